Background: an optimization exercise with open tools, aiming at small area. Do not read the settings as production practice. The RTL was checked by simulation tests, not by an equivalence proof against the original design. Order is by start time. A run may have started before the one above it ended, and the first run may already hold edits. The series may have gaps, and a smaller design here may also do less where the tests do not look. No activity file was given, so power comes from the tool's default toggle rates. The flow treats the clock pin as an ideal source, which a real chip does not have.

==> design/flow/config.mk <==
export PLATFORM = sky130hd
export DESIGN_NAME = viterbi_top
export DESIGN_NICKNAME = viterbi_top
export VERILOG_FILES = /design/flow/design.v
export SDC_FILE = /design/flow/constraint.sdc
export NUM_CORES = 4
export LEC_CHECK = 0
export CAP_MARGIN = 20
export CORE_MARGIN = 2
export CORE_UTILIZATION = 40
export SLEW_MARGIN = 20
==> design/flow/run.sh <==
#!/bin/bash
# synth_recipe.tcl (not shown) runs the flow's synth.tcl, then flattens the netlist and writes it again
# the make line also repeats each setting of config.mk as NAME=value (left out here)
make -C /OpenROAD-flow-scripts/flow DESIGN_CONFIG=/design/flow/config.mk WORK_HOME=/design/flow/orfs CLKGATE_MAP_FILE= SYNTH_SCRIPT=/design/flow/synth_recipe.tcl finish
==> design/flow/constraint.sdc <==
create_clock -name core_clock -period 5.0 [get_ports {clk}]
set_input_delay 1.0000 -clock core_clock [delete_from_list [all_inputs] [get_ports {clk}]]
set_output_delay 1.0000 -clock core_clock [all_outputs]
set_load 0.01 [all_outputs]
==> design/flow/design.v <==
module viterbi_top(input clk, input reset, input clk_enable, input [31:0] encoded, output [15:0] Out);
  Viterbi_Decoder1 u_bit15 (.clk(clk),
                                       .reset(reset),
                                       .enb(clk_enable),
                                       .Viterbi_Decoder1_in_0(encoded[31]),   
                                       .Viterbi_Decoder1_in_1(encoded[30]),   
                                       .decoded(Out[15])
                                       );
  Viterbi_Decoder1 u_bit14 (.clk(clk),
                                       .reset(reset),
                                       .enb(clk_enable),
                                       .Viterbi_Decoder1_in_0(encoded[29]),   
                                       .Viterbi_Decoder1_in_1(encoded[28]),   
                                       .decoded(Out[14])
                                       );
  Viterbi_Decoder1 u_bit13 (.clk(clk),
                                       .reset(reset),
                                       .enb(clk_enable),
                                       .Viterbi_Decoder1_in_0(encoded[27]),   
                                       .Viterbi_Decoder1_in_1(encoded[26]),   
                                       .decoded(Out[13])
                                       );
  Viterbi_Decoder1 u_bit12 (.clk(clk),
                                       .reset(reset),
                                       .enb(clk_enable),
                                       .Viterbi_Decoder1_in_0(encoded[25]),   
                                       .Viterbi_Decoder1_in_1(encoded[24]),   
                                       .decoded(Out[12])
                                       );
  Viterbi_Decoder1 u_bit11 (.clk(clk),
                                       .reset(reset),
                                       .enb(clk_enable),
                                       .Viterbi_Decoder1_in_0(encoded[23]),   
                                       .Viterbi_Decoder1_in_1(encoded[22]),   
                                       .decoded(Out[11])
                                       );
  Viterbi_Decoder1 u_bit10 (.clk(clk),
                                       .reset(reset),
                                       .enb(clk_enable),
                                       .Viterbi_Decoder1_in_0(encoded[21]),   
                                       .Viterbi_Decoder1_in_1(encoded[20]),   
                                       .decoded(Out[10])
                                       );
  Viterbi_Decoder1 u_bit9 (.clk(clk),
                                       .reset(reset),
                                       .enb(clk_enable),
                                       .Viterbi_Decoder1_in_0(encoded[19]),   
                                       .Viterbi_Decoder1_in_1(encoded[18]),   
                                       .decoded(Out[9])
                                       );
  Viterbi_Decoder1 u_bit8 (.clk(clk),
                                       .reset(reset),
                                       .enb(clk_enable),
                                       .Viterbi_Decoder1_in_0(encoded[17]),   
                                       .Viterbi_Decoder1_in_1(encoded[16]),   
                                       .decoded(Out[8])
                                       );
  Viterbi_Decoder1 u_bit7 (.clk(clk),
                                       .reset(reset),
                                       .enb(clk_enable),
                                       .Viterbi_Decoder1_in_0(encoded[15]),   
                                       .Viterbi_Decoder1_in_1(encoded[14]),   
                                       .decoded(Out[7])
                                       );
  Viterbi_Decoder1 u_bit6 (.clk(clk),
                                       .reset(reset),
                                       .enb(clk_enable),
                                       .Viterbi_Decoder1_in_0(encoded[13]),   
                                       .Viterbi_Decoder1_in_1(encoded[12]),   
                                       .decoded(Out[6])
                                       );
  Viterbi_Decoder1 u_bit5 (.clk(clk),
                                       .reset(reset),
                                       .enb(clk_enable),
                                       .Viterbi_Decoder1_in_0(encoded[11]),   
                                       .Viterbi_Decoder1_in_1(encoded[10]),   
                                       .decoded(Out[5])
                                       );
  Viterbi_Decoder1 u_bit4 (.clk(clk),
                                       .reset(reset),
                                       .enb(clk_enable),
                                       .Viterbi_Decoder1_in_0(encoded[9]),   
                                       .Viterbi_Decoder1_in_1(encoded[8]),   
                                       .decoded(Out[4])
                                       );
  Viterbi_Decoder1 u_bit3 (.clk(clk),
                                       .reset(reset),
                                       .enb(clk_enable),
                                       .Viterbi_Decoder1_in_0(encoded[7]),   
                                       .Viterbi_Decoder1_in_1(encoded[6]),   
                                       .decoded(Out[3])
                                       );
  Viterbi_Decoder1 u_bit2 (.clk(clk),
                                       .reset(reset),
                                       .enb(clk_enable),
                                       .Viterbi_Decoder1_in_0(encoded[5]),   
                                       .Viterbi_Decoder1_in_1(encoded[4]),   
                                       .decoded(Out[2])
                                       );
  Viterbi_Decoder1 u_bit1 (.clk(clk),
                                       .reset(reset),
                                       .enb(clk_enable),
                                       .Viterbi_Decoder1_in_0(encoded[3]),   
                                       .Viterbi_Decoder1_in_1(encoded[2]),   
                                       .decoded(Out[1])
                                       );
  Viterbi_Decoder1 u_bit0 (.clk(clk),
                                       .reset(reset),
                                       .enb(clk_enable),
                                       .Viterbi_Decoder1_in_0(encoded[1]),   
                                       .Viterbi_Decoder1_in_1(encoded[0]),   
                                       .decoded(Out[0])
                                       );
endmodule
`timescale 1 ns / 1 ns
module Viterbi_Decoder1
          (clk,
           reset,
           enb,
           Viterbi_Decoder1_in_0,
           Viterbi_Decoder1_in_1,
           decoded);
  input   clk;
  input   reset;
  input   enb;
  input   Viterbi_Decoder1_in_0;   
  input   Viterbi_Decoder1_in_1;   
  output  decoded;
  wire [1:0] Viterbi_Decoder1_in;   
  reg  [1:0] regin;   
  wire [1:0] bMet_0;   
  wire [1:0] bMet_1;   
  wire [1:0] bMet_2;   
  wire [1:0] bMet_3;   
  wire [1:0] bMet [0:3];   
  reg [1:0] regBMet [0:3];   
  wire dec_0;   
  wire dec_1;   
  wire dec_2;   
  wire dec_3;   
  wire [1:0] idx;   
  wire [3:0] dec;   
  reg  [3:0] regdec;   
  reg [1:0] regidx;   
  wire decoded_1;   
  reg  outreg;   
  reg signed [31:0] BMetRegister_t_0_0;   
  reg signed [31:0] BMetRegister_t_1;   
  assign Viterbi_Decoder1_in[0] = Viterbi_Decoder1_in_0;
  assign Viterbi_Decoder1_in[1] = Viterbi_Decoder1_in_1;
  always @(posedge clk or posedge reset)
    begin : InputRegister_process
      if (reset == 1'b1) begin
        regin <= {2{1'b0}};
      end
      else begin
        if (enb) begin
          regin <= Viterbi_Decoder1_in;
        end
      end
    end
  BranchMetric u_BMet_inst (.din_0(regin[0]),   
                            .din_1(regin[1]),   
                            .bMet_0(bMet_0),   
                            .bMet_1(bMet_1),   
                            .bMet_2(bMet_2),   
                            .bMet_3(bMet_3)   
                            );
  assign bMet[0] = bMet_0;
  assign bMet[1] = bMet_1;
  assign bMet[2] = bMet_2;
  assign bMet[3] = bMet_3;
  always @(posedge clk or posedge reset)
    begin : BMetRegister_process
      if (reset == 1'b1) begin
        for(BMetRegister_t_1 = 32'sd0; BMetRegister_t_1 <= 32'sd3; BMetRegister_t_1 = BMetRegister_t_1 + 32'sd1) begin
          regBMet[BMetRegister_t_1] <= 2'b00;
        end
      end
      else begin
        if (enb) begin
          for(BMetRegister_t_0_0 = 32'sd0; BMetRegister_t_0_0 <= 32'sd3; BMetRegister_t_0_0 = BMetRegister_t_0_0 + 32'sd1) begin
            regBMet[BMetRegister_t_0_0] <= bMet[BMetRegister_t_0_0];
          end
        end
      end
    end
  ACS u_ACS_inst (.clk(clk),
                  .reset(reset),
                  .enb(enb),
                  .acs_in_0(regBMet[0]),   
                  .acs_in_1(regBMet[1]),   
                  .acs_in_2(regBMet[2]),   
                  .acs_in_3(regBMet[3]),   
                  .dec_0(dec_0),   
                  .dec_1(dec_1),   
                  .dec_2(dec_2),   
                  .dec_3(dec_3),   
                  .idx(idx)   
                  );
  assign dec[0] = dec_0;
  assign dec[1] = dec_1;
  assign dec[2] = dec_2;
  assign dec[3] = dec_3;
  always @(posedge clk or posedge reset)
    begin : decRegister_process
      if (reset == 1'b1) begin
        regdec <= {4{1'b0}};
      end
      else begin
        if (enb) begin
          regdec <= dec;
        end
      end
    end
  always @(posedge clk or posedge reset)
    begin : idxRegister_process
      if (reset == 1'b1) begin
        regidx <= 2'b00;
      end
      else begin
        if (enb) begin
          regidx <= idx;
        end
      end
    end
  Traceback u_Traceback_inst (.clk(clk),
                              .reset(reset),
                              .enb(enb),
                              .dec_0(regdec[0]),   
                              .dec_1(regdec[1]),   
                              .dec_2(regdec[2]),   
                              .dec_3(regdec[3]),   
                              .idx(regidx),   
                              .decoded(decoded_1)   
                              );
  always @(posedge clk or posedge reset)
    begin : DecoderoutputRegister_process
      if (reset == 1'b1) begin
        outreg <= 1'b0;
      end
      else begin
        if (enb) begin
          outreg <= decoded_1;
        end
      end
    end
  assign decoded = outreg;
endmodule   
`timescale 1 ns / 1 ns
module BranchMetric
          (din_0,
           din_1,
           bMet_0,
           bMet_1,
           bMet_2,
           bMet_3);
  input   din_0;   
  input   din_1;   
  output  [1:0] bMet_0;   
  output  [1:0] bMet_1;   
  output  [1:0] bMet_2;   
  output  [1:0] bMet_3;   
  wire [1:0] BMet_adders_1;   
  wire [1:0] BMet_adders_2;   
  wire [1:0] bMet_entry1;   
  wire nsDecmax;
  wire maxsubin2;
  wire [1:0] BMet_adders_4;   
  wire [1:0] BMet_adders_5;   
  wire [1:0] bMet_entry2;   
  wire maxsubin1;
  wire [1:0] BMet_adders_7;   
  wire [1:0] BMet_adders_8;   
  wire [1:0] bMet_entry3;   
  wire [1:0] BMet_adders_10;   
  wire [1:0] BMet_adders_11;   
  wire [1:0] bMet_entry4;   
  assign BMet_adders_1 = {1'b0, din_1};
  assign BMet_adders_2 = {1'b0, din_0};
  assign bMet_entry1 = BMet_adders_1 + BMet_adders_2;
  assign bMet_0 = bMet_entry1;
  assign nsDecmax = 1'b1;
  assign maxsubin2 = nsDecmax ^ din_1;
  assign BMet_adders_4 = {1'b0, maxsubin2};
  assign BMet_adders_5 = {1'b0, din_0};
  assign bMet_entry2 = BMet_adders_4 + BMet_adders_5;
  assign bMet_1 = bMet_entry2;
  assign maxsubin1 = nsDecmax ^ din_0;
  assign BMet_adders_7 = {1'b0, din_1};
  assign BMet_adders_8 = {1'b0, maxsubin1};
  assign bMet_entry3 = BMet_adders_7 + BMet_adders_8;
  assign bMet_2 = bMet_entry3;
  assign BMet_adders_10 = {1'b0, maxsubin2};
  assign BMet_adders_11 = {1'b0, maxsubin1};
  assign bMet_entry4 = BMet_adders_10 + BMet_adders_11;
  assign bMet_3 = bMet_entry4;
endmodule   
`timescale 1 ns / 1 ns
module ACS
          (clk,
           reset,
           enb,
           acs_in_0,
           acs_in_1,
           acs_in_2,
           acs_in_3,
           dec_0,
           dec_1,
           dec_2,
           dec_3,
           idx);
  input   clk;
  input   reset;
  input   enb;
  input   [1:0] acs_in_0;   
  input   [1:0] acs_in_1;   
  input   [1:0] acs_in_2;   
  input   [1:0] acs_in_3;   
  output  dec_0;   
  output  dec_1;   
  output  dec_2;   
  output  dec_3;   
  output  [1:0] idx;   
  wire [1:0] acs_in [0:3];   
  reg [1:0] syncnt;   
  wire isCntLimit;   
  wire synaccu;   
  reg  dsyncaccu;   
  wire stMetregEnb;
  reg [3:0] stMet [0:3];   
  wire [3:0] nstMet_0;   
  wire [3:0] nstMet_1;   
  wire [3:0] nstMet_2;   
  wire [3:0] nstMet_3;   
  wire [3:0] nstMet [0:3];   
  reg [3:0] stMetRegister_1 [0:3];   
  wire [3:0] bMet_normed [0:3];   
  wire [3:0] normval;   
  reg [3:0] dnormval;   
  wire [3:0] BMet_adjustment_adders_1 [0:3];   
  wire acsdec_0;   
  wire acsdec_1;   
  wire acsdec_2;   
  wire acsdec_3;   
  wire intdelay_out_1;   
  reg  [3:0] intdelay_1_reg;   
  wire intdelay_out_2;   
  wire intdelay_out_3;   
  wire intdelay_out_4;   
  reg  [3:0] intdelay_1_reg_1;   
  reg  [3:0] intdelay_1_reg_2;   
  reg  [3:0] intdelay_1_reg_3;   
  reg signed [31:0] stMetRegister_t_0_0;   
  reg signed [31:0] stMetRegister_t_1;   
  assign acs_in[0] = acs_in_0;
  assign acs_in[1] = acs_in_1;
  assign acs_in[2] = acs_in_2;
  assign acs_in[3] = acs_in_3;
  always @(posedge clk or posedge reset)
    begin : counter_process
      if (reset == 1'b1) begin
        syncnt <= 2'b00;
      end
      else begin
        if (enb) begin
          if (syncnt >= 2'b10) begin
            syncnt <= 2'b00;
          end
          else begin
            syncnt <= syncnt + 2'b01;
          end
        end
      end
    end
  assign isCntLimit = syncnt >= 2'b10;
  always @(posedge clk or posedge reset)
    begin : synaccuRegister_process
      if (reset == 1'b1) begin
        dsyncaccu <= 1'b0;
      end
      else begin
        if (enb) begin
          dsyncaccu <= synaccu;
        end
      end
    end
  assign synaccu = isCntLimit | dsyncaccu;
  assign stMetregEnb = synaccu > 1'b0;
  assign nstMet[0] = nstMet_0;
  assign nstMet[1] = nstMet_1;
  assign nstMet[2] = nstMet_2;
  assign nstMet[3] = nstMet_3;
  always @(posedge clk or posedge reset)
    begin : stMetRegister_process
      if (reset == 1'b1) begin
        stMet[0] <= 4'b0000;
        stMet[1] <= 4'b0111;
        stMet[2] <= 4'b0111;
        stMet[3] <= 4'b0111;
      end
      else begin
        if (enb && stMetregEnb) begin
          for(stMetRegister_t_0_0 = 32'sd0; stMetRegister_t_0_0 <= 32'sd3; stMetRegister_t_0_0 = stMetRegister_t_0_0 + 32'sd1) begin
            stMet[stMetRegister_t_0_0] <= nstMet[stMetRegister_t_0_0];
          end
        end
      end
    end
  ACSRenorm u_ACSrenorm_inst (.clk(clk),
                              .reset(reset),
                              .enb(enb),
                              .stMet_0(nstMet_0),   
                              .stMet_1(nstMet_1),   
                              .stMet_2(nstMet_2),   
                              .stMet_3(nstMet_3),   
                              .normval(normval),   
                              .idx(idx)   
                              );
  always @(posedge clk or posedge reset)
    begin : NormvalRegister_process
      if (reset == 1'b1) begin
        dnormval <= 4'b0000;
      end
      else begin
        if (enb) begin
          dnormval <= normval;
        end
      end
    end
  genvar t_0_01;
  generate
    for(t_0_01 = 32'sd0; t_0_01 <= 32'sd3; t_0_01 = t_0_01 + 32'sd1) begin:bMet_normed_gen
      assign BMet_adjustment_adders_1[t_0_01] = {2'b0, acs_in[t_0_01]};
      assign bMet_normed[t_0_01] = BMet_adjustment_adders_1[t_0_01] + dnormval;
    end
  endgenerate
  ACSEngine u_ACSEngine (.branchMetric_0(bMet_normed[0]),   
                         .branchMetric_1(bMet_normed[1]),   
                         .branchMetric_2(bMet_normed[2]),   
                         .branchMetric_3(bMet_normed[3]),   
                         .stateMetric_0(stMet[0]),   
                         .stateMetric_1(stMet[1]),   
                         .stateMetric_2(stMet[2]),   
                         .stateMetric_3(stMet[3]),   
                         .acsDecision_0(acsdec_0),   
                         .acsDecision_1(acsdec_1),   
                         .acsDecision_2(acsdec_2),   
                         .acsDecision_3(acsdec_3),   
                         .nextStateMetric_0(nstMet_0),   
                         .nextStateMetric_1(nstMet_1),   
                         .nextStateMetric_2(nstMet_2),   
                         .nextStateMetric_3(nstMet_3)   
                         );
  always @(posedge clk or posedge reset)
    begin : intdelay_1_process
      if (reset == 1'b1) begin
        intdelay_1_reg <= {4{1'b0}};
        intdelay_1_reg_1 <= {4{1'b0}};
        intdelay_1_reg_2 <= {4{1'b0}};
        intdelay_1_reg_3 <= {4{1'b0}};
      end
      else begin
        if (enb) begin
          intdelay_1_reg[0] <= acsdec_0;
          intdelay_1_reg[32'sd3:32'sd1] <= intdelay_1_reg[32'sd2:32'sd0];
          intdelay_1_reg_1[0] <= acsdec_1;
          intdelay_1_reg_1[32'sd3:32'sd1] <= intdelay_1_reg_1[32'sd2:32'sd0];
          intdelay_1_reg_2[0] <= acsdec_2;
          intdelay_1_reg_2[32'sd3:32'sd1] <= intdelay_1_reg_2[32'sd2:32'sd0];
          intdelay_1_reg_3[0] <= acsdec_3;
          intdelay_1_reg_3[32'sd3:32'sd1] <= intdelay_1_reg_3[32'sd2:32'sd0];
        end
      end
    end
  assign intdelay_out_1 = intdelay_1_reg[3];
  assign intdelay_out_2 = intdelay_1_reg_1[3];
  assign intdelay_out_3 = intdelay_1_reg_2[3];
  assign intdelay_out_4 = intdelay_1_reg_3[3];
  assign dec_0 = intdelay_out_1;
  assign dec_1 = intdelay_out_2;
  assign dec_2 = intdelay_out_3;
  assign dec_3 = intdelay_out_4;
endmodule   
`timescale 1 ns / 1 ns
module ACSEngine
          (branchMetric_0,
           branchMetric_1,
           branchMetric_2,
           branchMetric_3,
           stateMetric_0,
           stateMetric_1,
           stateMetric_2,
           stateMetric_3,
           acsDecision_0,
           acsDecision_1,
           acsDecision_2,
           acsDecision_3,
           nextStateMetric_0,
           nextStateMetric_1,
           nextStateMetric_2,
           nextStateMetric_3);
  input   [3:0] branchMetric_0;   
  input   [3:0] branchMetric_1;   
  input   [3:0] branchMetric_2;   
  input   [3:0] branchMetric_3;   
  input   [3:0] stateMetric_0;   
  input   [3:0] stateMetric_1;   
  input   [3:0] stateMetric_2;   
  input   [3:0] stateMetric_3;   
  output  acsDecision_0;   
  output  acsDecision_1;   
  output  acsDecision_2;   
  output  acsDecision_3;   
  output  [3:0] nextStateMetric_0;   
  output  [3:0] nextStateMetric_1;   
  output  [3:0] nextStateMetric_2;   
  output  [3:0] nextStateMetric_3;   
  wire acsdec_entry0;   
  wire [3:0] nstMet_entry0;   
  wire acsdec_entry1;   
  wire [3:0] nstMet_entry1;   
  wire acsdec_entry2;   
  wire [3:0] nstMet_entry2;   
  wire acsdec_entry3;   
  wire [3:0] nstMet_entry3;   
  ACSUnit u_ACSUnit1 (.bmet0(branchMetric_0),   
                      .bmet1(branchMetric_1),   
                      .smet0(stateMetric_0),   
                      .smet1(stateMetric_1),   
                      .branchdec(acsdec_entry0),   
                      .nextsmet(nstMet_entry0)   
                      );
  assign acsDecision_0 = acsdec_entry0;
  ACSUnit u_ACSUnit2 (.bmet0(branchMetric_3),   
                      .bmet1(branchMetric_2),   
                      .smet0(stateMetric_2),   
                      .smet1(stateMetric_3),   
                      .branchdec(acsdec_entry1),   
                      .nextsmet(nstMet_entry1)   
                      );
  assign acsDecision_1 = acsdec_entry1;
  ACSUnit u_ACSUnit3 (.bmet0(branchMetric_3),   
                      .bmet1(branchMetric_2),   
                      .smet0(stateMetric_0),   
                      .smet1(stateMetric_1),   
                      .branchdec(acsdec_entry2),   
                      .nextsmet(nstMet_entry2)   
                      );
  assign acsDecision_2 = acsdec_entry2;
  ACSUnit u_ACSUnit4 (.bmet0(branchMetric_0),   
                      .bmet1(branchMetric_1),   
                      .smet0(stateMetric_2),   
                      .smet1(stateMetric_3),   
                      .branchdec(acsdec_entry3),   
                      .nextsmet(nstMet_entry3)   
                      );
  assign acsDecision_3 = acsdec_entry3;
  assign nextStateMetric_0 = nstMet_entry0;
  assign nextStateMetric_1 = nstMet_entry1;
  assign nextStateMetric_2 = nstMet_entry2;
  assign nextStateMetric_3 = nstMet_entry3;
endmodule   
`timescale 1 ns / 1 ns
module ACSUnit
          (bmet0,
           bmet1,
           smet0,
           smet1,
           branchdec,
           nextsmet);
  input   [3:0] bmet0;   
  input   [3:0] bmet1;   
  input   [3:0] smet0;   
  input   [3:0] smet1;   
  output  branchdec;   
  output  [3:0] nextsmet;   
  wire [3:0] sum0;   
  wire [3:0] sum1;   
  wire relop_relop1;
  assign sum0 = bmet0 + smet0;
  assign sum1 = bmet1 + smet1;
  assign relop_relop1 = sum0 > sum1;
  assign branchdec = relop_relop1;
  assign nextsmet = (relop_relop1 == 1'b0 ? sum0 :
              sum1);
endmodule   
`timescale 1 ns / 1 ns
module ACSRenorm
          (clk,
           reset,
           enb,
           stMet_0,
           stMet_1,
           stMet_2,
           stMet_3,
           normval,
           idx);
  input   clk;
  input   reset;
  input   enb;
  input   [3:0] stMet_0;   
  input   [3:0] stMet_1;   
  input   [3:0] stMet_2;   
  input   [3:0] stMet_3;   
  output  [3:0] normval;   
  output  [1:0] idx;   
  wire [3:0] stMet [0:3];   
  reg [3:0] stMetRegister_1 [0:3];   
  reg [3:0] dstMet [0:3];   
  wire [3:0] stMet_reorder [0:3];   
  reg [3:0] MininputRegister_1 [0:3];   
  reg [3:0] dstMet_reorder [0:3];   
  wire [1:0] const_idx [0:3];   
  wire [1:0] MinimumTree_treestage1_isless;   
  wire [3:0] MinimumTree_stage1_val [0:1];   
  wire [1:0] MinimumTree_stage1_idx [0:1];   
  reg [3:0] MinimumTree_stage1_val_reg [0:1];   
  reg [1:0] MinimumTree_stage1_idx_reg [0:1];   
  wire MinimumTree_treestage2_isless;
  wire [3:0] MinimumTree_stage2_val;   
  wire [1:0] MinimumTree_stage2_idx;   
  reg [3:0] MinimumTree_stage2_val_reg;   
  wire sel;   
  wire switch_compare_1;
  wire [3:0] conststep;   
  wire [3:0] constzero;   
  wire [1:0] idxmax;   
  reg [1:0] MinimumTree_stage2_idx_reg;   
  reg signed [31:0] stMetRegister_t_0_0;   
  reg signed [31:0] stMetRegister_t_1;   
  reg signed [31:0] MininputRegister_t_0_0;   
  reg signed [31:0] MininputRegister_t_1;   
  reg signed [31:0] MinimumTree_stage1_val_t_0_0;   
  reg signed [31:0] MinimumTree_stage1_val_t_1;   
  reg signed [31:0] MinimumTree_stage1_idx_t_0_0;   
  reg signed [31:0] MinimumTree_stage1_idx_t_1;   
  assign stMet[0] = stMet_0;
  assign stMet[1] = stMet_1;
  assign stMet[2] = stMet_2;
  assign stMet[3] = stMet_3;
  always @(posedge clk or posedge reset)
    begin : stMetRegister_process
      if (reset == 1'b1) begin
        dstMet[0] <= 4'b0111;
        dstMet[1] <= 4'b0111;
        dstMet[2] <= 4'b0111;
        dstMet[3] <= 4'b0000;
      end
      else begin
        if (enb) begin
          for(stMetRegister_t_0_0 = 32'sd0; stMetRegister_t_0_0 <= 32'sd3; stMetRegister_t_0_0 = stMetRegister_t_0_0 + 32'sd1) begin
            dstMet[stMetRegister_t_0_0] <= stMet[stMetRegister_t_0_0];
          end
        end
      end
    end
  assign stMet_reorder[0] = dstMet[3];
  assign stMet_reorder[1] = dstMet[2];
  assign stMet_reorder[2] = dstMet[1];
  assign stMet_reorder[3] = dstMet[0];
  always @(posedge clk or posedge reset)
    begin : MininputRegister_process
      if (reset == 1'b1) begin
        dstMet_reorder[0] <= 4'b0111;
        dstMet_reorder[1] <= 4'b0111;
        dstMet_reorder[2] <= 4'b0111;
        dstMet_reorder[3] <= 4'b0000;
      end
      else begin
        if (enb) begin
          for(MininputRegister_t_0_0 = 32'sd0; MininputRegister_t_0_0 <= 32'sd3; MininputRegister_t_0_0 = MininputRegister_t_0_0 + 32'sd1) begin
            dstMet_reorder[MininputRegister_t_0_0] <= stMet_reorder[MininputRegister_t_0_0];
          end
        end
      end
    end
  assign const_idx[0] = 2'b00;
  assign const_idx[1] = 2'b01;
  assign const_idx[2] = 2'b10;
  assign const_idx[3] = 2'b11;
  assign MinimumTree_treestage1_isless[0] = (dstMet_reorder[0] <= dstMet_reorder[1] ? 1'b1 :
              1'b0);
  assign MinimumTree_stage1_val[0] = (MinimumTree_treestage1_isless[0] ? dstMet_reorder[0] :
              dstMet_reorder[1]);
  assign MinimumTree_stage1_idx[0] = (MinimumTree_treestage1_isless[0] ? const_idx[0] :
              const_idx[1]);
  assign MinimumTree_treestage1_isless[1] = (dstMet_reorder[2] <= dstMet_reorder[3] ? 1'b1 :
              1'b0);
  assign MinimumTree_stage1_val[1] = (MinimumTree_treestage1_isless[1] ? dstMet_reorder[2] :
              dstMet_reorder[3]);
  assign MinimumTree_stage1_idx[1] = (MinimumTree_treestage1_isless[1] ? const_idx[2] :
              const_idx[3]);
  always @(posedge clk or posedge reset)
    begin : MinimumTree_stage1_val_1_process
      if (reset == 1'b1) begin
        for(MinimumTree_stage1_val_t_1 = 32'sd0; MinimumTree_stage1_val_t_1 <= 32'sd1; MinimumTree_stage1_val_t_1 = MinimumTree_stage1_val_t_1 + 32'sd1) begin
          MinimumTree_stage1_val_reg[MinimumTree_stage1_val_t_1] <= 4'b0000;
        end
      end
      else begin
        if (enb) begin
          for(MinimumTree_stage1_val_t_0_0 = 32'sd0; MinimumTree_stage1_val_t_0_0 <= 32'sd1; MinimumTree_stage1_val_t_0_0 = MinimumTree_stage1_val_t_0_0 + 32'sd1) begin
            MinimumTree_stage1_val_reg[MinimumTree_stage1_val_t_0_0] <= MinimumTree_stage1_val[MinimumTree_stage1_val_t_0_0];
          end
        end
      end
    end
  always @(posedge clk or posedge reset)
    begin : MinimumTree_stage1_idx_1_process
      if (reset == 1'b1) begin
        for(MinimumTree_stage1_idx_t_1 = 32'sd0; MinimumTree_stage1_idx_t_1 <= 32'sd1; MinimumTree_stage1_idx_t_1 = MinimumTree_stage1_idx_t_1 + 32'sd1) begin
          MinimumTree_stage1_idx_reg[MinimumTree_stage1_idx_t_1] <= 2'b00;
        end
      end
      else begin
        if (enb) begin
          for(MinimumTree_stage1_idx_t_0_0 = 32'sd0; MinimumTree_stage1_idx_t_0_0 <= 32'sd1; MinimumTree_stage1_idx_t_0_0 = MinimumTree_stage1_idx_t_0_0 + 32'sd1) begin
            MinimumTree_stage1_idx_reg[MinimumTree_stage1_idx_t_0_0] <= MinimumTree_stage1_idx[MinimumTree_stage1_idx_t_0_0];
          end
        end
      end
    end
  assign MinimumTree_treestage2_isless = MinimumTree_stage1_val_reg[0] <= MinimumTree_stage1_val_reg[1];
  assign MinimumTree_stage2_val = (MinimumTree_treestage2_isless ? MinimumTree_stage1_val_reg[0] :
              MinimumTree_stage1_val_reg[1]);
  assign MinimumTree_stage2_idx = (MinimumTree_treestage2_isless ? MinimumTree_stage1_idx_reg[0] :
              MinimumTree_stage1_idx_reg[1]);
  always @(posedge clk or posedge reset)
    begin : MinimumTree_stage2_val_1_process
      if (reset == 1'b1) begin
        MinimumTree_stage2_val_reg <= 4'b0000;
      end
      else begin
        if (enb) begin
          MinimumTree_stage2_val_reg <= MinimumTree_stage2_val;
        end
      end
    end
  assign sel = MinimumTree_stage2_val_reg < 4'b0101;
  assign switch_compare_1 = sel > 1'b0;
  assign conststep = 4'b1111;
  assign constzero = 4'b0000;
  assign normval = (switch_compare_1 == 1'b0 ? conststep :
              constzero);
  assign idxmax = 2'b11;
  always @(posedge clk or posedge reset)
    begin : MinimumTree_stage2_idx_1_process
      if (reset == 1'b1) begin
        MinimumTree_stage2_idx_reg <= 2'b00;
      end
      else begin
        if (enb) begin
          MinimumTree_stage2_idx_reg <= MinimumTree_stage2_idx;
        end
      end
    end
  assign idx = idxmax - MinimumTree_stage2_idx_reg;
endmodule   
`timescale 1 ns / 1 ns
module Traceback
          (clk,
           reset,
           enb,
           dec_0,
           dec_1,
           dec_2,
           dec_3,
           idx,
           decoded);
  input   clk;
  input   reset;
  input   enb;
  input   dec_0;   
  input   dec_1;   
  input   dec_2;   
  input   dec_3;   
  input   [1:0] idx;   
  output  decoded;   
  wire dec1_0;   
  wire dec1_1;   
  wire dec1_2;   
  wire dec1_3;   
  wire [1:0] idx1;   
  wire dec2_0;   
  wire dec2_1;   
  wire dec2_2;   
  wire dec2_3;   
  wire [1:0] idx2;   
  wire dec3_0;   
  wire dec3_1;   
  wire dec3_2;   
  wire dec3_3;   
  wire [1:0] idx3;   
  wire dec4_0;   
  wire dec4_1;   
  wire dec4_2;   
  wire dec4_3;   
  wire [1:0] idx4;   
  wire [3:0] dec4;   
  reg  [3:0] decpipereg1;   
  reg [1:0] idxpipereg1;   
  wire dec5_0;   
  wire dec5_1;   
  wire dec5_2;   
  wire dec5_3;   
  wire [1:0] idx5;   
  wire dec6_0;   
  wire dec6_1;   
  wire dec6_2;   
  wire dec6_3;   
  wire [1:0] idx6;   
  wire dec7_0;   
  wire dec7_1;   
  wire dec7_2;   
  wire dec7_3;   
  wire [1:0] idx7;   
  wire dec8_0;   
  wire dec8_1;   
  wire dec8_2;   
  wire dec8_3;   
  wire [1:0] idx8;   
  wire [3:0] dec8;   
  reg  [3:0] decpipereg2;   
  reg [1:0] idxpipereg2;   
  wire dec9_0;   
  wire dec9_1;   
  wire dec9_2;   
  wire dec9_3;   
  wire [1:0] idx9;   
  wire dec10_0;   
  wire dec10_1;   
  wire dec10_2;   
  wire dec10_3;   
  wire [1:0] idx10;   
  wire dec11_0;   
  wire dec11_1;   
  wire dec11_2;   
  wire dec11_3;   
  wire [1:0] idx11;   
  wire dec12_0;   
  wire dec12_1;   
  wire dec12_2;   
  wire dec12_3;   
  wire [1:0] idx12;   
  wire [3:0] dec12;   
  reg  [3:0] decpipereg3;   
  reg [1:0] idxpipereg3;   
  wire dec13_0;   
  wire dec13_1;   
  wire dec13_2;   
  wire dec13_3;   
  wire [1:0] idx13;   
  wire dec14_0;   
  wire dec14_1;   
  wire dec14_2;   
  wire dec14_3;   
  wire [1:0] idx14;   
  wire dec15_0;   
  wire dec15_1;   
  wire dec15_2;   
  wire dec15_3;   
  wire [1:0] idx15;   
  wire dec16_0;   
  wire dec16_1;   
  wire dec16_2;   
  wire dec16_3;   
  wire [1:0] idx16;   
  wire [3:0] dec16;   
  reg  [3:0] decpipereg4;   
  reg [1:0] idxpipereg4;   
  wire dec17_0;   
  wire dec17_1;   
  wire dec17_2;   
  wire dec17_3;   
  wire [1:0] idx17;   
  wire dec18_0;   
  wire dec18_1;   
  wire dec18_2;   
  wire dec18_3;   
  wire [1:0] idx18;   
  wire dec19_0;   
  wire dec19_1;   
  wire dec19_2;   
  wire dec19_3;   
  wire [1:0] idx19;   
  wire dec20_0;   
  wire dec20_1;   
  wire dec20_2;   
  wire dec20_3;   
  wire [1:0] idx20;   
  wire [3:0] dec20;   
  reg  [3:0] decpipereg5;   
  reg [1:0] idxpipereg5;   
  wire dec21_0;   
  wire dec21_1;   
  wire dec21_2;   
  wire dec21_3;   
  wire [1:0] idx21;   
  wire dec22_0;   
  wire dec22_1;   
  wire dec22_2;   
  wire dec22_3;   
  wire [1:0] idx22;   
  wire dec23_0;   
  wire dec23_1;   
  wire dec23_2;   
  wire dec23_3;   
  wire [1:0] idx23;   
  wire dec24_0;   
  wire dec24_1;   
  wire dec24_2;   
  wire dec24_3;   
  wire [1:0] idx24;   
  wire [3:0] dec24;   
  reg  [3:0] decpipereg6;   
  reg [1:0] idxpipereg6;   
  wire dec25_0;   
  wire dec25_1;   
  wire dec25_2;   
  wire dec25_3;   
  wire [1:0] idx25;   
  wire dec26_0;   
  wire dec26_1;   
  wire dec26_2;   
  wire dec26_3;   
  wire [1:0] idx26;   
  wire dec27_0;   
  wire dec27_1;   
  wire dec27_2;   
  wire dec27_3;   
  wire [1:0] idx27;   
  wire dec28_0;   
  wire dec28_1;   
  wire dec28_2;   
  wire dec28_3;   
  wire [1:0] idx28;   
  wire [3:0] dec28;   
  reg  [3:0] decpipereg7;   
  reg [1:0] idxpipereg7;   
  wire dec29_0;   
  wire dec29_1;   
  wire dec29_2;   
  wire dec29_3;   
  wire [1:0] idx29;   
  wire dec30_0;   
  wire dec30_1;   
  wire dec30_2;   
  wire dec30_3;   
  wire [1:0] idx30;   
  wire dec31_0;   
  wire dec31_1;   
  wire dec31_2;   
  wire dec31_3;   
  wire [1:0] idx31;   
  wire dec32deadOut_0;   
  wire dec32deadOut_1;   
  wire dec32deadOut_2;   
  wire dec32deadOut_3;   
  wire [1:0] idx32;   
  reg [1:0] idxpipereg8;   
  TracebackUnit u_TracebackComp_inst1 (.clk(clk),
                                       .reset(reset),
                                       .enb(enb),
                                       .dec_in_0(dec_0),   
                                       .dec_in_1(dec_1),   
                                       .dec_in_2(dec_2),   
                                       .dec_in_3(dec_3),   
                                       .idx_in(idx),   
                                       .dec_out_0(dec1_0),   
                                       .dec_out_1(dec1_1),   
                                       .dec_out_2(dec1_2),   
                                       .dec_out_3(dec1_3),   
                                       .idx_out(idx1)   
                                       );
  TracebackUnit u_TracebackComp_inst2 (.clk(clk),
                                       .reset(reset),
                                       .enb(enb),
                                       .dec_in_0(dec1_0),   
                                       .dec_in_1(dec1_1),   
                                       .dec_in_2(dec1_2),   
                                       .dec_in_3(dec1_3),   
                                       .idx_in(idx1),   
                                       .dec_out_0(dec2_0),   
                                       .dec_out_1(dec2_1),   
                                       .dec_out_2(dec2_2),   
                                       .dec_out_3(dec2_3),   
                                       .idx_out(idx2)   
                                       );
  TracebackUnit u_TracebackComp_inst3 (.clk(clk),
                                       .reset(reset),
                                       .enb(enb),
                                       .dec_in_0(dec2_0),   
                                       .dec_in_1(dec2_1),   
                                       .dec_in_2(dec2_2),   
                                       .dec_in_3(dec2_3),   
                                       .idx_in(idx2),   
                                       .dec_out_0(dec3_0),   
                                       .dec_out_1(dec3_1),   
                                       .dec_out_2(dec3_2),   
                                       .dec_out_3(dec3_3),   
                                       .idx_out(idx3)   
                                       );
  TracebackUnit u_TracebackComp_inst4 (.clk(clk),
                                       .reset(reset),
                                       .enb(enb),
                                       .dec_in_0(dec3_0),   
                                       .dec_in_1(dec3_1),   
                                       .dec_in_2(dec3_2),   
                                       .dec_in_3(dec3_3),   
                                       .idx_in(idx3),   
                                       .dec_out_0(dec4_0),   
                                       .dec_out_1(dec4_1),   
                                       .dec_out_2(dec4_2),   
                                       .dec_out_3(dec4_3),   
                                       .idx_out(idx4)   
                                       );
  assign dec4[0] = dec4_0;
  assign dec4[1] = dec4_1;
  assign dec4[2] = dec4_2;
  assign dec4[3] = dec4_3;
  always @(posedge clk or posedge reset)
    begin : decpipelineregister_process
      if (reset == 1'b1) begin
        decpipereg1 <= {4{1'b0}};
      end
      else begin
        if (enb) begin
          decpipereg1 <= dec4;
        end
      end
    end
  always @(posedge clk or posedge reset)
    begin : idxpipelineregister_process
      if (reset == 1'b1) begin
        idxpipereg1 <= 2'b00;
      end
      else begin
        if (enb) begin
          idxpipereg1 <= idx4;
        end
      end
    end
  TracebackUnit u_TracebackComp_inst5 (.clk(clk),
                                       .reset(reset),
                                       .enb(enb),
                                       .dec_in_0(decpipereg1[0]),   
                                       .dec_in_1(decpipereg1[1]),   
                                       .dec_in_2(decpipereg1[2]),   
                                       .dec_in_3(decpipereg1[3]),   
                                       .idx_in(idxpipereg1),   
                                       .dec_out_0(dec5_0),   
                                       .dec_out_1(dec5_1),   
                                       .dec_out_2(dec5_2),   
                                       .dec_out_3(dec5_3),   
                                       .idx_out(idx5)   
                                       );
  TracebackUnit u_TracebackComp_inst6 (.clk(clk),
                                       .reset(reset),
                                       .enb(enb),
                                       .dec_in_0(dec5_0),   
                                       .dec_in_1(dec5_1),   
                                       .dec_in_2(dec5_2),   
                                       .dec_in_3(dec5_3),   
                                       .idx_in(idx5),   
                                       .dec_out_0(dec6_0),   
                                       .dec_out_1(dec6_1),   
                                       .dec_out_2(dec6_2),   
                                       .dec_out_3(dec6_3),   
                                       .idx_out(idx6)   
                                       );
  TracebackUnit u_TracebackComp_inst7 (.clk(clk),
                                       .reset(reset),
                                       .enb(enb),
                                       .dec_in_0(dec6_0),   
                                       .dec_in_1(dec6_1),   
                                       .dec_in_2(dec6_2),   
                                       .dec_in_3(dec6_3),   
                                       .idx_in(idx6),   
                                       .dec_out_0(dec7_0),   
                                       .dec_out_1(dec7_1),   
                                       .dec_out_2(dec7_2),   
                                       .dec_out_3(dec7_3),   
                                       .idx_out(idx7)   
                                       );
  TracebackUnit u_TracebackComp_inst8 (.clk(clk),
                                       .reset(reset),
                                       .enb(enb),
                                       .dec_in_0(dec7_0),   
                                       .dec_in_1(dec7_1),   
                                       .dec_in_2(dec7_2),   
                                       .dec_in_3(dec7_3),   
                                       .idx_in(idx7),   
                                       .dec_out_0(dec8_0),   
                                       .dec_out_1(dec8_1),   
                                       .dec_out_2(dec8_2),   
                                       .dec_out_3(dec8_3),   
                                       .idx_out(idx8)   
                                       );
  assign dec8[0] = dec8_0;
  assign dec8[1] = dec8_1;
  assign dec8[2] = dec8_2;
  assign dec8[3] = dec8_3;
  always @(posedge clk or posedge reset)
    begin : decpipelineregister_1_process
      if (reset == 1'b1) begin
        decpipereg2 <= {4{1'b0}};
      end
      else begin
        if (enb) begin
          decpipereg2 <= dec8;
        end
      end
    end
  always @(posedge clk or posedge reset)
    begin : idxpipelineregister_1_process
      if (reset == 1'b1) begin
        idxpipereg2 <= 2'b00;
      end
      else begin
        if (enb) begin
          idxpipereg2 <= idx8;
        end
      end
    end
  TracebackUnit u_TracebackComp_inst9 (.clk(clk),
                                       .reset(reset),
                                       .enb(enb),
                                       .dec_in_0(decpipereg2[0]),   
                                       .dec_in_1(decpipereg2[1]),   
                                       .dec_in_2(decpipereg2[2]),   
                                       .dec_in_3(decpipereg2[3]),   
                                       .idx_in(idxpipereg2),   
                                       .dec_out_0(dec9_0),   
                                       .dec_out_1(dec9_1),   
                                       .dec_out_2(dec9_2),   
                                       .dec_out_3(dec9_3),   
                                       .idx_out(idx9)   
                                       );
  TracebackUnit u_TracebackComp_inst10 (.clk(clk),
                                        .reset(reset),
                                        .enb(enb),
                                        .dec_in_0(dec9_0),   
                                        .dec_in_1(dec9_1),   
                                        .dec_in_2(dec9_2),   
                                        .dec_in_3(dec9_3),   
                                        .idx_in(idx9),   
                                        .dec_out_0(dec10_0),   
                                        .dec_out_1(dec10_1),   
                                        .dec_out_2(dec10_2),   
                                        .dec_out_3(dec10_3),   
                                        .idx_out(idx10)   
                                        );
  TracebackUnit u_TracebackComp_inst11 (.clk(clk),
                                        .reset(reset),
                                        .enb(enb),
                                        .dec_in_0(dec10_0),   
                                        .dec_in_1(dec10_1),   
                                        .dec_in_2(dec10_2),   
                                        .dec_in_3(dec10_3),   
                                        .idx_in(idx10),   
                                        .dec_out_0(dec11_0),   
                                        .dec_out_1(dec11_1),   
                                        .dec_out_2(dec11_2),   
                                        .dec_out_3(dec11_3),   
                                        .idx_out(idx11)   
                                        );
  TracebackUnit u_TracebackComp_inst12 (.clk(clk),
                                        .reset(reset),
                                        .enb(enb),
                                        .dec_in_0(dec11_0),   
                                        .dec_in_1(dec11_1),   
                                        .dec_in_2(dec11_2),   
                                        .dec_in_3(dec11_3),   
                                        .idx_in(idx11),   
                                        .dec_out_0(dec12_0),   
                                        .dec_out_1(dec12_1),   
                                        .dec_out_2(dec12_2),   
                                        .dec_out_3(dec12_3),   
                                        .idx_out(idx12)   
                                        );
  assign dec12[0] = dec12_0;
  assign dec12[1] = dec12_1;
  assign dec12[2] = dec12_2;
  assign dec12[3] = dec12_3;
  always @(posedge clk or posedge reset)
    begin : decpipelineregister_2_process
      if (reset == 1'b1) begin
        decpipereg3 <= {4{1'b0}};
      end
      else begin
        if (enb) begin
          decpipereg3 <= dec12;
        end
      end
    end
  always @(posedge clk or posedge reset)
    begin : idxpipelineregister_2_process
      if (reset == 1'b1) begin
        idxpipereg3 <= 2'b00;
      end
      else begin
        if (enb) begin
          idxpipereg3 <= idx12;
        end
      end
    end
  TracebackUnit u_TracebackComp_inst13 (.clk(clk),
                                        .reset(reset),
                                        .enb(enb),
                                        .dec_in_0(decpipereg3[0]),   
                                        .dec_in_1(decpipereg3[1]),   
                                        .dec_in_2(decpipereg3[2]),   
                                        .dec_in_3(decpipereg3[3]),   
                                        .idx_in(idxpipereg3),   
                                        .dec_out_0(dec13_0),   
                                        .dec_out_1(dec13_1),   
                                        .dec_out_2(dec13_2),   
                                        .dec_out_3(dec13_3),   
                                        .idx_out(idx13)   
                                        );
  TracebackUnit u_TracebackComp_inst14 (.clk(clk),
                                        .reset(reset),
                                        .enb(enb),
                                        .dec_in_0(dec13_0),   
                                        .dec_in_1(dec13_1),   
                                        .dec_in_2(dec13_2),   
                                        .dec_in_3(dec13_3),   
                                        .idx_in(idx13),   
                                        .dec_out_0(dec14_0),   
                                        .dec_out_1(dec14_1),   
                                        .dec_out_2(dec14_2),   
                                        .dec_out_3(dec14_3),   
                                        .idx_out(idx14)   
                                        );
  TracebackUnit u_TracebackComp_inst15 (.clk(clk),
                                        .reset(reset),
                                        .enb(enb),
                                        .dec_in_0(dec14_0),   
                                        .dec_in_1(dec14_1),   
                                        .dec_in_2(dec14_2),   
                                        .dec_in_3(dec14_3),   
                                        .idx_in(idx14),   
                                        .dec_out_0(dec15_0),   
                                        .dec_out_1(dec15_1),   
                                        .dec_out_2(dec15_2),   
                                        .dec_out_3(dec15_3),   
                                        .idx_out(idx15)   
                                        );
  TracebackUnit u_TracebackComp_inst16 (.clk(clk),
                                        .reset(reset),
                                        .enb(enb),
                                        .dec_in_0(dec15_0),   
                                        .dec_in_1(dec15_1),   
                                        .dec_in_2(dec15_2),   
                                        .dec_in_3(dec15_3),   
                                        .idx_in(idx15),   
                                        .dec_out_0(dec16_0),   
                                        .dec_out_1(dec16_1),   
                                        .dec_out_2(dec16_2),   
                                        .dec_out_3(dec16_3),   
                                        .idx_out(idx16)   
                                        );
  assign dec16[0] = dec16_0;
  assign dec16[1] = dec16_1;
  assign dec16[2] = dec16_2;
  assign dec16[3] = dec16_3;
  always @(posedge clk or posedge reset)
    begin : decpipelineregister_3_process
      if (reset == 1'b1) begin
        decpipereg4 <= {4{1'b0}};
      end
      else begin
        if (enb) begin
          decpipereg4 <= dec16;
        end
      end
    end
  always @(posedge clk or posedge reset)
    begin : idxpipelineregister_3_process
      if (reset == 1'b1) begin
        idxpipereg4 <= 2'b00;
      end
      else begin
        if (enb) begin
          idxpipereg4 <= idx16;
        end
      end
    end
  TracebackUnit u_TracebackComp_inst17 (.clk(clk),
                                        .reset(reset),
                                        .enb(enb),
                                        .dec_in_0(decpipereg4[0]),   
                                        .dec_in_1(decpipereg4[1]),   
                                        .dec_in_2(decpipereg4[2]),   
                                        .dec_in_3(decpipereg4[3]),   
                                        .idx_in(idxpipereg4),   
                                        .dec_out_0(dec17_0),   
                                        .dec_out_1(dec17_1),   
                                        .dec_out_2(dec17_2),   
                                        .dec_out_3(dec17_3),   
                                        .idx_out(idx17)   
                                        );
  TracebackUnit u_TracebackComp_inst18 (.clk(clk),
                                        .reset(reset),
                                        .enb(enb),
                                        .dec_in_0(dec17_0),   
                                        .dec_in_1(dec17_1),   
                                        .dec_in_2(dec17_2),   
                                        .dec_in_3(dec17_3),   
                                        .idx_in(idx17),   
                                        .dec_out_0(dec18_0),   
                                        .dec_out_1(dec18_1),   
                                        .dec_out_2(dec18_2),   
                                        .dec_out_3(dec18_3),   
                                        .idx_out(idx18)   
                                        );
  TracebackUnit u_TracebackComp_inst19 (.clk(clk),
                                        .reset(reset),
                                        .enb(enb),
                                        .dec_in_0(dec18_0),   
                                        .dec_in_1(dec18_1),   
                                        .dec_in_2(dec18_2),   
                                        .dec_in_3(dec18_3),   
                                        .idx_in(idx18),   
                                        .dec_out_0(dec19_0),   
                                        .dec_out_1(dec19_1),   
                                        .dec_out_2(dec19_2),   
                                        .dec_out_3(dec19_3),   
                                        .idx_out(idx19)   
                                        );
  TracebackUnit u_TracebackComp_inst20 (.clk(clk),
                                        .reset(reset),
                                        .enb(enb),
                                        .dec_in_0(dec19_0),   
                                        .dec_in_1(dec19_1),   
                                        .dec_in_2(dec19_2),   
                                        .dec_in_3(dec19_3),   
                                        .idx_in(idx19),   
                                        .dec_out_0(dec20_0),   
                                        .dec_out_1(dec20_1),   
                                        .dec_out_2(dec20_2),   
                                        .dec_out_3(dec20_3),   
                                        .idx_out(idx20)   
                                        );
  assign dec20[0] = dec20_0;
  assign dec20[1] = dec20_1;
  assign dec20[2] = dec20_2;
  assign dec20[3] = dec20_3;
  always @(posedge clk or posedge reset)
    begin : decpipelineregister_4_process
      if (reset == 1'b1) begin
        decpipereg5 <= {4{1'b0}};
      end
      else begin
        if (enb) begin
          decpipereg5 <= dec20;
        end
      end
    end
  always @(posedge clk or posedge reset)
    begin : idxpipelineregister_4_process
      if (reset == 1'b1) begin
        idxpipereg5 <= 2'b00;
      end
      else begin
        if (enb) begin
          idxpipereg5 <= idx20;
        end
      end
    end
  TracebackUnit u_TracebackComp_inst21 (.clk(clk),
                                        .reset(reset),
                                        .enb(enb),
                                        .dec_in_0(decpipereg5[0]),   
                                        .dec_in_1(decpipereg5[1]),   
                                        .dec_in_2(decpipereg5[2]),   
                                        .dec_in_3(decpipereg5[3]),   
                                        .idx_in(idxpipereg5),   
                                        .dec_out_0(dec21_0),   
                                        .dec_out_1(dec21_1),   
                                        .dec_out_2(dec21_2),   
                                        .dec_out_3(dec21_3),   
                                        .idx_out(idx21)   
                                        );
  TracebackUnit u_TracebackComp_inst22 (.clk(clk),
                                        .reset(reset),
                                        .enb(enb),
                                        .dec_in_0(dec21_0),   
                                        .dec_in_1(dec21_1),   
                                        .dec_in_2(dec21_2),   
                                        .dec_in_3(dec21_3),   
                                        .idx_in(idx21),   
                                        .dec_out_0(dec22_0),   
                                        .dec_out_1(dec22_1),   
                                        .dec_out_2(dec22_2),   
                                        .dec_out_3(dec22_3),   
                                        .idx_out(idx22)   
                                        );
  TracebackUnit u_TracebackComp_inst23 (.clk(clk),
                                        .reset(reset),
                                        .enb(enb),
                                        .dec_in_0(dec22_0),   
                                        .dec_in_1(dec22_1),   
                                        .dec_in_2(dec22_2),   
                                        .dec_in_3(dec22_3),   
                                        .idx_in(idx22),   
                                        .dec_out_0(dec23_0),   
                                        .dec_out_1(dec23_1),   
                                        .dec_out_2(dec23_2),   
                                        .dec_out_3(dec23_3),   
                                        .idx_out(idx23)   
                                        );
  TracebackUnit u_TracebackComp_inst24 (.clk(clk),
                                        .reset(reset),
                                        .enb(enb),
                                        .dec_in_0(dec23_0),   
                                        .dec_in_1(dec23_1),   
                                        .dec_in_2(dec23_2),   
                                        .dec_in_3(dec23_3),   
                                        .idx_in(idx23),   
                                        .dec_out_0(dec24_0),   
                                        .dec_out_1(dec24_1),   
                                        .dec_out_2(dec24_2),   
                                        .dec_out_3(dec24_3),   
                                        .idx_out(idx24)   
                                        );
  assign dec24[0] = dec24_0;
  assign dec24[1] = dec24_1;
  assign dec24[2] = dec24_2;
  assign dec24[3] = dec24_3;
  always @(posedge clk or posedge reset)
    begin : decpipelineregister_5_process
      if (reset == 1'b1) begin
        decpipereg6 <= {4{1'b0}};
      end
      else begin
        if (enb) begin
          decpipereg6 <= dec24;
        end
      end
    end
  always @(posedge clk or posedge reset)
    begin : idxpipelineregister_5_process
      if (reset == 1'b1) begin
        idxpipereg6 <= 2'b00;
      end
      else begin
        if (enb) begin
          idxpipereg6 <= idx24;
        end
      end
    end
  TracebackUnit u_TracebackComp_inst25 (.clk(clk),
                                        .reset(reset),
                                        .enb(enb),
                                        .dec_in_0(decpipereg6[0]),   
                                        .dec_in_1(decpipereg6[1]),   
                                        .dec_in_2(decpipereg6[2]),   
                                        .dec_in_3(decpipereg6[3]),   
                                        .idx_in(idxpipereg6),   
                                        .dec_out_0(dec25_0),   
                                        .dec_out_1(dec25_1),   
                                        .dec_out_2(dec25_2),   
                                        .dec_out_3(dec25_3),   
                                        .idx_out(idx25)   
                                        );
  TracebackUnit u_TracebackComp_inst26 (.clk(clk),
                                        .reset(reset),
                                        .enb(enb),
                                        .dec_in_0(dec25_0),   
                                        .dec_in_1(dec25_1),   
                                        .dec_in_2(dec25_2),   
                                        .dec_in_3(dec25_3),   
                                        .idx_in(idx25),   
                                        .dec_out_0(dec26_0),   
                                        .dec_out_1(dec26_1),   
                                        .dec_out_2(dec26_2),   
                                        .dec_out_3(dec26_3),   
                                        .idx_out(idx26)   
                                        );
  TracebackUnit u_TracebackComp_inst27 (.clk(clk),
                                        .reset(reset),
                                        .enb(enb),
                                        .dec_in_0(dec26_0),   
                                        .dec_in_1(dec26_1),   
                                        .dec_in_2(dec26_2),   
                                        .dec_in_3(dec26_3),   
                                        .idx_in(idx26),   
                                        .dec_out_0(dec27_0),   
                                        .dec_out_1(dec27_1),   
                                        .dec_out_2(dec27_2),   
                                        .dec_out_3(dec27_3),   
                                        .idx_out(idx27)   
                                        );
  TracebackUnit u_TracebackComp_inst28 (.clk(clk),
                                        .reset(reset),
                                        .enb(enb),
                                        .dec_in_0(dec27_0),   
                                        .dec_in_1(dec27_1),   
                                        .dec_in_2(dec27_2),   
                                        .dec_in_3(dec27_3),   
                                        .idx_in(idx27),   
                                        .dec_out_0(dec28_0),   
                                        .dec_out_1(dec28_1),   
                                        .dec_out_2(dec28_2),   
                                        .dec_out_3(dec28_3),   
                                        .idx_out(idx28)   
                                        );
  assign dec28[0] = dec28_0;
  assign dec28[1] = dec28_1;
  assign dec28[2] = dec28_2;
  assign dec28[3] = dec28_3;
  always @(posedge clk or posedge reset)
    begin : decpipelineregister_6_process
      if (reset == 1'b1) begin
        decpipereg7 <= {4{1'b0}};
      end
      else begin
        if (enb) begin
          decpipereg7 <= dec28;
        end
      end
    end
  always @(posedge clk or posedge reset)
    begin : idxpipelineregister_6_process
      if (reset == 1'b1) begin
        idxpipereg7 <= 2'b00;
      end
      else begin
        if (enb) begin
          idxpipereg7 <= idx28;
        end
      end
    end
  TracebackUnit u_TracebackComp_inst29 (.clk(clk),
                                        .reset(reset),
                                        .enb(enb),
                                        .dec_in_0(decpipereg7[0]),   
                                        .dec_in_1(decpipereg7[1]),   
                                        .dec_in_2(decpipereg7[2]),   
                                        .dec_in_3(decpipereg7[3]),   
                                        .idx_in(idxpipereg7),   
                                        .dec_out_0(dec29_0),   
                                        .dec_out_1(dec29_1),   
                                        .dec_out_2(dec29_2),   
                                        .dec_out_3(dec29_3),   
                                        .idx_out(idx29)   
                                        );
  TracebackUnit u_TracebackComp_inst30 (.clk(clk),
                                        .reset(reset),
                                        .enb(enb),
                                        .dec_in_0(dec29_0),   
                                        .dec_in_1(dec29_1),   
                                        .dec_in_2(dec29_2),   
                                        .dec_in_3(dec29_3),   
                                        .idx_in(idx29),   
                                        .dec_out_0(dec30_0),   
                                        .dec_out_1(dec30_1),   
                                        .dec_out_2(dec30_2),   
                                        .dec_out_3(dec30_3),   
                                        .idx_out(idx30)   
                                        );
  TracebackUnit u_TracebackComp_inst31 (.clk(clk),
                                        .reset(reset),
                                        .enb(enb),
                                        .dec_in_0(dec30_0),   
                                        .dec_in_1(dec30_1),   
                                        .dec_in_2(dec30_2),   
                                        .dec_in_3(dec30_3),   
                                        .idx_in(idx30),   
                                        .dec_out_0(dec31_0),   
                                        .dec_out_1(dec31_1),   
                                        .dec_out_2(dec31_2),   
                                        .dec_out_3(dec31_3),   
                                        .idx_out(idx31)   
                                        );
  TracebackUnit u_TracebackComp_inst32 (.clk(clk),
                                        .reset(reset),
                                        .enb(enb),
                                        .dec_in_0(dec31_0),   
                                        .dec_in_1(dec31_1),   
                                        .dec_in_2(dec31_2),   
                                        .dec_in_3(dec31_3),   
                                        .idx_in(idx31),   
                                        .dec_out_0(dec32deadOut_0),   
                                        .dec_out_1(dec32deadOut_1),   
                                        .dec_out_2(dec32deadOut_2),   
                                        .dec_out_3(dec32deadOut_3),   
                                        .idx_out(idx32)   
                                        );
  always @(posedge clk or posedge reset)
    begin : idxpipelineregister_7_process
      if (reset == 1'b1) begin
        idxpipereg8 <= 2'b00;
      end
      else begin
        if (enb) begin
          idxpipereg8 <= idx32;
        end
      end
    end
  assign decoded = idxpipereg8[1];
endmodule   
`timescale 1 ns / 1 ns
module TracebackUnit
          (clk,
           reset,
           enb,
           dec_in_0,
           dec_in_1,
           dec_in_2,
           dec_in_3,
           idx_in,
           dec_out_0,
           dec_out_1,
           dec_out_2,
           dec_out_3,
           idx_out);
  input   clk;
  input   reset;
  input   enb;
  input   dec_in_0;   
  input   dec_in_1;   
  input   dec_in_2;   
  input   dec_in_3;   
  input   [1:0] idx_in;   
  output  dec_out_0;   
  output  dec_out_1;   
  output  dec_out_2;   
  output  dec_out_3;   
  output  [1:0] idx_out;   
  wire [3:0] dec_in;   
  reg  [3:0] dec_out;   
  wire slicedidx;   
  wire thread;   
  assign dec_in[0] = dec_in_0;
  assign dec_in[1] = dec_in_1;
  assign dec_in[2] = dec_in_2;
  assign dec_in[3] = dec_in_3;
  always @(posedge clk or posedge reset)
    begin : decshiftRegister_process
      if (reset == 1'b1) begin
        dec_out <= {4{1'b0}};
      end
      else begin
        if (enb) begin
          dec_out <= dec_in;
        end
      end
    end
  assign dec_out_0 = dec_out[0];
  assign dec_out_1 = dec_out[1];
  assign dec_out_2 = dec_out[2];
  assign dec_out_3 = dec_out[3];
  assign slicedidx = idx_in[0];
  assign thread = (idx_in == 2'b00 ? dec_in[0] :
              (idx_in == 2'b01 ? dec_in[1] :
              (idx_in == 2'b10 ? dec_in[2] :
              dec_in[3])));
  assign idx_out = {slicedidx, thread};
endmodule   
==> metrics.cfg, run 1 <==
[status]
status = complete, no violations

[clocking]
post_cts_buffers = 0
cts_sinks = 4193
htreeDepth = 5
cts_root_buffer = clkbuf_16
cts_tree = done
clk_pin_slew_ns = 0.06
cts_resized = 0
clk_path_buf_depth = 4
clkLatencyLatePin_ns = 1.01
numCtsBuffers = 464
holdBufCountCts = 0

[global_route]
grt_max_degree = 205
grt_pass1_wl_um = 656000
grt_antenna_before_repair = 5
grt_pass1_vias = 125004
grt.total_usage_pct = 14.4
grt.overflow.total = 0

[critical_path]
crit_arrival_ns = 5.00
crit_type = flip-flop to flip-flop
crit_path_start_kind = flip-flop
cp_slowest_cell = fa_1
critPathBufInv = 2
path_delay_family = adder cells
rrSetupSlack_ns = 0.88
startpoint = u_bit12.u_ACS_inst.dnormval[2]
crit_chain = ha_1 > fa_1 > inv_1 > fa_1 > xnor2_1 > inv_1 > ha_1 > and4_1 > a21oi_1 > mux2i_1 > mux2_2
path_max_fanout = 14
crit_path_end_kind = flip-flop
cp.depth = 11
critPathMaxStageDelay_ns = 0.61
cp_data_required_time_ns = 5.88
rr_worst_depth = 11
r2r-start = u_bit12.u_ACS_inst.dnormval[2]

[yosys]
synthArstFlopShare_pct = 100
yosysTopAreaCellShare_pct = 45.2
yosysMostFrequentCell = dfrtp_1
synth_edf_count = 0
synthFlopType = dfrtp_1
synth_seq_cells = 4193
yosysUniqueCellTypes = 46
synth_warnings = 13
syn_area_um2 = 208000
postSynthAreaPerCell_um2 = 12.9
syn_inst = 16179
synth_largest_area_cell = dfrtp_1
ys_seq_area_share_pct = 50.7
synth_common_cells = dfrtp_1 (3761), mux2_2 (3233), mux2i_1 (1332), ha_1 (976), nand2_1 (956)
synth.area.top_cells = dfrtp_1 (45%), mux2_2 (17%), mux2i_1 (6.4%), ha_1 (5.9%), dfstp_2 (5.5%)

[die]
die_w_um = 725
row_count = 264
die_h_um = 725
core_area_um2 = 518000
ioPinCount = 51
design.die.area_um2 = 526000
start_util_pct = 40.2

[routing]
first_pass_iters = 7
drc = 0
vias_per_cell = 5.10
wl_um = 380000
ant_nets = 0
drt_iter0_drc = 6029
drt-wirelength-per-cell_um = 16.1
num_vias = 120302

[timing]
rsz0062_at_grt = false
hold_violations = 0
fin_setup_tns_ns = 0
slew_viol_final = 0
setup_viol = 0
tightest_slew_ns = 1.08
skew_ns = 0.0518
fin_crit_ns = 4.12
max-slew-margin-rel_pct = 27.9
timing.fmax_mhz = 243
min_period_over_period_pct = 82.4

[placement]
place_hpwl_um = 250000
io_buffer_count = 50
gp_congestion = 0.818
dp_cells = 22725

[worst_hold_path]
min_path_cells = 1
hold_path_class = flip-flop to flip-flop

[run]
maxCapViolations = 0

[final_layout]
drive_gt1_share_pct = 28.8
fin_nets = 17478
finalNonFillerCells = 23599
areaGrowthSynthToFinish_pct = 12.0

final timing paths:
check,endpoint
worst max-delay path,u_bit12.u_ACS_inst.stMet[0][1]
worst min-delay path,u_bit14.regidx[1]
worst max register to register,u_bit12.u_ACS_inst.stMet[0][1]
worst min register to register,u_bit14.regidx[1]
max in group asynchronous,u_bit15.u_Traceback_inst.idxpipereg6[0]
min in group asynchronous,asynchronous set/reset pin
cell usage in the layout, fill, tap and decap left out, types with 49 or more instances in the layout:
cell / n
bufinv_16: 51
mux4_2: 146
and4_1: 58
xnor2_1: 424
clkbuf_1: 125
a211oi_1: 122
clkbuf_16: 473
mux2i_1: 1332
buf_4: 149
nor2_1: 423
inv_1: 802
ha_1: 976
o2111ai_1: 208
nand4_1: 61
o21a_1: 157
o31ai_1: 139
mux2_2: 3233
clkdlybuf4s50_1: 49
o211ai_1: 211
o21ai_0: 449
a21o_1: 157
fa_1: 192
dfstp_2: 432
a21oi_1: 499
xor2_1: 88
clkinv_2: 77
and3_1: 140
buf_12: 66
clkbuf_8: 96
nand2_1: 956
dfrtp_1: 3761
a31oi_1: 68
nor2b_1: 241
worst reg2reg max path, cell delays in order, from the launching register on:
cell     delay (ns)
dfrtp_1        0.59
ha_1           0.39
fa_1           0.61
inv_1          0.11
fa_1           0.45
xnor2_1        0.31
inv_1          0.09
ha_1           0.32
and4_1         0.20
a21oi_1        0.48
mux2i_1        0.19
mux2_2         0.29
kinds of logic after synthesis:
kind of cell | share of synthesized area, %
muxes | 25.5
DFF | 50.7
and+or+nand+nor | 4.33
xor gates and xnor gates | 2.15
buffers and inverters | 2.75
adders and majority gates | 7.71
AOI/OAI and AO/OA | 6.83
final cells by class:
class | count | area, um^2
diodes | 2 | 5.00
clock buffers | 694 | 13600
clock inverters | 178 | 2470
fillers | 46984 | 284000
inverters | 804 | 3030
multi-input cells | 10547 | 97000
flip-flops and latches | 4193 | 105000
well taps | 6916 | 8650
repair buffers | 265 | 2960
per-stage QoR:
| stage | hold slack, ns | setup slack [ns] | utilization (%) | cell area [um^2] |
|---|---|---|---|---|
| floorplan | 0.422 | -54.08 | - | 208000 |
| global placement | 0.431 | 0.948 | 41.9 | 217000 |
| detailed placement | 0.436 | 0.877 | 41.9 | 217000 |
| CTS | 0.428 | 0.845 | 45.0 | 233000 |
| global route | 0.459 | 0.581 | 45.1 | 233000 |
| finish | 0.417 | 0.880 | 45.1 | 233000 |
routing by layer:
layer	vias up	global-route usage [%]	wire [um]
met1	60479	21.1	191000
met5	-	0	0
met4	0	3.71	9150
met3	591	1.72	9880
li1	58292	-	-
met2	940	22.7	170000
Power of run 1 is not shown: the default activity estimate is doubtful for this run.
==> run 2, diff against run 1 <==
==> design/flow/design.v (replaced) <==
module viterbi_top(input clk, input reset, input clk_enable, input [31:0] encoded, output [15:0] Out);
  reg  [5:0] cnt;
  always @(posedge clk or posedge reset)
    if (reset)
      cnt <= 6'd0;
    else if (clk_enable && cnt != 6'd45)
      cnt <= cnt + 6'd1;
  wire warm  = cnt >= 6'd4;    
  wire valid = cnt == 6'd45;   
  genvar k;
  generate
    for (k = 0; k < 16; k = k + 1) begin : lane
      Viterbi_Decoder1 u_dec (.clk(clk), .enb(clk_enable), .reset(reset),
                              .c0(encoded[2*k+1]), .c1(encoded[2*k]),
                              .warm(warm), .valid(valid), .decoded(Out[k]));
    end
  endgenerate
endmodule
module Viterbi_Decoder1 (input clk, input enb, input reset, input c0, input c1,
                         input warm, input valid, output decoded);
  wire [1:0] bm0 = {1'b0, c1} + {1'b0, c0};
  wire [1:0] bm1 = {1'b0, ~c1} + {1'b0, c0};
  wire [1:0] bm2 = {1'b0, c1} + {1'b0, ~c0};
  wire [1:0] bm3 = {1'b0, ~c1} + {1'b0, ~c0};
  reg  [3:0] sm0, sm1, sm2, sm3;
  reg  [4:1] fl;               
  wire norm = fl[4] & warm;
  wire [3:0] u0 = sm0 + {4{norm}};
  wire [3:0] u1 = sm1 + {4{norm}};
  wire [3:0] u2 = sm2 + {4{norm}};
  wire [3:0] u3 = sm3 + {4{norm}};
  wire [3:0] a0 = u0 + {2'b00, bm0}, b0 = u1 + {2'b00, bm1};
  wire [3:0] a1 = u2 + {2'b00, bm3}, b1 = u3 + {2'b00, bm2};
  wire [3:0] a2 = u0 + {2'b00, bm3}, b2 = u1 + {2'b00, bm2};
  wire [3:0] a3 = u2 + {2'b00, bm0}, b3 = u3 + {2'b00, bm1};
  wire [3:0] d = {a3 > b3, a2 > b2, a1 > b1, a0 > b0};
  wire [3:0] n0 = d[0] ? b0 : a0;
  wire [3:0] n1 = d[1] ? b1 : a1;
  wire [3:0] n2 = d[2] ? b2 : a2;
  wire [3:0] n3 = d[3] ? b3 : a3;
  wire ge5 = (sm0 >= 4'd5) & (sm1 >= 4'd5) & (sm2 >= 4'd5) & (sm3 >= 4'd5);
  always @(posedge clk or posedge reset)
    if (reset) begin
      sm0 <= 4'd0; sm1 <= 4'd7; sm2 <= 4'd7; sm3 <= 4'd7;
    end else if (enb) begin
      sm0 <= n0; sm1 <= n1; sm2 <= n2; sm3 <= n3;
    end
  always @(posedge clk)
    if (enb) fl <= {fl[3:1], ge5};
  wire p1 = n3 <= n2;
  wire [3:0] v1 = p1 ? n3 : n2;
  wire p0 = n1 <= n0;
  wire [3:0] v0 = p0 ? n1 : n0;
  wire pf = v1 <= v0;
  wire [1:0] m = pf ? {1'b1, p1} : {1'b0, p0};
  reg  [3:0] r [0:29];
  integer j;
  always @(posedge clk or posedge reset)
    if (reset)
      r[0] <= 4'b0010;
    else if (enb)
      r[0] <= d;
  always @(posedge clk)
    if (enb)
      for (j = 1; j < 30; j = j + 1) begin
        r[j][0] <= d[0] ? r[j-1][1] : r[j-1][0];
        r[j][2] <= d[2] ? r[j-1][1] : r[j-1][0];
        r[j][1] <= d[1] ? r[j-1][3] : r[j-1][2];
        r[j][3] <= d[3] ? r[j-1][3] : r[j-1][2];
      end
  wire [1:0] pm = {m[0], d[m]};
  wire t = r[29][pm];
  reg [15:0] dl;
  always @(posedge clk)
    if (enb) dl <= {dl[14:0], t};
  assign decoded = dl[15] & valid;
endmodule
==> run 2 against run 1 <==
  * Now fails the layout checks on setup timing
  * Critical path type unchanged
  * Synthesized cell count is 41% lower
  * Hold slack worse by 0.039 ns
  * Clock skew is 0.0047 ns higher
  * Setup slack worse by 3.1 ns
  * Non-clock buffer count is 1869 higher
==> metrics.cfg, run 2 <==
[yosys]
ys_seq_area_share_pct = 55.8  ; +5.1 points
synth_warnings = 3  ; -10
postSynthAreaPerCell_um2 = 13.8  ; +7.6%
synth_seq_cells = 2502  ; -40%
yosysMostFrequentCell = edfxtp_1
synthFlopType = edfxtp_1
synth.area.top_cells = edfxtp_1 (49%), mux2_2 (16%), ha_1 (6.9%), dfstp_2 (3.2%), dfrtp_1 (3.1%)
syn_inst = 9542  ; -41%
yosysTopAreaCellShare_pct = 49.5  ; +4.3 points
syn_area_um2 = 132000  ; -37%
synth_edf_count = 2176  ; +2176
synthArstFlopShare_pct = 13.0  ; -87 points
synth_largest_area_cell = edfxtp_1
synth_common_cells = edfxtp_1 (2176), mux2_2 (1931), ha_1 (731), inv_1 (619), a21oi_1 (502)
yosysUniqueCellTypes = 101  ; +120%

[worst_hold_path]
min_from = lane[1].u_dec.dl[13]
min_to = lane[1].u_dec.dl[14]
hold_path_class = flip-flop to flip-flop
min_path_cells = 0  ; -1

[routing]
wl_um = 282000  ; -26%
first_pass_iters = 5  ; -2
drc = 0  ; unchanged
ant_nets = 0  ; unchanged
num_vias = 81602  ; -32%
drt-wirelength-per-cell_um = 17.4  ; +8.2%
vias_per_cell = 5.04  ; -1.2%
drt_iter0_drc = 4343  ; -28%

[global_route]
grt.overflow.total = 0  ; unchanged
top_usage_layer = met2
grt.total_usage_pct = 16.4  ; +2.0 points
grt_pass1_vias = 86412  ; -31%
grt_antenna_before_repair = 4  ; -1
grt_max_degree = 163  ; -20%
grt_pass1_wl_um = 451000  ; -31%
grt_use_met1_pct = 21.7  ; +0.56 points
grtUsageMet2_pct = 27.9  ; +5.2 points
use_met3_pct = 2.19  ; +0.47 points

[final_layout]
fin_nets = 12517  ; -28%
areaGrowthSynthToFinish_pct = 28.1
drive_gt1_share_pct = 47.4  ; +19 points
largest_reg_flops = 1920
reg_top3 = lane.u_dec.r: 1920 flops, lane.u_dec.dl: 256 flops
finalNonFillerCells = 16206  ; -31%
layout_commonest_cell = edfxtp_1
regMostFlops = lane.u_dec.r
final_cell_mix = edfxtp_1 (2176), buf_4 (1908), mux2_2 (1885)

[clocking]
numCtsBuffers = 286  ; -38%
cts_sinks = 2502  ; -40%
cts_tree = done
holdBufCountCts = 0  ; unchanged
clkLatencyLatePin_ns = 0.90  ; -0.11 ns
clk_path_buf_depth = 4  ; unchanged
htreeDepth = 5  ; unchanged
clk_pin_slew_ns = 0.06  ; about the same
cts_root_buffer = clkbuf_16

[timing]
fin_crit_ns = 7.27  ; +3.15 ns
max-slew-margin-rel_pct = 33.5  ; +5.6 points
hold_violations = 0  ; unchanged
rsz0062_at_grt = true
tightest_slew_ns = 0.998  ; -0.0839 ns
final.setup.worst_slack_ns = -2.27  ; -3.15 ns
slew_viol_final = 0  ; unchanged
setup_viol = 45  ; +45
timing.fmax_mhz = 138  ; -43%
holdWs_ns = 0.379  ; -0.0385 ns
min_period_over_period_pct = 145  ; +63 points
skew_ns = 0.0564  ; +0.00466 ns
fin_setup_tns_ns = -36.55  ; -36.55 ns

[critical_path]
cp_slowest_cell = o41ai_4
r2r-start = cnt[2]
startpoint = cnt[2]
rrSetupSlack_ns = -2.27  ; -3.15 ns
rr_worst_depth = 28  ; +17
reg2reg_to = lane[9].u_dec.dl[0]
crit_path_start_kind = flip-flop
path_max_fanout = 5  ; -9
crit_type = flip-flop to flip-flop
crit_arrival_ns = 7.86  ; +2.86 ns
cp_data_required_time_ns = 5.59  ; -0.29 ns
critPathMaxStageDelay_ns = 0.62  ; about the same
path_common_cell = ha_4
crit_path_end_kind = flip-flop

[die]
die_h_um = 579  ; -20%
core_area_um2 = 328000  ; -37%
design.die.area_um2 = 335000  ; -36%
start_util_pct = 40.3  ; +0.063 points
die_w_um = 579  ; -20%
ioPinCount = 51  ; unchanged
row_count = 210  ; -20%

[status]
status = complete, but fails checks
so_faults = setup timing

[placement]
place_hpwl_um = 185000  ; -26%
dp_cells = 15441  ; -32%
io_buffer_count = 50  ; unchanged
gp_congestion = 0.856  ; +4.7%
place_ws_ns = -2.71  ; -3.59 ns

[run]
maxCapViolations = 0  ; unchanged

run 2: changes by cell type in the layout (fill, tap and decap cells not counted), moves of 215 or more:
cell,delta
dfrtp_1,-3599
edfxtp_1,+2176
buf_4,+1759
mux2_2,-1348
mux2i_1,-1156
ha_1,-493
nand2_1,-469
o21ai_0,-333
inv_1,-314
dfstp_2,-272
ha_4,+215
run 2: critical path: cells and delay by family, from the launching register on:
family	cells	cell delay [ns]
AND/OR/NAND/NOR	7	1.37
buffers and inverters	4	0.42
flip-flops	1	0.51
AO/OA/AOI/OAI	8	1.66
adder cells (fa/ha/maj)	6	1.91
multiplexers	3	1.07
run 2: how the worst max path moves through the flow:
| stage | to | slack (ns) | depth (start not counted) |
|---|---|---|---|
| finish | lane[9].u_dec.dl[0] | -2.27 | 28 |
| global route | lane[9].u_dec.dl[0] | -2.56 | 33 |
| CTS | lane[9].u_dec.dl[0] | -2.34 | 34 |
| detailed placement | lane[9].u_dec.dl[0] | -2.71 | 29 |
| global placement | lane[9].u_dec.dl[0] | -2.73 | 29 |
| floorplan | lane[9].u_dec.dl[0] | -2.08 | 27 |
run 2: cell families after synthesis:
family | synth area share [%]
mux | 18.6
fa+ha+maj | 9.27
buf+inv | 2.86
simple gates | 4.75
flops | 55.8
compound gates | 5.66
xor+xnor | 3.07
run 2: metrics by stage:
| stage | instance area, um^2 | utilization, % |
|---|---|---|
| after global routing | 169000 | 51.6 |
| after CTS | 166000 | 50.5 |
| after floorplan | 134000 | - |
| after global placement | 153000 | 46.6 |
| after detailed placement | 153000 | 46.6 |
| final | 169000 | 51.6 |
run 2: timing repair:
action	4_1_cts	5_1_grt
resized for setup	481	570
cloned	1	12
buffers inserted	136	96
endpoints found under the hold margin	0	0
pin swaps	272	272
setup endpoints to repair	363	895
run 2: area by class of cell:
cell class,count,area (um^2)
Timing Repair Buffer,2134,17500
Multi-Input combinational cell,6074,60900
Clock buffer,386,7920
Fill cell,27323,159000
Clock inverter,132,1250
Antenna cell,7,17.5
Inverter,625,2450
Sequential cell,2502,73700
Tap cell,4346,5440
run 2: routing by layer:
metal	vias to the layer above	share of wire, %
met3	396	3.0
met1	40717	45
li1	39561	-
met2	928	49
met4	0	2.5
met5	-	0
Power of run 2 is not shown: default switching activity piles up to over one toggle a cycle in this logic, so the estimate is an artifact.
==> run 3, diff against run 2 <==
==> design/flow/design.v (replaced) <==
module viterbi_top(input clk, input reset, input clk_enable, input [31:0] encoded, output [15:0] Out);
  reg  [5:0] cnt;
  always @(posedge clk or posedge reset)
    if (reset)
      cnt <= 6'd0;
    else if (clk_enable && cnt != 6'd45)
      cnt <= cnt + 6'd1;
  wire valid = cnt == 6'd45;
  wire run   = cnt != 6'd0;
  genvar k;
  generate
    for (k = 0; k < 16; k = k + 1) begin : lane
      Viterbi_Decoder1 u_dec (.clk(clk), .enb(clk_enable), .reset(reset), .run(run),
                              .c0(encoded[2*k+1]), .c1(encoded[2*k]),
                              .valid(valid), .decoded(Out[k]));
    end
  endgenerate
endmodule
module Viterbi_Decoder1 (input clk, input enb, input reset, input run, input c0, input c1,
                         input valid, output decoded);
  reg x0, x1;
  always @(posedge clk or posedge reset)
    if (reset) begin
      x0 <= 1'b0; x1 <= 1'b0;
    end else if (enb) begin
      x0 <= c0; x1 <= c1;
    end
  reg  [4:0] s;         
  reg  [4:0] ns;
  reg  [3:0] d;         
  reg  [1:0] pm;        
  always @* begin
    case ({s, x1, x0})
      7'd76: begin ns = 5'd17; d = 4'd2; pm = 2'd0; end
      7'd77: begin ns = 5'd23; d = 4'd2; pm = 2'd0; end
      7'd78: begin ns = 5'd23; d = 4'd8; pm = 2'd0; end
      7'd79: begin ns = 5'd27; d = 4'd8; pm = 2'd0; end
      7'd68: begin ns = 5'd18; d = 4'd0; pm = 2'd0; end
      7'd69: begin ns = 5'd23; d = 4'd0; pm = 2'd0; end
      7'd70: begin ns = 5'd23; d = 4'd0; pm = 2'd0; end
      7'd71: begin ns = 5'd31; d = 4'd0; pm = 2'd0; end
      7'd92: begin ns = 5'd0; d = 4'd0; pm = 2'd2; end
      7'd93: begin ns = 5'd22; d = 4'd0; pm = 2'd2; end
      7'd94: begin ns = 5'd22; d = 4'd0; pm = 2'd2; end
      7'd95: begin ns = 5'd15; d = 4'd0; pm = 2'd0; end
      7'd108: begin ns = 5'd28; d = 4'd0; pm = 2'd2; end
      7'd109: begin ns = 5'd3; d = 4'd0; pm = 2'd2; end
      7'd110: begin ns = 5'd3; d = 4'd0; pm = 2'd2; end
      7'd111: begin ns = 5'd9; d = 4'd0; pm = 2'd2; end
      7'd72: begin ns = 5'd18; d = 4'd2; pm = 2'd0; end
      7'd73: begin ns = 5'd23; d = 4'd2; pm = 2'd0; end
      7'd74: begin ns = 5'd23; d = 4'd8; pm = 2'd0; end
      7'd75: begin ns = 5'd31; d = 4'd8; pm = 2'd0; end
      7'd124: begin ns = 5'd28; d = 4'd4; pm = 2'd2; end
      7'd125: begin ns = 5'd11; d = 4'd4; pm = 2'd2; end
      7'd126: begin ns = 5'd1; d = 4'd1; pm = 2'd2; end
      7'd127: begin ns = 5'd9; d = 4'd1; pm = 2'd2; end
      7'd0: begin ns = 5'd26; d = 4'd10; pm = 2'd0; end
      7'd1: begin ns = 5'd14; d = 4'd10; pm = 2'd3; end
      7'd2: begin ns = 5'd12; d = 4'd10; pm = 2'd3; end
      7'd3: begin ns = 5'd24; d = 4'd10; pm = 2'd0; end
      7'd88: begin ns = 5'd8; d = 4'd6; pm = 2'd2; end
      7'd89: begin ns = 5'd4; d = 4'd6; pm = 2'd1; end
      7'd90: begin ns = 5'd8; d = 4'd9; pm = 2'd3; end
      7'd91: begin ns = 5'd4; d = 4'd9; pm = 2'd0; end
      7'd60: begin ns = 5'd12; d = 4'd5; pm = 2'd2; end
      7'd61: begin ns = 5'd24; d = 4'd5; pm = 2'd1; end
      7'd62: begin ns = 5'd26; d = 4'd5; pm = 2'd1; end
      7'd63: begin ns = 5'd14; d = 4'd5; pm = 2'd2; end
      7'd112: begin ns = 5'd1; d = 4'd14; pm = 2'd3; end
      7'd113: begin ns = 5'd9; d = 4'd14; pm = 2'd3; end
      7'd114: begin ns = 5'd28; d = 4'd11; pm = 2'd3; end
      7'd115: begin ns = 5'd11; d = 4'd11; pm = 2'd3; end
      7'd12: begin ns = 5'd22; d = 4'd15; pm = 2'd3; end
      7'd13: begin ns = 5'd15; d = 4'd15; pm = 2'd1; end
      7'd14: begin ns = 5'd0; d = 4'd15; pm = 2'd3; end
      7'd15: begin ns = 5'd22; d = 4'd15; pm = 2'd3; end
      7'd36: begin ns = 5'd23; d = 4'd7; pm = 2'd1; end
      7'd37: begin ns = 5'd31; d = 4'd7; pm = 2'd1; end
      7'd38: begin ns = 5'd18; d = 4'd13; pm = 2'd1; end
      7'd39: begin ns = 5'd23; d = 4'd13; pm = 2'd1; end
      7'd4: begin ns = 5'd22; d = 4'd14; pm = 2'd3; end
      7'd5: begin ns = 5'd15; d = 4'd14; pm = 2'd1; end
      7'd6: begin ns = 5'd0; d = 4'd11; pm = 2'd3; end
      7'd7: begin ns = 5'd22; d = 4'd11; pm = 2'd3; end
      7'd44: begin ns = 5'd22; d = 4'd7; pm = 2'd2; end
      7'd45: begin ns = 5'd15; d = 4'd7; pm = 2'd1; end
      7'd46: begin ns = 5'd0; d = 4'd13; pm = 2'd3; end
      7'd47: begin ns = 5'd22; d = 4'd13; pm = 2'd3; end
      7'd104: begin ns = 5'd18; d = 4'd2; pm = 2'd0; end
      7'd105: begin ns = 5'd6; d = 4'd2; pm = 2'd0; end
      7'd106: begin ns = 5'd30; d = 4'd8; pm = 2'd3; end
      7'd107: begin ns = 5'd31; d = 4'd8; pm = 2'd0; end
      7'd48: begin ns = 5'd10; d = 4'd2; pm = 2'd2; end
      7'd49: begin ns = 5'd9; d = 4'd2; pm = 2'd3; end
      7'd50: begin ns = 5'd28; d = 4'd8; pm = 2'd3; end
      7'd51: begin ns = 5'd13; d = 4'd8; pm = 2'd3; end
      7'd56: begin ns = 5'd30; d = 4'd4; pm = 2'd2; end
      7'd57: begin ns = 5'd31; d = 4'd4; pm = 2'd1; end
      7'd58: begin ns = 5'd18; d = 4'd1; pm = 2'd1; end
      7'd59: begin ns = 5'd6; d = 4'd1; pm = 2'd0; end
      7'd96: begin ns = 5'd28; d = 4'd4; pm = 2'd2; end
      7'd97: begin ns = 5'd13; d = 4'd4; pm = 2'd2; end
      7'd98: begin ns = 5'd10; d = 4'd1; pm = 2'd2; end
      7'd99: begin ns = 5'd9; d = 4'd1; pm = 2'd2; end
      7'd32: begin ns = 5'd26; d = 4'd2; pm = 2'd0; end
      7'd33: begin ns = 5'd14; d = 4'd2; pm = 2'd3; end
      7'd34: begin ns = 5'd12; d = 4'd8; pm = 2'd3; end
      7'd35: begin ns = 5'd24; d = 4'd8; pm = 2'd0; end
      7'd16: begin ns = 5'd12; d = 4'd4; pm = 2'd2; end
      7'd17: begin ns = 5'd24; d = 4'd4; pm = 2'd1; end
      7'd18: begin ns = 5'd26; d = 4'd1; pm = 2'd1; end
      7'd19: begin ns = 5'd14; d = 4'd1; pm = 2'd2; end
      7'd120: begin ns = 5'd0; d = 4'd2; pm = 2'd2; end
      7'd121: begin ns = 5'd29; d = 4'd2; pm = 2'd3; end
      7'd122: begin ns = 5'd20; d = 4'd8; pm = 2'd3; end
      7'd123: begin ns = 5'd15; d = 4'd8; pm = 2'd0; end
      7'd24: begin ns = 5'd8; d = 4'd4; pm = 2'd2; end
      7'd25: begin ns = 5'd25; d = 4'd4; pm = 2'd1; end
      7'd26: begin ns = 5'd16; d = 4'd1; pm = 2'd1; end
      7'd27: begin ns = 5'd4; d = 4'd1; pm = 2'd0; end
      7'd40: begin ns = 5'd16; d = 4'd14; pm = 2'd0; end
      7'd41: begin ns = 5'd4; d = 4'd14; pm = 2'd1; end
      7'd42: begin ns = 5'd8; d = 4'd11; pm = 2'd3; end
      7'd43: begin ns = 5'd25; d = 4'd11; pm = 2'd0; end
      7'd52: begin ns = 5'd20; d = 4'd7; pm = 2'd2; end
      7'd53: begin ns = 5'd15; d = 4'd7; pm = 2'd1; end
      7'd54: begin ns = 5'd0; d = 4'd13; pm = 2'd3; end
      7'd55: begin ns = 5'd29; d = 4'd13; pm = 2'd2; end
      7'd80: begin ns = 5'd2; d = 4'd6; pm = 2'd2; end
      7'd81: begin ns = 5'd21; d = 4'd6; pm = 2'd3; end
      7'd82: begin ns = 5'd7; d = 4'd9; pm = 2'd3; end
      7'd83: begin ns = 5'd5; d = 4'd9; pm = 2'd3; end
      7'd116: begin ns = 5'd30; d = 4'd6; pm = 2'd2; end
      7'd117: begin ns = 5'd24; d = 4'd6; pm = 2'd1; end
      7'd118: begin ns = 5'd26; d = 4'd9; pm = 2'd1; end
      7'd119: begin ns = 5'd6; d = 4'd9; pm = 2'd0; end
      7'd64: begin ns = 5'd26; d = 4'd2; pm = 2'd0; end
      7'd65: begin ns = 5'd6; d = 4'd2; pm = 2'd0; end
      7'd66: begin ns = 5'd30; d = 4'd8; pm = 2'd3; end
      7'd67: begin ns = 5'd24; d = 4'd8; pm = 2'd0; end
      7'd100: begin ns = 5'd7; d = 4'd4; pm = 2'd2; end
      7'd101: begin ns = 5'd5; d = 4'd4; pm = 2'd2; end
      7'd102: begin ns = 5'd2; d = 4'd1; pm = 2'd2; end
      7'd103: begin ns = 5'd21; d = 4'd1; pm = 2'd2; end
      7'd8: begin ns = 5'd16; d = 4'd6; pm = 2'd0; end
      7'd9: begin ns = 5'd4; d = 4'd6; pm = 2'd1; end
      7'd10: begin ns = 5'd8; d = 4'd9; pm = 2'd3; end
      7'd11: begin ns = 5'd25; d = 4'd9; pm = 2'd0; end
      7'd28: begin ns = 5'd10; d = 4'd10; pm = 2'd3; end
      7'd29: begin ns = 5'd9; d = 4'd10; pm = 2'd3; end
      7'd30: begin ns = 5'd28; d = 4'd10; pm = 2'd3; end
      7'd31: begin ns = 5'd13; d = 4'd10; pm = 2'd3; end
      7'd84: begin ns = 5'd30; d = 4'd5; pm = 2'd2; end
      7'd85: begin ns = 5'd31; d = 4'd5; pm = 2'd1; end
      7'd86: begin ns = 5'd18; d = 4'd5; pm = 2'd1; end
      7'd87: begin ns = 5'd6; d = 4'd5; pm = 2'd1; end
      7'd20: begin ns = 5'd20; d = 4'd6; pm = 2'd2; end
      7'd21: begin ns = 5'd15; d = 4'd6; pm = 2'd1; end
      7'd22: begin ns = 5'd0; d = 4'd9; pm = 2'd3; end
      7'd23: begin ns = 5'd29; d = 4'd9; pm = 2'd2; end
    endcase
  end
  always @(posedge clk or posedge reset)
    if (reset)
      s <= 5'd19;
    else if (enb && run)      
      s <= ns;
  reg  [3:0] q [0:2];
  reg  [3:0] r [0:26];
  integer j;
  always @(posedge clk)
    if (enb) begin
      q[0] <= d;
      for (j = 1; j < 3; j = j + 1) q[j] <= q[j-1];
      r[0] <= q[2];
      for (j = 1; j < 27; j = j + 1) begin
        r[j][0] <= ~(q[2][0] ? r[j-1][1] : r[j-1][0]);
        r[j][2] <= ~(q[2][2] ? r[j-1][1] : r[j-1][0]);
        r[j][1] <= ~(q[2][1] ? r[j-1][3] : r[j-1][2]);
        r[j][3] <= ~(q[2][3] ? r[j-1][3] : r[j-1][2]);
      end
    end
  wire [1:0] st1 = {pm[0], q[0][pm]};
  wire [1:0] st2 = {st1[0], q[1][st1]};
  wire [1:0] st3 = {st2[0], q[2][st2]};
  wire t = r[26][st3];
  reg  [14:0] dl;
  always @(posedge clk)
    if (enb)
      dl <= {dl[13:0], t};
  assign decoded = dl[14] & valid;
endmodule
--- a/design/flow/config.mk
+++ b/design/flow/config.mk
@@ -7,5 +7,8 @@
 export LEC_CHECK = 0
 export CAP_MARGIN = 20
 export CORE_MARGIN = 2
-export CORE_UTILIZATION = 40
+export CORE_UTILIZATION = 60
+export CTS_BUF_LIST = sky130_fd_sc_hd__clkbuf_8
+export CTS_CLUSTER_SIZE = 30
+export GPL_TIMING_DRIVEN = 0
 export SLEW_MARGIN = 20
==> run 3 against run 2 <==
  * Now clean on timing, DRC and antenna
  * Cell count decreased by 28%
  * Synthesized area decreased by 16%
  * First-iteration DRC count increased by 100%
  * Non-clock buffer count decreased by 1366
  * Final area decreased by 28%
  * Global-route usage increased by 10 points
  * Setup slack improved by 2.5 ns
  * Critical path depth decreased by 21
  * Die area decreased by 44%
  * Routed wire length decreased by 10%
  * Synthesized cell count decreased by 12%
  * Count of clock-buffer cells in the layout increased by 4
  * Highest routed layer unchanged
==> metrics.cfg, run 3 <==
[yosys]
synth_largest_area_cell = edfxtp_1
synthArstFlopShare_pct = 5.18  ; -7.8 points
synth_edf_count = 2160  ; -0.74%
synth_common_cells = edfxtp_1 (2160), mux2i_1 (1859), a21oi_1 (531), o21ai_0 (527), nand2_1 (508)
yosysTopAreaCellShare_pct = 58.8  ; +9.3 points
ys_seq_area_share_pct = 61.5  ; +5.7 points
synth_seq_cells = 2278  ; -9.0%
yosysUniqueCellTypes = 98  ; -3.0%
synth_warnings = 4  ; +1
synth.area.top_cells = edfxtp_1 (59%), mux2i_1 (17%), a21oi_1 (2.4%), o21ai_0 (2.4%), nand2_1 (1.7%)
yosysMostFrequentCell = edfxtp_1
syn_area_um2 = 110000  ; -16%
synthFlopType = edfxtp_1
syn_inst = 8408  ; -12%
postSynthAreaPerCell_um2 = 13.1  ; -5.2%

[routing]
ant_nets = 0  ; unchanged
wl_um = 254000  ; -10%
first_pass_iters = 7  ; +2
drt_iter0_drc = 8668  ; +100%
drt-wirelength-per-cell_um = 21.8  ; +25%
vias_per_cell = 6.30  ; +25%
num_vias = 73210  ; -10%
drc = 0  ; unchanged

[final_layout]
drive_gt1_share_pct = 8.20  ; -39 points
utilization_pct = 66.4  ; +15 points
fin_nets = 9018  ; -28%
fill_cells = 13390  ; -51%
areaGrowthSynthToFinish_pct = 10.1
regMostFlops = lane.u_dec.r
layout_commonest_cell = edfxtp_1
reg_top3 = lane.u_dec.r: 1728 flops, lane.u_dec.dl: 240 flops, lane.u_dec.q: 192 flops
largest_reg_flops = 1728  ; -10%
final_area_um2 = 121000  ; -28%
final_cell_mix = edfxtp_1 (2160), mux2i_1 (1859), a21oi_1 (531)
finalNonFillerCells = 11612  ; -28%

[pwr]
powerDensity_nw_per_um2 = 546
leakagePower_nw = 46.3
ir_worst_vdd_v = 0.000322

[timing]
fin_crit_ns = 4.78  ; -2.48 ns
skew_ns = 0.0663  ; +0.00991 ns
timing.fmax_mhz = 209  ; +52%
max-slew-margin-rel_pct = 21.7  ; -12 points
setup_viol = 0  ; -100%
slew_viol_final = 0  ; unchanged
final.setup.worst_slack_ns = 0.218  ; +2.48 ns
hold_violations = 0  ; unchanged
min_period_over_period_pct = 95.6  ; -50 points
holdWs_ns = 0.350  ; -0.0294 ns
rsz0062_at_grt = false
tightest_slew_ns = 1.18  ; +0.178 ns

[critical_path]
crit_arrival_ns = 3.78  ; -4.08 ns
crit_type = flip-flop to primary output
cp_data_required_time_ns = 4.00  ; -1.59 ns
crit_path_start_kind = flip-flop
crit_path_end_kind = primary output
path_max_fanout = 10  ; +5

[global_route]
use_met3_pct = 4.65  ; +2.5 points
grt_pass1_wl_um = 398000  ; -12%
grt.total_usage_pct = 26.5  ; +10 points
grt_pass1_vias = 71156  ; -18%
top_usage_layer = met2
grt_antenna_before_repair = 9  ; +5
grt_max_degree = 163  ; unchanged
grtUsageMet2_pct = 40.3  ; +12 points
grt_use_met1_pct = 37.8  ; +16 points
grt.overflow.total = 0  ; unchanged

[die]
ioPinCount = 51  ; unchanged
die_h_um = 433  ; -25%
design.die.area_um2 = 187000  ; -44%
core_area_um2 = 183000  ; -44%
die_w_um = 433  ; -25%
row_count = 157  ; -25%
start_util_pct = 60.3  ; +20 points

[placement]
place_ws_ns = -1.47  ; +1.24 ns
dp_cells = 10941  ; -29%
io_buffer_count = 50  ; unchanged
gp_congestion = 0.991  ; +16%
place_hpwl_um = 160000  ; -14%
postPlaceCellArea_um2 = 114000  ; -25%

[clocking]
htreeDepth = 5  ; unchanged
clkLatencyLatePin_ns = 1.10  ; +0.20 ns
cts_sinks = 2278  ; -9.0%
cts_tree = done
clk_pin_slew_ns = 0.07  ; about the same
post_cts_buffers = 0  ; -100%
cts_root_buffer = clkbuf_8
clk_path_buf_depth = 4  ; unchanged
numCtsBuffers = 379  ; +33%

[run]
maxCapViolations = 0  ; unchanged

[worst_hold_path]
hold_path_class = input port to asynchronous set/reset pin

[status]
status = complete, no violations

-- run 3: changes by cell type after synthesis, moves of 70 or more --
cell,previous run,this run
mux2_2,1931,21
mux2i_1,244,1859
ha_1,731,123
inv_1,619,107
o21ai_0,186,527
xnor2_1,270,13
clkbuf_1,230,459
xor2_1,149,5
fa_1,128,0
dfstp_2,160,48
dfrtp_1,166,70
buf_1,63,153
o211ai_1,8,81
o21a_1,79,9
-- run 3: report_power, final --
| part | internal [mW] | switching [mW] | total [mW] |
|---|---|---|---|
| clock | 8.05 | 7.34 | 15.4 |
| sequential | 25.4 | 1.83 | 27.2 |
| combinational | 8.77 | 14.9 | 23.7 |
| total | 42.2 | 24.1 | 66.3 |
-- run 3: area by class of cell --
class	instances	area (um^2)	area share, %
Buffer	697	2810	2.31
Timing Repair Buffer	71	1090	0.894
Clock buffer	390	5370	4.42
Multi-Input combinational cell	5293	39100	32.2
Clock inverter	270	1550	1.28
Tap cell	2464	3080	2.54
Inverter	140	533	0.439
Sequential cell	2278	67900	55.9
Antenna cell	9	22.5	0.0185
-- run 3: timing repair --
action / 4_1_cts / 5_1_grt
hold buffers: 0 / 0
gates resized for setup: 6 / 4
cloned: 1 / 1
hold endpoints to repair: 0 / 0
setup endpoints to repair: 63 / 13
-- run 3: routing by layer --
layer	routed length [um]	up-vias
li1	-	33370
met3	17900	708
met2	115000	3313
met5	0	-
met1	110000	35819
met4	10200	0
-- run 3: stage by stage --
step,setup TNS (ns),power (mW)
finish,0,66.3
global route,0,69.8
CTS,0,66.2
detailed placement,-141.85,50.5
global placement,-,50.1
floorplan,0,43.8
-- run 3: cell families after synthesis --
group	share of synthesized area (%)
buf+inv	2.99
compound gates	10.7
xor+xnor	0.143
mux	17.6
simple gates	5.59
fa+ha+maj	1.40
flops	61.5
-- run 3: path summary, 6_finish.rpt --
path | startpoint | to | slack (ns) | cells after the start
worst max-delay path | cnt[1] | Out[10] | 0.22 | 7
worst min-delay path | reset | lane[12].u_dec.x1 | 0.35 | 2
worst max register to register | lane[8].u_dec.x0 | lane[8].u_dec.dl[0] | 0.31 | 12
worst min register to register | lane[8].u_dec.dl[2] | lane[8].u_dec.dl[3] | 0.37 | 0
max in group asynchronous | reset | lane[7].u_dec.s[1] | 3.77 | 3
min in group core_clock | clk_enable | lane[13].u_dec.r[14][2] | 0.35 | 1
-- run 3: critical path, stage by stage (launching register included) --
cell and delay [ns]:
dfrtp_1 0.40, inv_1 0.09, ha_1 0.16, and4b_2 0.55, clkbuf_4 0.50, and2_1 0.31
buf_4 0.14, clkdlybuf4s50_1 0.52
==> run 4, diff against run 3 <==
==> design/flow/flow/run.sh (new file) <==
#!/bin/bash
# Own layout flow: the standard flow, with two changes after the standard
# synthesis: the buffers that ABC inserted during synthesis are removed at
# floorplan (the placer's repair re-buffers where needed), and the clock tree
# is built without dummy balancing loads and with larger sink clusters.
set -euo pipefail
bash standard.sh synth > synth.log 2>&1
bash standard.sh REMOVE_ABC_BUFFERS=1 \
  "CTS_ARGS=-sink_clustering_enable -repair_clock_nets -dont_use_dummy_load -buf_list sky130_fd_sc_hd__clkbuf_8 -sink_clustering_size 30" \
  finish > layout.log 2>&1
==> design/flow/standard.sh (new file) <==
#!/bin/bash
# synth_recipe.tcl (not shown) runs the flow's synth.tcl, then flattens the netlist and writes it again
# the make line also repeats each setting of config.mk as NAME=value (left out here)
make -C /OpenROAD-flow-scripts/flow DESIGN_CONFIG=/design/flow/config.mk WORK_HOME=/design/flow/orfs CLKGATE_MAP_FILE= SYNTH_SCRIPT=/design/flow/synth_recipe.tcl "${@:-finish}"
removed: design/flow/run.sh
==> run 4 against run 3 <==
  * Synthesized cell count is the same
  * Sequential share of layout area grew 0.88 points
  * Via count shrank 7.2%
  * Clock power shrank 14%
  * Setup slack gained 0.13 ns
  * Sequential cell count is the same
  * Die area is the same
  * Routed wire length shrank 16%
  * Largest cell class unchanged
==> metrics.cfg, run 4 <==
[critical_path]
rrSetupSlack_ns = 0.35  ; +0.04 ns
crit_type = flip-flop to flip-flop
rr_worst_depth = 9  ; -3
r2r-start = lane[6].u_dec.x1
crit_path_start_kind = flip-flop
path_max_fanout = 18  ; +8
crit_arrival_ns = 5.41  ; +1.63 ns
cp_data_required_time_ns = 5.76  ; +1.76 ns
reg2reg_to = lane[6].u_dec.dl[0]
critPathCapture = lane[6].u_dec.dl[0]
startpoint = lane[6].u_dec.x1
crit_path_end_kind = flip-flop

[final_layout]
final_cell_mix = edfxtp_1 (2160), mux2i_1 (1859), a21oi_1 (531)
drive_gt1_share_pct = 8.53  ; +0.33 points
layout_commonest_cell = edfxtp_1
regMostFlops = lane.u_dec.r
fin_nets = 8463  ; -6.2%
fill_cells = 13467  ; +0.58%
reg_top3 = lane.u_dec.r: 1728 flops, lane.u_dec.dl: 240 flops, lane.u_dec.q: 192 flops
largest_reg_flops = 1728  ; unchanged
final_area_um2 = 120000  ; -1.5%
areaGrowthSynthToFinish_pct = 8.44

[pwr]
power.total_mw = 62.3  ; -6.1%
leakagePower_nw = 45.2  ; -2.4%
powerDensity_nw_per_um2 = 521  ; -4.7%
ir_worst_vdd_v = 0.000336  ; +4.2%

[timing]
holdWs_ns = 0.359  ; +0.00961 ns
fin_crit_ns = 4.65  ; -0.132 ns
tightest_slew_ns = 1.13  ; -0.0440 ns
fin_setup_tns_ns = 0  ; unchanged
rsz0062_at_grt = false
max-slew-margin-rel_pct = 24.6  ; +2.9 points
skew_ns = 0.0869  ; +0.0205 ns
hold_violations = 0  ; unchanged
setup_viol = 0  ; unchanged
timing.fmax_mhz = 215  ; +2.8%
min_period_over_period_pct = 93.0  ; -2.6 points
slew_viol_final = 0  ; unchanged

[placement]
gp_congestion = 0.893  ; -9.9%
io_buffer_count = 50  ; unchanged
place_hpwl_um = 127000  ; -21%
postPlaceCellArea_um2 = 114000  ; -0.15%

[routing]
drt_iter0_drc = 6649  ; -23%
met2_length_um = 99800  ; -14%
first_pass_iters = 7  ; unchanged
met1_length_um = 96000  ; -13%
vias_per_cell = 6.31  ; about the same
drc = 0  ; unchanged
highest_layer = met4
drt-wirelength-per-cell_um = 19.7  ; -10%
num_vias = 67934  ; -7.2%
ant_nets = 0  ; unchanged
wl_um = 212000  ; -16%
wl_met3_um = 10900  ; -39%

[clocking]
holdBufCountCts = 0  ; unchanged
clk_pin_slew_ns = 0.05  ; -0.02 ns
cts_resized = 0  ; -6
cts_tree = done
cts_root_buffer = clkbuf_8
clk_path_buf_depth = 4  ; unchanged
htreeDepth = 5  ; unchanged
post_cts_buffers = 0  ; unchanged
clkLatencyLatePin_ns = 1.04  ; -0.06 ns
numCtsBuffers = 386  ; +1.8%
cts_sinks = 2278  ; unchanged

[yosys]
synthFlopType = edfxtp_1
postSynthAreaPerCell_um2 = 13.1  ; unchanged
synth_warnings = 4  ; unchanged
yosysMostFrequentCell = edfxtp_1
ys_seq_area_share_pct = 61.5  ; unchanged
syn_inst = 8408  ; unchanged
synth_edf_count = 2160  ; unchanged
yosysUniqueCellTypes = 98  ; unchanged
synthArstFlopShare_pct = 5.18  ; unchanged
synth_seq_cells = 2278  ; unchanged
yosysTopAreaCellShare_pct = 58.8  ; unchanged
synth.area.top_cells = edfxtp_1 (59%), mux2i_1 (17%), a21oi_1 (2.4%), o21ai_0 (2.4%), nand2_1 (1.7%)
synth_largest_area_cell = edfxtp_1
syn_area_um2 = 110000  ; unchanged
synth_common_cells = edfxtp_1 (2160), mux2i_1 (1859), a21oi_1 (531), o21ai_0 (527), nand2_1 (508)

[status]
status = complete, no violations

[global_route]
grt_max_degree = 156  ; -4.3%
grt.total_usage_pct = 22.3  ; -4.3 points
grt_pass1_wl_um = 346000  ; -13%
grt_pass1_vias = 66110  ; -7.1%
grt_antenna_before_repair = 2  ; -7
grt.overflow.total = 0  ; unchanged

[die]
design.die.area_um2 = 187000  ; unchanged
start_util_pct = 60.3  ; unchanged
ioPinCount = 51  ; unchanged
core_area_um2 = 183000  ; unchanged
die_h_um = 433  ; unchanged
die_w_um = 433  ; unchanged
row_count = 157  ; unchanged

[worst_hold_path]
hold_path_class = flip-flop to flip-flop

[run]
maxCapViolations = 0  ; unchanged

-- run 4: cell count changes in the layout (fill, tap and decap cells not counted), sizes merged, moves of 3 or more --
cell | previous run | this run
bufinv | 16 | 0
clkbuf | 850 | 386
clkinv | 160 | 12
inv | 226 | 128
diode | 9 | 6
clkinvlp | 8 | 0
buf | 258 | 157
-- run 4: per-layer routing --
| layer | track usage [%] | vias to the layer above |
|---|---|---|
| li1 | - | 32007 |
| met3 | 3.41 | 460 |
| met2 | 35.0 | 2042 |
| met5 | 0 | - |
| met1 | 32.1 | 33425 |
| met4 | 7.16 | 0 |
-- run 4: logic make-up after synthesis --
| group | share of synthesized area (%) |
|---|---|
| AOI/OAI and AO/OA | 10.7 |
| xor gates and xnor gates | 0.143 |
| adders and majority gates | 1.40 |
| buffers and inverters | 2.99 |
| DFF | 61.5 |
| muxes | 17.6 |
| and+or+nand+nor | 5.59 |
-- run 4: worst max-delay path: stages, from the launching register on --
cell and delay, ns:
dfrtp_1 0.82, clkinv_1 0.56, ha_1 0.75, nor2_1 0.22
o31a_1 0.32, o32ai_1 0.53, mux4_2 0.64, mux2i_1 0.22
mux2i_1 0.23, mux2i_1 0.13
-- run 4: power breakdown --
group          leakage, nW  total, mW  switching (mW)  internal [mW]
registers             22.5       30.8            5.32           25.4
clock network         2.78       13.3            6.50           6.78
logic                 20.0       18.2            9.62           8.62
-- run 4: final cells by class --
| type | instances | area, um^2 | area share (%) |
|---|---|---|---|
| flip-flops and latches | 2278 | 67900 | 56.8 |
| multi-input cells | 5293 | 39100 | 32.7 |
| clock buffers | 386 | 5310 | 4.44 |
| repair buffers | 206 | 3630 | 3.03 |
| well taps | 2464 | 3080 | 2.58 |
| inverters | 140 | 533 | 0.446 |
| diodes | 6 | 15.0 | 0.0126 |
-- run 4: worst min path at each step --
stage / to / slack [ns] / from / cells after the start
3_3_place_gp: lane[15].u_dec.dl[5] / 0.40 / lane[15].u_dec.dl[4] / 0
2_1_floorplan: lane[0].u_dec.dl[10] / 0.40 / lane[0].u_dec.dl[9] / 0
4_1_cts: lane[13].u_dec.s[3] / 0.31 / reset / 2
5_1_grt: lane[3].u_dec.s[3] / 0.36 / reset / 2
6_report: lane[10].u_dec.dl[6] / 0.36 / lane[10].u_dec.dl[5] / 0
3_5_place_dp: lane[10].u_dec.dl[6] / 0.40 / lane[10].u_dec.dl[5] / 0
-- run 4: metrics by stage --
stage / instances / util [%] / worst slack [ns]
2_1_floorplan: 7711 / - / 0.950
6_report: 10773 / 65.4 / 0.349
4_1_cts: 10767 / 65.4 / 0.397
5_1_grt: 10771 / 65.4 / 0.0522
3_3_place_gp: 10225 / 60.7 / -130.19
3_5_place_dp: 10381 / 62.5 / 0.425
==> run 5, diff against run 4 <==
--- a/design/flow/flow/run.sh
+++ b/design/flow/flow/run.sh
@@ -6,5 +6,5 @@
 set -euo pipefail
 bash standard.sh synth > synth.log 2>&1
 bash standard.sh REMOVE_ABC_BUFFERS=1 \
-  "CTS_ARGS=-sink_clustering_enable -repair_clock_nets -dont_use_dummy_load -buf_list sky130_fd_sc_hd__clkbuf_8 -sink_clustering_size 30" \
+  "CTS_ARGS=-sink_clustering_enable -repair_clock_nets -dont_use_dummy_load -buf_list sky130_fd_sc_hd__clkbuf_16 -sink_clustering_size 28 -sink_clustering_max_diameter 150" \
   finish > layout.log 2>&1
==> run 5 against run 4 <==
  * Sequential power hardly changed
  * Synthesized area did not move
  * Global-route usage decreased by 0.70 points
  * Count of clock-buffer cells in the layout down 295
  * Total power shrank 7.5%
  * Die area unchanged
  * Critical path type unchanged
  * Hold slack improved by 0.043 ns
  * Cell count shrank 2.8%
  * Sequential cell count did not move
  * Via count shrank 2.3%
  * Sequential share of layout area up 1.5 points
==> metrics.cfg, run 5 <==
[final_layout]
reg_top3 = lane.u_dec.r: 1728 flops, lane.u_dec.dl: 240 flops, lane.u_dec.q: 192 flops
multi_input_area_um2 = 39100  ; unchanged
final_area_um2 = 117000  ; -2.6%
fin_nets = 8168  ; -3.5%
areaGrowthSynthToFinish_pct = 5.67
regMostFlops = lane.u_dec.r
layout_commonest_cell = edfxtp_1
num_antenna_cells = 0  ; -6
final_cell_mix = edfxtp_1 (2160), mux2i_1 (1859), a21oi_1 (531)
largest_reg_flops = 1728  ; unchanged
regArea_um2 = 67900  ; unchanged
drive_gt1_share_pct = 5.16  ; -3.4 points
fill_cells = 13676  ; +1.6%

[die]
row_count = 157  ; unchanged
core_area_um2 = 183000  ; unchanged
start_util_pct = 60.3  ; unchanged
design.die.area_um2 = 187000  ; unchanged
ioPinCount = 51  ; unchanged
die_w_um = 433  ; unchanged
die_h_um = 433  ; unchanged

[timing]
max-slew-margin-rel_pct = 24.1  ; -0.49 points
min_period_over_period_pct = 93.4  ; +0.41 points
timing.fmax_mhz = 214  ; -0.44%
fin_setup_tns_ns = 0  ; unchanged
slew_viol_final = 0  ; unchanged
tightest_slew_ns = 1.14  ; +0.00738 ns
fin_crit_ns = 4.67  ; +0.0206 ns
skew_ns = 0.0631  ; -0.0238 ns
setup_viol = 0  ; unchanged
rsz0062_at_grt = false
final.setup.worst_slack_ns = 0.329  ; -0.0206 ns
hold_violations = 0  ; unchanged

[worst_hold_path]
min_to = lane[5].u_dec.dl[4]
hold_path_class = flip-flop to flip-flop
min_path_cells = 0  ; unchanged
min_from = lane[5].u_dec.dl[3]

[global_route]
grt.overflow.total = 0  ; unchanged
grt_pass1_vias = 63667  ; -3.7%
grt_pass1_wl_um = 337000  ; -2.7%
grt_max_degree = 156  ; unchanged
grt_antenna_before_repair = 0  ; -2
grt.total_usage_pct = 21.6  ; -0.70 points

[yosys]
ys_seq_area_share_pct = 61.5  ; unchanged
synthFlopType = edfxtp_1
yosysTopAreaCellShare_pct = 58.8  ; unchanged
synth_seq_cells = 2278  ; unchanged
syn_area_um2 = 110000  ; unchanged
synthArstFlopShare_pct = 5.18  ; unchanged
yosysUniqueCellTypes = 98  ; unchanged
synth_common_cells = edfxtp_1 (2160), mux2i_1 (1859), a21oi_1 (531), o21ai_0 (527), nand2_1 (508)
synth_edf_count = 2160  ; unchanged
syn_inst = 8408  ; unchanged
yosysMostFrequentCell = edfxtp_1
synth_largest_area_cell = edfxtp_1
synth_warnings = 4  ; unchanged
postSynthAreaPerCell_um2 = 13.1  ; unchanged
synth.area.top_cells = edfxtp_1 (59%), mux2i_1 (17%), a21oi_1 (2.4%), o21ai_0 (2.4%), nand2_1 (1.7%)

[critical_path]
cp_slowest_cell = dfrtp_1
path_max_fanout = 18  ; unchanged
crit_arrival_ns = 5.16  ; -0.25 ns
path_common_cell = mux2i_1
crit_path_start_kind = flip-flop
rrSetupSlack_ns = 0.33  ; -0.02 ns
critPathMaxStageDelay_ns = 0.82  ; about the same
crit_type = flip-flop to flip-flop
crit_path_end_kind = flip-flop
reg2reg_to = lane[6].u_dec.dl[0]
r2r-start = lane[6].u_dec.x1
crit_chain = clkinv_1 > ha_1 > nor2_1 > o31a_1 > o32ai_1 > mux4_2 > mux2i_1 > mux2i_1 > mux2i_1
rr_worst_depth = 9  ; unchanged
cp_data_required_time_ns = 5.49  ; -0.27 ns

[routing]
ant_nets = 0  ; unchanged
drt_iter0_drc = 7087  ; +6.6%
wl_met3_um = 8270  ; -24%
vias_per_cell = 6.34  ; +0.48%
wl_um = 206000  ; -2.6%
num_vias = 66355  ; -2.3%
drc = 0  ; unchanged
met1_length_um = 95500  ; -0.46%
met2_length_um = 98800  ; -1.0%
first_pass_iters = 6  ; -1
highest_layer = met4
drt-wirelength-per-cell_um = 19.7  ; +0.22%

[status]
status = complete, no violations

[pwr]
ir_worst_vdd_v = 0.000376  ; +12%
powerDensity_nw_per_um2 = 494  ; -5.1%
leakagePower_nw = 43.6  ; -3.7%

[clocking]
holdBufCountCts = 0  ; unchanged
cts_tree = done
post_cts_buffers = 0  ; unchanged
clkLatencyLatePin_ns = 0.77  ; -0.27 ns
cts_sinks = 2278  ; unchanged
htreeDepth = 3  ; -2
cts_resized = 0  ; unchanged
clk_path_buf_depth = 3  ; -1
clk_pin_slew_ns = 0.12  ; +0.07 ns
numCtsBuffers = 91  ; -76%
cts_root_buffer = clkbuf_16

[placement]
io_buffer_count = 50  ; unchanged
place_ws_ns = 0.425  ; unchanged
place_hpwl_um = 127000  ; unchanged
postPlaceCellArea_um2 = 114000  ; unchanged
gp_congestion = 0.893  ; unchanged

[run]
maxCapViolations = 0  ; unchanged

run 5: per-stage QoR:
step / utilization (%) / hold slack [ns] / power (mW) / instances
2_1_floorplan: - / 0.400 / 43.0 / 7711
3_3_place_gp: 60.7 / 0.400 / 47.8 / 10225
3_5_place_dp: 62.5 / 0.405 / 49.0 / 10381
4_1_cts: 63.7 / 0.391 / 57.8 / 10472
5_1_grt: 63.7 / 0.404 / 61.2 / 10472
6_report: 63.7 / 0.402 / 57.6 / 10472
run 5: worst max-delay path by stage:
stage	start	end	slack (ns)	cells past startpoint
final	lane[6].u_dec.x1	lane[6].u_dec.dl[0]	0.33	9
after detailed placement	clk_enable	lane[9].u_dec.r[15][3]	0.42	6
after global placement	clk_enable	lane[7].u_dec.s[3]	-130.19	5
after floorplan	reset	cnt[0]	0.95	1
after global routing	lane[14].u_dec.x1	lane[14].u_dec.dl[0]	0.03	13
after CTS	lane[14].u_dec.x1	lane[14].u_dec.dl[0]	0.39	13
run 5: cell type report:
cell class                 count  share of cell area [%]
sequential                  2278                    58.3
clock buffer                  91                    1.95
multi-input combinational   5293                    33.6
inverter                     140                   0.457
timing repair buffer         206                    3.11
tap                         2464                    2.65
run 5: power breakdown:
| group | internal [mW] | total [mW] | leakage [nW] | switching (mW) |
|---|---|---|---|---|
| sequential | 25.4 | 30.7 | 22.5 | 5.31 |
| combinational | 8.62 | 18.2 | 20.0 | 9.61 |
| clock | 3.28 | 8.69 | 1.12 | 5.41 |
| total | 37.3 | 57.6 | 43.6 | 20.3 |
run 5: routing by layer:
layer | up-vias | GRT usage [%]
met5 | - | 0
met4 | 0 | 4.79
met3 | 227 | 2.26
met2 | 1682 | 34.9
met1 | 33008 | 31.8
li1 | 31438 | -
run 5: logic make-up after synthesis:
| family | after synthesis | synth area share (%) |
|---|---|---|
| multiplexers | 1910 | 17.6 |
| AO/OA/AOI/OAI | 1892 | 10.7 |
| flip-flops | 2278 | 61.5 |
| adder cells (fa/ha/maj) | 124 | 1.40 |
| AND/OR/NAND/NOR | 1349 | 5.59 |
| XOR/XNOR | 18 | 0.143 |
| buffers and inverters | 837 | 2.99 |
run 5: critical path, delay by kind of cell (launching register included):
kind | cells | cell delay (ns)
muxes | 4 | 1.20
AOI/OAI and AO/OA | 2 | 0.86
DFF | 1 | 0.82
adders and majority gates | 1 | 0.74
buffers and inverters | 1 | 0.55
and+or+nand+nor | 1 | 0.22
==> run 6, diff against run 5 <==
==> design/flow/config.mk (replaced) <==
export PLATFORM = sky130hd
export DESIGN_NAME = viterbi_top
export DESIGN_NICKNAME = viterbi_top
export VERILOG_FILES = /design/flow/design.v
export SDC_FILE = /design/flow/constraint.sdc
export NUM_CORES = 4
export LEC_CHECK = 0
export CAP_MARGIN = 5
export CORE_MARGIN = 2
export CORE_UTILIZATION = 60
export GPL_TIMING_DRIVEN = 0
export SLEW_MARGIN = 5
==> run 6 against run 5 <==
  * Fmax fell by 1.1%
  * Clock power about the same
  * Sequential cell count unchanged
  * Final area about the same
  * Total power rose by 0.13%
  * Die area unchanged
  * Critical path depth grew 4
  * Critical endpoint is now lane[14].u_dec.dl[0]
  * Still clean on timing, DRC and antenna
==> metrics.cfg, run 6 <==
[status]
status = complete, no violations

[timing]
skew_ns = 0.0741  ; +0.0110 ns
fin_setup_tns_ns = 0  ; unchanged
min_period_over_period_pct = 94.4  ; +1.0 points
setup_viol = 0  ; unchanged
rsz0062_at_grt = false
slew_viol_final = 0  ; unchanged
timing.fmax_mhz = 212  ; -1.1%
max-slew-margin-rel_pct = 10.8  ; -13 points
fin_crit_ns = 4.72  ; +0.0503 ns
hold_violations = 0  ; unchanged
tightest_slew_ns = 1.34  ; +0.199 ns

[critical_path]
crit_chain = inv_1 > ha_1 > inv_1 > ha_1 > nor2_1 > a32oi_1 > a22oi_1 > a221oi_1 > mux2_2 > mux2i_1 > mux2i_1 > mux2i_1 > mux2i_1
crit_path_end_kind = flip-flop
critPathMaxStageDelay_ns = 0.86  ; +0.04 ns
crit_type = flip-flop to flip-flop
cp_slowest_cell = dfrtp_1
startpoint = lane[14].u_dec.x1
rr_worst_depth = 13  ; +4
crit_path_start_kind = flip-flop
crit_arrival_ns = 5.22  ; +0.06 ns
r2r-start = lane[14].u_dec.x1
path_max_fanout = 20  ; +2
path_common_cell = mux2i_1
cp_data_required_time_ns = 5.49  ; about the same

[worst_hold_path]
hold_path_class = flip-flop to flip-flop
min_path_cells = 0  ; unchanged
min_from = lane[11].u_dec.dl[7]

[routing]
ant_nets = 0  ; unchanged
drt_iter0_drc = 7012  ; -1.1%
vias_per_cell = 6.34  ; about the same
wl_um = 206000  ; about the same
drt-wirelength-per-cell_um = 19.7  ; +0.14%
num_vias = 66245  ; -0.17%
drc = 0  ; unchanged
first_pass_iters = 6  ; unchanged

[pwr]
powerDensity_nw_per_um2 = 494  ; about the same
leakagePower_nw = 43.6  ; about the same
ir_worst_vdd_v = 0.000327  ; -13%
switching_power_mw = 20.3  ; about the same
p_clk_share_pct = 15.1  ; about the same
power_frac_seq_pct = 53.2  ; about the same
p_comb_share_pct = 31.7  ; about the same
power.total_mw = 57.7  ; +0.13%
internal_power_mw = 37.3  ; +0.23%
power.share.switching_pct = 35.2  ; -0.065 points

[clocking]
clk_pin_slew_ns = 0.12  ; about the same
cts_tree = done
numCtsBuffers = 91  ; unchanged
holdBufCountCts = 0  ; unchanged
htreeDepth = 3  ; unchanged
clkLatencyLatePin_ns = 0.79  ; +0.02 ns
cts_sinks = 2278  ; unchanged
cts_root_buffer = clkbuf_16
clk_path_buf_depth = 3  ; unchanged

[final_layout]
reg_top3 = lane.u_dec.r: 1728 flops, lane.u_dec.dl: 240 flops, lane.u_dec.q: 192 flops
fill_cells = 13635  ; -0.30%
regArea_um2 = 67900  ; about the same
areaGrowthSynthToFinish_pct = 5.76  ; about the same
drive_gt1_share_pct = 4.82  ; -0.34 points
fin_nets = 8147  ; -0.26%
regMostFlops = lane.u_dec.r
finalNonFillerCells = 10452  ; -0.19%
multi_input_area_um2 = 39100  ; about the same
utilization_pct = 63.8  ; about the same
final_cell_mix = edfxtp_1 (2160), mux2i_1 (1859), a21oi_1 (531)
layout_commonest_cell = edfxtp_1
largest_reg_flops = 1728  ; unchanged

[yosys]
synth_largest_area_cell = edfxtp_1
ys_seq_area_share_pct = 61.5  ; unchanged
synthArstFlopShare_pct = 5.18  ; unchanged
syn_inst = 8408  ; unchanged
synth_common_cells = edfxtp_1 (2160), mux2i_1 (1859), a21oi_1 (531), o21ai_0 (527), nand2_1 (508)
yosysMostFrequentCell = edfxtp_1
synth.area.top_cells = edfxtp_1 (59%), mux2i_1 (17%), a21oi_1 (2.4%), o21ai_0 (2.4%), nand2_1 (1.7%)
syn_area_um2 = 110000  ; unchanged
synth_warnings = 4  ; unchanged
yosysUniqueCellTypes = 98  ; unchanged
synthFlopType = edfxtp_1
synth_seq_cells = 2278  ; unchanged
postSynthAreaPerCell_um2 = 13.1  ; unchanged
yosysTopAreaCellShare_pct = 58.8  ; unchanged
synth_edf_count = 2160  ; unchanged

[die]
design.die.area_um2 = 187000  ; unchanged
die_w_um = 433  ; unchanged
die_h_um = 433  ; unchanged
ioPinCount = 51  ; unchanged
core_area_um2 = 183000  ; unchanged
start_util_pct = 60.3  ; unchanged
row_count = 157  ; unchanged

[global_route]
grt_pass1_vias = 63508  ; -0.25%
grt_pass1_wl_um = 336000  ; -0.20%
grt_antenna_before_repair = 0  ; unchanged
grt_max_degree = 191  ; +22%
grt.total_usage_pct = 21.6  ; -0.031 points
grt.overflow.total = 0  ; unchanged

[placement]
place_hpwl_um = 125000  ; -1.8%
io_buffer_count = 50  ; unchanged
dp_cells = 10358  ; -0.22%
gp_congestion = 0.893  ; unchanged

[run]
maxCapViolations = 0  ; unchanged

-- run 6: cell count changes in the layout (fill, tap and decap cells not counted), sizes merged --
cell / delta
buf: -21
diode: +1
-- run 6: power by group through the flow --
stage               combinational, mW  clock (mW)  sequential, mW
finish                           18.3        8.69            30.7
CTS                              18.2        9.07            30.6
floorplan                        13.1           0            29.9
global placement                 15.4           0            32.4
global route                     20.3        9.63            31.4
detailed placement               18.0           0            31.0
-- run 6: path summary, 6_finish.rpt --
check | to | slack (ns)
max | lane[14].u_dec.dl[0] | 0.28
min | lane[11].u_dec.dl[8] | 0.36
max reg2reg | lane[14].u_dec.dl[0] | 0.28
min reg2reg | lane[11].u_dec.dl[8] | 0.36
max in group asynchronous | lane[12].u_dec.s[2] | 3.43
min in group asynchronous | lane[3].u_dec.s[3] | 0.66
-- run 6: area by class of cell --
type,instances,area share (%)
flip-flops and latches,2278,58.2
diodes,1,0.00215
repair buffers,185,3.20
well taps,2464,2.64
multi-input cells,5293,33.5
inverters,140,0.457
clock buffers,91,1.95
-- run 6: kinds of logic (layout without fill, tap and decap cells) --
group / after synthesis / count (layout) / share of synthesized area [%]
compound gates: 1892 / 1892 / 10.7
xor+xnor: 18 / 18 / 0.143
mux: 1910 / 1910 / 17.6
buf+inv: 837 / 416 / 2.99
fa+ha+maj: 124 / 124 / 1.40
flops: 2278 / 2278 / 61.5
simple gates: 1349 / 1349 / 5.59
other cells: 0 / 1 / 0
-- run 6: worst max-delay path: cells and delay by family, from the launching register on --
kind | cells | cell delay [ns]
AOI/OAI and AO/OA | 3 | 0.84
adders and majority gates | 2 | 0.76
and+or+nand+nor | 1 | 0.11
muxes | 5 | 1.32
buffers and inverters | 2 | 0.57
DFF | 1 | 0.86
-- run 6: routing by layer --
metal / GRT usage [%] / up-vias / part of all wire [%]
li1: - / 31376 / -
met1: 31.8 / 33043 / 46
met2: 35.0 / 1597 / 48
met3: 2.11 / 229 / 4.2
met4: 4.70 / 0 / 1.5
met5: 0 / - / 0
-- run 6: timing repair --
action / in CTS / in global routing
setup buffers: 0 / 0
endpoints found under the setup margin: 0 / 1
resized for setup: 0 / 1
endpoints found under the hold margin: 0 / 0
-- run 6: through the flow --
| step | area [um^2] | worst slack [ns] | hold slack [ns] |
|---|---|---|---|
| after floorplan | 108000 | 0.950 | 0.400 |
| after detailed placement | 114000 | 0.0901 | 0.405 |
| after CTS | 117000 | 0.372 | 0.356 |
| final | 117000 | 0.278 | 0.359 |
| after global routing | 117000 | 0.0219 | 0.373 |
| after global placement | 111000 | -130.19 | 0.400 |

-- static timing again, ports no longer ideal --
How much do the figures lean on ideal ports? The routed layouts below were timed once more, with nothing changed but the port constraints.
Step 1, drivers: a clkbuf_16 drives clk and a buf_2 each remaining input, both assumed.
Step 2 times the ports against the registers' clock, not the clock port: input delays grow and output delays shrink by t, the midpoint of the rising clock arrivals with the driver on.
Slacks: no drivers / after step 1 / after step 2; pairs: no drivers / after step 1.
| run | shift t [ns] | setup WS [ns] | worst hold slack (ns) | worst data-port slew with drivers (ns) |
|---|---|---|---|---|
| run 1 | 1.096 | 0.880 / 0.880 / 0.880 | 0.417 / 0.417 / 0.417 | 0.09 |
| run 2 | 0.979 | -2.266 / -2.266 / -2.675 | 0.379 / 0.379 / 0.379 | 0.13 |
| run 3 | 1.154 | 0.218 / 0.126 / -0.760 | 0.350 / 0.299 / 0.365 | 0.16 |
| run 4 | 1.087 | 0.349 / 0.349 / 0.349 | 0.359 / 0.327 / 0.359 | 0.09 |
| run 5 | 0.820 | 0.329 / 0.329 / 0.329 | 0.402 / 0.402 / 0.402 | 0.10 |
| run 6 | 0.835 | 0.278 / 0.278 / 0.016 | 0.359 / 0.359 / 0.359 | 0.10 |
Met with ideal ports but missed after step 2: setup timing in run 3. For run 3, which loses most, drivers alone change the setup slack by -0.092 ns; drivers and shift together by -0.978 ns.
